Background: an optimization exercise with open tools, aiming at a short achievable clock period and few clock cycles. Do not read the settings as production practice.
At most, simulation tests tie the RTL to the original design; equivalence was not proved.
Order is by start time. A run may have started before the one above it ended, and the first run may already hold edits.
Some runs may be left out. An edit can pass the tests and still lose a function that they never use.
No functional check of the RTL was part of run 6.
The clock cells of runs 4 to 13 come from the design's own scripts or RTL, not from TritonCTS.
The clock port is modelled as an ideal driver, which makes a skipped or thinned clock tree look cheaper than it is; a real chip needs a root buffer or a tree.

## config.mk

```make
export PLATFORM = sky130hd
export DESIGN_NAME = reduction
export DESIGN_NICKNAME = reduction
export VERILOG_FILES = /design/flow/design.v
export SDC_FILE = /design/flow/constraint.sdc
export NUM_CORES = 4
export LEC_CHECK = 0
export ABC_CLOCK_PERIOD_IN_PS = 10000
export CAP_MARGIN = 20
export CORE_MARGIN = 2
export CORE_UTILIZATION = 40
export PLACE_DENSITY = 0.6
export SLEW_MARGIN = 20
```

## constraint.sdc

```tcl
create_clock -name core_clock -period 13.0 [get_ports {clk}]
set_input_delay 2.6000 -clock core_clock [delete_from_list [all_inputs] [get_ports {clk}]]
set_output_delay 2.6000 -clock core_clock [all_outputs]
set_load 0.01 [all_outputs]
```

## design.v

```verilog
`timescale 1ns/1ns
module reduction
#( 
    parameter SOURCE_WIDTH = 640,
    parameter SOURCE_HEIGHT = 480,
    parameter SOURCE_DATA_WIDTH = 1,
    parameter SOURCE_ADDR_WIDTH = 19,
    parameter DEST_ADDR_WIDTH = 17,
    parameter DEST_DATA_WIDTH = 1
)
(
    input clk,
    input resetn,
    input go,
    input [SOURCE_DATA_WIDTH-1:0] source_data,
    output reg [SOURCE_ADDR_WIDTH-1:0] source_addr,
    output reg [DEST_ADDR_WIDTH-1:0] dest_addr,
    output reg [DEST_DATA_WIDTH-1:0] dest_data,
    output reg dest_write_enable,
    output reg done
);
    localparam RESET = 0,
               ISSUE_READ_TL = 1,
               ISSUE_READ_TR = 2,
               ISSUE_READ_BL_AND_TL_READY = 3,
               ISSUE_READ_BR_AND_TR_READY = 4,
               BL_READY = 5,
               BR_READY = 6,
               WRITE_RESULT = 7,
               DONE = 8;
     reg [4:0] curState, nextState;
     always@(posedge clk) begin
         if(resetn == 1'b0)
             curState <= RESET;
         else
             curState <= nextState;
     end
     always@(*) begin
         case (curState)
             RESET: begin
                if(go)
                    nextState <= ISSUE_READ_TL;
                else
                    nextState <= RESET;
             end
             ISSUE_READ_TL: begin
                 nextState <= ISSUE_READ_TR;
             end
             ISSUE_READ_TR: begin
                 nextState <= ISSUE_READ_BL_AND_TL_READY;
             end
             ISSUE_READ_BL_AND_TL_READY: begin
                 nextState <= ISSUE_READ_BR_AND_TR_READY;
             end
             ISSUE_READ_BR_AND_TR_READY: begin
                 nextState <= BL_READY;
             end
             BL_READY: begin
                 nextState <= BR_READY;
             end
             BR_READY: begin
                 nextState <= WRITE_RESULT;
             end
             WRITE_RESULT: begin
                 if(dest_addr == (SOURCE_WIDTH * SOURCE_HEIGHT)/4 - 1)
                     nextState <= DONE;
                 else
                     nextState <= ISSUE_READ_TL;
             end
             DONE: begin
                 nextState <= DONE;
             end
             default: begin
                 nextState <= RESET;
             end
         endcase
     end
     reg [SOURCE_ADDR_WIDTH-1:0] source_index;
     reg last;
     always@(posedge clk) begin
        case (curState)
            RESET: begin
                source_index <= 0;
                source_addr <= 0;
                dest_addr <= 0;
                dest_data <= 0;
                dest_write_enable <= 0;
                done <= 0;
                last <= 0;
            end
            ISSUE_READ_TL: begin
                source_addr <= source_index;
                dest_write_enable <= 0;
            end
            ISSUE_READ_TR: begin
                source_addr <= source_index + 1;
            end
            ISSUE_READ_BL_AND_TL_READY: begin
                source_addr <= (source_index + SOURCE_WIDTH);
                dest_data <= source_data[0];
            end
            ISSUE_READ_BR_AND_TR_READY: begin
                source_addr <= (source_index + SOURCE_WIDTH + 1);
                dest_data <= (dest_data & source_data[0]);
            end
            BL_READY: begin
                source_addr <= 0;
                dest_data <=  (dest_data & source_data[0]);
            end
            BR_READY: begin
                source_addr <= 0;
                dest_data <= (dest_data & source_data[0]);
                dest_write_enable <= 1;
            end
            WRITE_RESULT: begin
                if( (source_index + 2) % SOURCE_WIDTH == 0) begin
                    source_index <= source_index + 2 + SOURCE_WIDTH;
                    last <= 1;
                end
                else begin
                    source_index <= source_index + 2;
                    last <= 0;
                end
                dest_addr <= dest_addr + 1;
                dest_write_enable <= 0;
            end
            DONE: begin
                done <= 1'b1;
                dest_write_enable <= 0;
            end
            default: begin
                done <= 1'b0;
                dest_data <= 1'b0;
            end
        endcase
    end
endmodule
```

## run.sh

```bash
#!/bin/bash
# synth_recipe.tcl (not shown) runs the flow's synth.tcl, then flattens the netlist and writes it again
# the make line also repeats each setting of config.mk as NAME=value (left out here)
make -C /OpenROAD-flow-scripts/flow DESIGN_CONFIG=/design/flow/config.mk WORK_HOME=/design/flow/orfs CLKGATE_MAP_FILE= SYNTH_SCRIPT=/design/flow/synth_recipe.tcl finish
```

==> results of run 1 <==
==> logic make-up (layout without fill, tap and decap cells) <==
group | Yosys count | after routing
AO/OA/AOI/OAI | 293 | 293
buffers and inverters | 67 | 110
XOR/XNOR | 91 | 91
flip-flops | 61 | 61
adder cells (fa/ha/maj) | 7 | 7
AND/OR/NAND/NOR | 515 | 515
multiplexers | 20 | 20
==> worst min path at each step <==
stage,from,to,slack [ps],depth (start not counted)
2_1_floorplan,curState[1],curState[2],530,2
5_1_grt,curState[2],curState[2],660,2
6_report,curState[2],curState[2],620,2
4_1_cts,curState[2],curState[2],620,2
3_3_place_gp,curState[2],curState[2],600,2
3_5_place_dp,curState[2],curState[2],610,2
==> Yosys cell counts, drive strengths merged, types with 11 or more instances <==
cell    number  area share, %
and2        20            1.5
clkbuf      13           0.59
or3         16            1.4
o22ai       12           0.89
nor4        22            2.6
o21ai       47            2.8
nand4       26            2.3
edfxtp      57             20
a211oi      20            2.0
nor3        48            3.5
a21o        17            1.5
xnor2       64            6.8
buf         40            3.6
nand2       98            4.5
inv         14           0.62
nor2       143            6.4
xor2        27            2.9
o21a        11            1.1
and3        22            1.7
nand3       58            3.7
a21oi       56            3.5
mux2i       13            1.5
a31oi       23            2.3
==> layout make-up <==
class	instances	area [µm²]	area share [%]
multi-input combinational	926	6280	66.2
sequential	61	1790	18.9
inverter	14	52.6	0.554
tap	275	344	3.63
clock buffer	10	229	2.41
timing repair buffer	81	713	7.52
clock inverter	5	76.3	0.804
==> worst min-delay path, stage by stage (launching register included) <==
cell and delay, ps:
sky130_fd_sc_hd__dfxtp_1 410, sky130_fd_sc_hd__nand2_1 100, sky130_fd_sc_hd__a21oi_1 60
==> stage by stage <==
step                      util (%)  setup slack, ps  instances  cell area [µm²]  hold slack (ps)
after floorplan                  -             2090       1054             8440              529
after global placement        43.6              684       1351             9110              598
after detailed placement      43.6              604       1351             9110              610
after CTS                     45.1              573       1366             9420              622
after global routing          45.4             56.0       1372             9490              659
final                         45.4              764       1372             9490              616
==> what timing repair did <==
item                                    4_1_cts  5_1_grt
endpoints found under the hold margin         0        0
resized for setup                             0        6
setup buffers                                 0        6
endpoints found under the setup margin        0       12
==> layer usage <==
layer	global-route usage, %	vias up	share of wire (%)
met5	0	-	0
met4	4.57	0	1.4
met3	2.17	36	5.2
met2	36.0	304	46
met1	32.7	4075	48
li1	-	4126	-
==> sequential cells by signal (all words and copies together) (netlist names) <==
signal / count
source_addr: 19
source_index: 18
dest_addr: 17
curState: 4
dest_data: 1
dest_write_enable: 1
done: 1
==> qor.log, run 1 <==
[cells_and_area] Fillers 2112
[die] Core Box Area 20900 µm²
[timing] maximum clock skew at final layout 10.9 ps
[cells_and_area] nets 1104
[outcome] outcome complete, no violations
[yosys] post-synthesis share of cell area spent on full adders, half adders and majority gates 1.04%
[yosys] main combinational cell family by area after synthesis simple AND/OR/NAND/NOR gates
[place] I/O Buffers 42
[critical_path] arrival time at the worst endpoint 12300 ps
[timing] normalized max-slew margin 33.3%
[critical_path] worst flop-to-flop path startpoint source_index[1]
[yosys] flip-flop cell with the highest count after synthesis sky130_fd_sc_hd__edfxtp_1
[critical_path] nature of the critical path endpoint flop
[cells_and_area] P&R area growth vs syn 12.5%
[timing] highest clock frequency the design can meet 81.7 MHz
[clocking] Clock Latency Late Sink 320 ps
[yosys] share of the yosys chip area belonging to registers 21.2%
[timing] Tcrit/Tclk final 94.1%
[critical_path] path type of the worst setup path flop to flop
[die] height of the die 149 µm
[critical_path] Slowest cell on crit path sky130_fd_sc_hd__a2111oi_4
[die] die width 149 µm
[cells_and_area] diode count 0
[place] weighted congestion at the end of routability-driven global placement 0.962
[critical_path] source of the critical timing path source_index[1]
[yosys] number of distinct standard cells referenced by the synthesized netlist 117
[critical_path] top cell family by delay on the critical path compound AO/OA/AOI/OAI gates
[drt] average detailed-routed wire length per instance 18.7 µm
[timing] setup TNS 0 ps
[die] Initial Util 40.4%
[cells_and_area] most common cell after layout, fill and taps aside sky130_fd_sc_hd__nor2_1
[yosys] number of synthesized flops with an enable pin 57
[yosys] fraction of synthesized cell area in xor and xnor cells 9.72%
[yosys] post-synthesis instance area 8440 µm²
[drt] number of DRC violations after detailed routing 0
[yosys] synthesized-area fraction occupied by ao, oa, aoi and oai cells 27.3%
[critical_path] cell count of the worst reg-to-reg path 37
[die] Die Footprint 22300 µm²
[clocking] clock tree from TritonCTS yes
[grt] vias in the first global route 7742
[critical_path] critical path fanouts, max 16
[timing] Least-Margin Pin Slew 998 ps
[clocking] CTS H-tree depth 3
[clocking] maximum clock insertion buffer count 2
[drt] DRC violation total after the first TritonRoute iteration 884
[place] half-perimeter wire length after placement 19900 µm
[drt] post-DR vias/cell 6.23
[grt] GR Util All Layers 22.4%
[critical_path] maximum single-stage delay on the critical path 590 ps
[clocking] Hold Buf Count CTS 0
[grt] leftover overflow at the end of global routing 0
[clocking] number of buffers inserted during clock tree synthesis 9
[worst_hold_path] worst hold path class flop to flop
[grt] initial antenna violation count 0
[cells_and_area] fraction of layout cells with a size suffix above 1 13.4%
[drt] Routed WL 25700 µm
[yosys] mean area per synthesized cell 8.00 µm²
[yosys] fraction of synthesis flops using an asynchronous set or reset pin 0%
[timing] count of final setup violators 0
[drt] Detail Route Antenna Nets 0
[die] I/O pin cnt 43
[critical_path] worst reg2reg path endpoint source_index[15]
[yosys] count of warnings emitted by yosys 1
[grt] first-pass GRT wire length 40600 µm
[yosys] synthesized netlist cell count 1054
[yosys] syn_nets 1065
[drt] drt first pass iters 6
[critical_path] Stages on worst setup path 37
[die] count of standard-cell rows 53
[critical_path] capture point of the worst path source_index[15]
[critical_path] crit path buf inv count 1
[timing] RSZ-0062 raised after global routing false
[critical_path] type of origin of the critical path flop
[critical_path] data required time at the worst endpoint 13060 ps
[yosys] share of synthesized area spent on multiplexers 2.57%
[timing] total count of max-transition violations in the final report 0
[clocking] Sink Count 61
[critical_path] worst-case register-to-register setup slack 760 ps
[timing] number of failing hold endpoints at the final stage 0
[grt] maximum number of pins on one net before global-route repair 36
[clocking] Worst-path clk slew 50 ps
[yosys] Seq cells post-synth 61
[timing] post-layout minimum cycle time 12240 ps
[clocking] CTS Root Buffer Type sky130_fd_sc_hd__clkbuf_16
[yosys] simple-gate portion of the synthesized area 33.3%
[cells_and_area] most frequent cells in the layout sky130_fd_sc_hd__nor2_1 (141), sky130_fd_sc_hd__nand2_1 (95), sky130_fd_sc_hd__xnor2_1 (60)
[flow_run] Max Cap Violations 0
[drt] total number of vias 8541
Testbench counts, summed over its fixed seeds: cycles 3,225,612.
Power of run 1 is not shown: the default activity estimate is doubtful for this run.
==> inputs of run 2 (changes only) <==
==> design.v (replaced) <==
`timescale 1ns/1ns
module reduction
#(
    parameter SOURCE_WIDTH = 640,
    parameter SOURCE_HEIGHT = 480,
    parameter SOURCE_DATA_WIDTH = 1,
    parameter SOURCE_ADDR_WIDTH = 19,
    parameter DEST_ADDR_WIDTH = 17,
    parameter DEST_DATA_WIDTH = 1
)
(
    input clk,
    input resetn,
    input go,
    input [SOURCE_DATA_WIDTH-1:0] source_data,
    output reg [SOURCE_ADDR_WIDTH-1:0] source_addr,
    output reg [DEST_ADDR_WIDTH-1:0] dest_addr,
    output reg [DEST_DATA_WIDTH-1:0] dest_data,
    output reg dest_write_enable,
    output reg done
);
    localparam AW = SOURCE_ADDR_WIDTH;
    localparam DW = DEST_ADDR_WIDTH;
    localparam BOXES_PER_ROW = SOURCE_WIDTH / 2;
    localparam NBOX = (SOURCE_WIDTH * SOURCE_HEIGHT) / 4;
    reg started;
    reg          v0, v1, v2;
    reg [1:0]    k0, k1, k2;
    reg [AW-1:0] s0, s1, s2;
    reg [AW-1:0] t0, t1, t2;
    reg [DW-1:0] d0, d1, d2;
    reg [AW-1:0] ca2;        
    reg          dq;         
    reg [AW-1:0] ns, nt;     
    reg [AW-1:0] rs, rt;     
    reg [DW-1:0] nd;
    reg [8:0]    col;
    reg          lastcol, lastbox, exhausted;
    wire fin   = ~v2 | ~dq | (k2 == 2'd3);
    wire alloc = fin & started & ~exhausted;
    always @(posedge clk) begin
        if (!resetn)
            started <= 1'b0;
        else if (go)
            started <= 1'b1;
    end
    always @(posedge clk) begin
        v1 <= v0; k1 <= k0; s1 <= s0; t1 <= t0; d1 <= d0;
        v2 <= v1; k2 <= k1; s2 <= s1; t2 <= t1; d2 <= d1;
        ca2 <= ((k1 == 2'd0) ? s1 : t1) | {{(AW-1){1'b0}}, ~k1[0]};
        dq <= source_data[0];
        if (fin) begin
            v0 <= alloc;
            k0 <= 2'd0;
            s0 <= ns;
            t0 <= nt;
            d0 <= nd;
            source_addr <= ns;
        end else begin
            v0 <= 1'b1;
            k0 <= k2 + 2'd1;
            s0 <= s2;
            t0 <= t2;
            d0 <= d2;
            source_addr <= ca2;
        end
        dest_addr <= d2;
        dest_data <= dq;
        dest_write_enable <= v2 & (~dq | (k2 == 2'd3));
        if (!resetn) begin
            v0 <= 1'b0;
            v1 <= 1'b0;
            v2 <= 1'b0;
            dest_write_enable <= 1'b0;
        end
    end
    always @(posedge clk) begin
        if (!started) begin
            ns <= 0;
            nt <= SOURCE_WIDTH;
            rs <= 2 * SOURCE_WIDTH;
            rt <= 3 * SOURCE_WIDTH;
            nd <= 0;
            col <= 0;
            lastcol <= 1'b0;
            lastbox <= 1'b0;
            exhausted <= 1'b0;
        end else if (alloc) begin
            nd <= nd + 1'b1;
            if (lastcol) begin
                ns <= rs;
                nt <= rt;
                rs <= rs + 2 * SOURCE_WIDTH;
                rt <= rt + 2 * SOURCE_WIDTH;
                col <= 0;
                lastcol <= 1'b0;
            end else begin
                ns <= ns + 2'd2;
                nt <= nt + 2'd2;
                col <= col + 1'b1;
                lastcol <= (col == BOXES_PER_ROW - 2);
            end
            lastbox <= (nd == NBOX - 2);
            exhausted <= lastbox;
        end
    end
    always @(posedge clk) begin
        if (!resetn)
            done <= 1'b0;
        else if (started & exhausted & ~v0 & ~v1 & ~v2)
            done <= 1'b1;
    end
endmodule
==> qor.log, run 2 <==
[outcome] outcome complete, no violations
[die] Initial Util 40.5%
[grt] met2 Usage GRT 24.4%
[yosys] fraction of synthesis flops using an asynchronous set or reset pin 0%
[clocking] Clock Latency Late Sink 500 ps
[yosys] Seq cells post-synth 318
[critical_path] crit path buf inv count 1
[yosys] number of distinct standard cells referenced by the synthesized netlist 54
[cells_and_area] multi-input combinational cell area 3510 µm²
[grt] met3 GRT Util 2.72%
[yosys] mean area per synthesized cell 10.1 µm²
[critical_path] series of cell instances along the critical path clkdlybuf4s50_1
[clocking] # Post-CTS Setup Buffers 0
[drt] post-DR vias/cell 5.07
[drt] DRC violation total after the first TritonRoute iteration 570
[grt] GRT met1 Usage 21.3%
[grt] maximum number of pins on one net before global-route repair 69
[cells_and_area] Fillers 2271
[drt] drt first pass iters 5
[timing] Tcrit/Tclk final 30.4%
[yosys] ranking of synthesized cells by area sky130_fd_sc_hd__dfxtp_1 (63%), sky130_fd_sc_hd__nand2_1 (8.2%), sky130_fd_sc_hd__mux2_2 (2.0%)
[yosys] flip-flop cell with the highest count after synthesis sky130_fd_sc_hd__dfxtp_1
[clocking] CTS Root Buffer Type sky130_fd_sc_hd__clkbuf_16
[timing] number of failing hold endpoints at the final stage 0
[timing] setup TNS 0 ps
[timing] Least-Margin Pin Slew 843 ps
[cells_and_area] diode count 0
[yosys] leading cell type by number of instances after synthesis sky130_fd_sc_hd__dfxtp_1
[die] die width 163 µm
[clocking] maximum clock insertion buffer count 3
[clocking] clock tree from TritonCTS yes
[yosys] cell type with the highest aggregate area in the netlist sky130_fd_sc_hd__dfxtp_1
[yosys] area share of the leading cell type in the synthesized netlist 62.8%
[clocking] CTS H-tree depth 2
[place] half-perimeter wire length after placement 12400 µm
[critical_path] data required time at the worst endpoint 10400 ps
[drt] average detailed-routed wire length per instance 14.6 µm
[yosys] post-synthesis instance area 10100 µm²
[timing] highest clock frequency the design can meet 253 MHz
[clocking] Worst-path clk slew 60 ps
[timing] total count of max-transition violations in the final report 0
[die] Die Footprint 26600 µm²
[timing] post-layout minimum cycle time 3950 ps
[timing] maximum clock skew at final layout 22.5 ps
[grt] first-pass GRT wire length 33700 µm
[cells_and_area] most frequent cells in the layout sky130_fd_sc_hd__dfxtp_1 (318), sky130_fd_sc_hd__nand2_1 (220), sky130_fd_sc_hd__clkdlybuf4s50_1 (42)
[cells_and_area] area taken by flip-flops and latches 6370 µm²
[timing] RSZ-0062 raised after global routing false
[worst_hold_path] worst hold path class flop to flop
[cells_and_area] P&R area growth vs syn 19.0%
[drt] number of DRC violations after detailed routing 0
[grt] global route hottest layer met2
[yosys] share of the yosys chip area belonging to registers 62.8%
[cells_and_area] nets 1048
[die] I/O pin cnt 43
[place] I/O Buffers 42
[clocking] Sink Count 318
[die] count of standard-cell rows 58
[critical_path] top cell family by delay on the critical path buffers and inverters
[drt] total number of vias 7028
[place] weighted congestion at the end of routability-driven global placement 0.782
[yosys] Commonest cells post-synth sky130_fd_sc_hd__dfxtp_1 (318), sky130_fd_sc_hd__nand2_1 (220), sky130_fd_sc_hd__clkbuf_1 (46), sky130_fd_sc_hd__nor2_1 (40)
[yosys] synthesized netlist cell count 999
[critical_path] worst-case register-to-register setup slack 10040 ps
[grt] vias in the first global route 6569
[grt] GR Util All Layers 15.5%
[die] height of the die 163 µm
[clocking] number of buffers inserted during clock tree synthesis 34
[grt] leftover overflow at the end of global routing 0
[critical_path] type of origin of the critical path flop
[critical_path] nature of the critical path endpoint output port
[flow_run] Max Cap Violations 0
[drt] Routed WL 20200 µm
[yosys] number of synthesized flops with an enable pin 0
[yosys] syn_nets 1012
[critical_path] path type of the worst setup path flop to output port
[timing] normalized max-slew margin 43.3%
[cells_and_area] fraction of layout cells with a size suffix above 1 8.33%
[timing] count of final setup violators 0
[die] Core Box Area 25000 µm²
[drt] Detail Route Antenna Nets 0
[critical_path] Slowest cell on crit path sky130_fd_sc_hd__clkdlybuf4s50_1
[grt] initial antenna violation count 0
[critical_path] critical path fanouts, max 2
[critical_path] maximum single-stage delay on the critical path 530 ps
[cells_and_area] most common cell after layout, fill and taps aside sky130_fd_sc_hd__dfxtp_1
[clocking] cts repair resizes 0
[critical_path] arrival time at the worst endpoint 1350 ps
[yosys] count of warnings emitted by yosys 1
[clocking] Hold Buf Count CTS 0
==> run 2: changes by cell type in the layout (fill, tap and decap cells not counted), moves of 31 or more <==
cell and delta:
sky130_fd_sc_hd__buf_4 -31, sky130_fd_sc_hd__dfxtp_1 +314, sky130_fd_sc_hd__edfxtp_1 -57, sky130_fd_sc_hd__nand2_1 +125, sky130_fd_sc_hd__nor2_1 -101, sky130_fd_sc_hd__xnor2_1 -37
==> run 2: metal layers <==
| metal | wire length (µm) | up-vias | share of wire [%] |
|---|---|---|---|
| met4 | 478 | 0 | 2.4 |
| li1 | - | 3536 | - |
| met2 | 9190 | 134 | 45 |
| met3 | 808 | 44 | 4.0 |
| met1 | 9770 | 3314 | 48 |
| met5 | 0 | - | 0 |
==> run 2: through the flow <==
stage | worst slack, ps | hold slack [ps] | util [%] | instance area (µm²) | cells
after floorplan | 10050 | 310 | - | 10100 | 999
after global placement | 9510 | 310 | 43.2 | 10800 | 1329
after detailed placement | 9500 | 312 | 43.2 | 10800 | 1329
after CTS | 9030 | 312 | 48.2 | 12100 | 1386
after global routing | 9010 | 315 | 48.2 | 12100 | 1386
final | 9050 | 310 | 48.2 | 12100 | 1386
==> run 2: area by class of cell <==
cell class | instances | area share (%)
Clock inverter | 14 | 2.16
Sequential cell | 318 | 52.8
Timing Repair Buffer | 50 | 3.98
Inverter | 14 | 0.436
Clock buffer | 43 | 8.09
Tap cell | 330 | 3.42
Multi-Input combinational cell | 617 | 29.1
==> run 2: worst paths after layout <==
| check | startpoint | end | cells past startpoint |
|---|---|---|---|
| setup / recovery | done | done | 1 |
| hold / removal | d1[2] | d2[2] | 0 |
| setup reg to reg | started | lastbox | 5 |
| hold reg to reg | d1[2] | d2[2] | 0 |
==> run 2: cell families (layout without fill, tap and decap cells) <==
group	after synthesis	in the layout	share of synthesized area (%)
flip-flops	318	318	62.8
buffers and inverters	64	121	2.53
AO/OA/AOI/OAI	118	118	7.60
AND/OR/NAND/NOR	429	429	20.1
XOR/XNOR	32	32	2.77
adder cells (fa/ha/maj)	9	9	1.11
multiplexers	29	29	3.09
Testbench counts for the RTL of run 2, summed over its fixed seeds: cycles 562,212.
Power of run 2 is not shown: the default activity estimate is doubtful for this run.
==> inputs of run 3 (changes only) <==
--- a/design.v
+++ b/design.v
@@ -47,7 +47,7 @@
     always @(posedge clk) begin
         v1 <= v0; k1 <= k0; s1 <= s0; t1 <= t0; d1 <= d0;
         v2 <= v1; k2 <= k1; s2 <= s1; t2 <= t1; d2 <= d1;
-        ca2 <= ((k1 == 2'd0) ? s1 : t1) | {{(AW-1){1'b0}}, ~k1[0]};
+        ca2 <= (k1[0] ? s1 : t1) | {{(AW-1){1'b0}}, ~k1[1]};
         dq <= source_data[0];
         if (fin) begin
             v0 <= alloc;
==> flow/run.sh (new file) <==
#!/bin/bash
# Standard synthesis and layout; the layout's timing repair aims for a wide
# setup margin so that cells on the I/O and register paths get sized up
# (the design's clock and constraints are unchanged).
set -euo pipefail
bash standard.sh synth > synth.log 2>&1
bash standard.sh SETUP_SLACK_MARGIN=9.8 finish > layout.log 2>&1
==> standard.sh (new file) <==
#!/bin/bash
# synth_recipe.tcl (not shown) runs the flow's synth.tcl, then flattens the netlist and writes it again
# the make line also repeats each setting of config.mk as NAME=value (left out here)
make -C /OpenROAD-flow-scripts/flow DESIGN_CONFIG=/design/flow/config.mk WORK_HOME=/design/flow/orfs CLKGATE_MAP_FILE= SYNTH_SCRIPT=/design/flow/synth_recipe.tcl "${@:-finish}"
removed: run.sh
==> qor.log, run 3 <==
[cells_and_area] multi-input combinational cell area 3530 µm²
[drt] Routed WL 20600 µm
[die] Core Box Area 25100 µm²
[yosys] post-synthesis share of cell area spent on full adders, half adders and majority gates 1.10%
[drt] drt first pass iters 5
[critical_path] critical path fanouts, max 2
[timing] RSZ-0062 raised after global routing true
[drt] total number of vias 7072
[yosys] share of the yosys chip area belonging to registers 63.0%
[critical_path] arrival time at the worst endpoint 930 ps
[yosys] Seq cells post-synth 321
[worst_hold_path] worst hold path class flop to flop
[clocking] maximum clock insertion buffer count 3
[clocking] Clock Latency Late Sink 500 ps
[timing] final worst setup slack 9470 ps
[die] die width 164 µm
[critical_path] Slowest cell on crit path sky130_fd_sc_hd__dfxtp_2
[yosys] number of synthesized flops with an enable pin 0
[yosys] number of distinct standard cells referenced by the synthesized netlist 54
[critical_path] Stages on worst setup path 1
[timing] normalized max-slew margin 33.7%
[cells_and_area] area taken by flip-flops and latches 6430 µm²
[yosys] syn_nets 1017
[yosys] cell type with the highest aggregate area in the netlist sky130_fd_sc_hd__dfxtp_1
[critical_path] worst flop-to-flop path startpoint k2[0]
[timing] count of final setup violators 0
[yosys] fraction of synthesis flops using an asynchronous set or reset pin 0%
[critical_path] path type of the worst setup path flop to output port
[clocking] CTS H-tree depth 2
[yosys] ranking of synthesized cells by area sky130_fd_sc_hd__dfxtp_1 (63%), sky130_fd_sc_hd__nand2_1 (8.1%), sky130_fd_sc_hd__mux2_2 (2.0%)
[timing] setup TNS 0 ps
[place] Post-Place Worst Slack 9510 ps
[place] weighted congestion at the end of routability-driven global placement 0.798
[yosys] simple-gate portion of the synthesized area 19.9%
[yosys] share of synthesized area spent on multiplexers 3.16%
[critical_path] cell count of the worst reg-to-reg path 6
[drt] post-DR vias/cell 5.07
[clocking] Worst-path clk slew 60 ps
[die] height of the die 164 µm
[cells_and_area] diode count 0
[place] half-perimeter wire length after placement 12400 µm
[drt] average detailed-routed wire length per instance 14.8 µm
[cells_and_area] nets 1053
[clocking] Sink Count 321
[critical_path] worst reg2reg path endpoint lastbox
[timing] post-layout minimum cycle time 3530 ps
[cells_and_area] most common cell after layout, fill and taps aside sky130_fd_sc_hd__dfxtp_1
[grt] leftover overflow at the end of global routing 0
[critical_path] type of origin of the critical path flop
[critical_path] data required time at the worst endpoint 10400 ps
[timing] number of failing hold endpoints at the final stage 0
[die] I/O pin cnt 43
[drt] DRC violation total after the first TritonRoute iteration 525
[cells_and_area] Fillers 2372
[critical_path] maximum single-stage delay on the critical path 320 ps
[clocking] clock tree from TritonCTS yes
[clocking] CTS Root Buffer Type sky130_fd_sc_hd__clkbuf_16
[cells_and_area] most frequent cells in the layout sky130_fd_sc_hd__dfxtp_1 (315), sky130_fd_sc_hd__nand2_1 (220), sky130_fd_sc_hd__nor2_1 (39)
[cells_and_area] P&R area growth vs syn 16.7%
[yosys] fraction of synthesized cell area in xor and xnor cells 2.75%
[die] Die Footprint 26800 µm²
[yosys] main combinational cell family by area after synthesis simple AND/OR/NAND/NOR gates
[timing] highest clock frequency the design can meet 284 MHz
[grt] GR Util All Layers 15.4%
[yosys] leading cell type by number of instances after synthesis sky130_fd_sc_hd__dfxtp_1
[critical_path] nature of the critical path endpoint output port
[yosys] flip-flop cell with the highest count after synthesis sky130_fd_sc_hd__dfxtp_1
[grt] maximum number of pins on one net before global-route repair 80
[critical_path] worst-case register-to-register setup slack 10100 ps
[yosys] mean area per synthesized cell 10.2 µm²
[cells_and_area] fraction of layout cells with a size suffix above 1 12.3%
[yosys] count of warnings emitted by yosys 1
[drt] number of DRC violations after detailed routing 0
[clocking] number of buffers inserted during clock tree synthesis 34
[timing] maximum clock skew at final layout 15.4 ps
[yosys] Commonest cells post-synth sky130_fd_sc_hd__dfxtp_1 (321), sky130_fd_sc_hd__nand2_1 (221), sky130_fd_sc_hd__clkbuf_1 (45), sky130_fd_sc_hd__nor2_1 (39)
[die] Initial Util 40.6%
[place] I/O Buffers 42
[flow_run] Max Cap Violations 0
[timing] total count of max-transition violations in the final report 0
[grt] initial antenna violation count 0
[critical_path] top cell family by delay on the critical path flip-flops
[die] count of standard-cell rows 58
[outcome] outcome complete, no violations
[critical_path] series of cell instances along the critical path buf_6
[yosys] post-synthesis instance area 10200 µm²
[yosys] area share of the leading cell type in the synthesized netlist 63.0%
[critical_path] capture point of the worst path done
[critical_path] crit path buf inv count 1
[grt] vias in the first global route 6495
[timing] Tcrit/Tclk final 27.1%
[grt] first-pass GRT wire length 33400 µm
[critical_path] source of the critical timing path done
[yosys] synthesized netlist cell count 1004
[timing] Least-Margin Pin Slew 992 ps
[yosys] synthesized-area fraction occupied by ao, oa, aoi and oai cells 7.54%
[drt] Detail Route Antenna Nets 0
-- run 3: cell type report --
type	count	share of cell area, %
Sequential cell	321	54.0
Multi-Input combinational cell	619	29.7
Clock buffer	52	8.92
Tap cell	330	3.47
Timing Repair Buffer	50	2.66
Clock inverter	8	0.840
Inverter	14	0.441
-- run 3: how the worst min path moves through the flow --
stage	start	to	slack [ps]	depth (start not counted)
floorplan	d0[0]	d1[0]	310	0
CTS	d1[8]	d2[8]	310	0
global route	d1[8]	d2[8]	330	0
detailed placement	s0[18]	s1[18]	310	0
finish	d1[8]	d2[8]	310	0
global placement	k0[0]	k1[0]	310	0
-- run 3: kinds of logic (layout without fill, tap and decap cells) --
| kind of cell | after synthesis | in the layout |
|---|---|---|
| and+or+nand+nor | 429 | 430 |
| AOI/OAI and AO/OA | 118 | 118 |
| xor gates and xnor gates | 32 | 32 |
| DFF | 321 | 321 |
| muxes | 30 | 30 |
| adders and majority gates | 9 | 9 |
| buffers and inverters | 65 | 124 |
-- run 3: metrics by stage --
step	cell area, µm²	utilization [%]	hold slack (ps)	std cells
floorplan	10200	-	310	1004
global placement	10900	43.4	310	1333
detailed placement	10900	43.4	312	1333
CTS	11900	47.3	313	1393
global route	11900	47.4	327	1394
finish	11900	47.4	314	1394
-- run 3: routing by layer --
| metal | routed length (µm) | GRT usage (%) | up-vias |
|---|---|---|---|
| li1 | - | - | 3554 |
| met1 | 10100 | 22.0 | 3334 |
| met2 | 8910 | 23.5 | 148 |
| met3 | 1030 | 2.95 | 36 |
| met4 | 488 | 5.30 | 0 |
| met5 | 0 | 0 | - |
-- run 3: repair_timing --
action,4_1_cts,5_1_grt
endpoints found under the setup margin,44,56
gates cloned,0,1
endpoints found under the hold margin,0,0
gates resized for setup,158,9
hold buffers,0,0
buffers inserted,0,0
Testbench counts for the RTL of run 3, summed over its fixed seeds: cycles 561,903.
Power of run 3 is not shown: the default activity estimate is doubtful for this run.
==> inputs of run 4 (changes only) <==
==> flow/run.sh (replaced) <==
#!/bin/bash
# Standard synthesis and placement; a hand-built two-level clock tree with
# timing repair aiming for a wide setup margin (flow/cts.tcl) in place of
# ORFS's CTS step; then ORFS's routing and finishing with the same margin.
# The design's clock and constraints are unchanged.
set -euo pipefail
MARGIN=9.8
bash standard.sh synth > synth.log 2>&1
bash standard.sh place > place.log 2>&1
export RESULTS=$PWD/orfs/results/sky130hd/reduction/base
export FLOWDIR=$PWD/flow
export MARGIN CTS_NTOP=4 CTS_NLEAF=16 CTS_LEAF_BUF=sky130_fd_sc_hd__clkbuf_16
export DONT_USE="sky130_fd_sc_hd__probe_p_8 sky130_fd_sc_hd__probec_p_8 sky130_fd_sc_hd__lpflow_*"
openroad -no_init -exit flow/cts.tcl > cts.log 2>&1
bash standard.sh SETUP_SLACK_MARGIN=$MARGIN finish > finish.log 2>&1
==> flow/cts.tcl (new file) <==
# Clock tree and timing repair in place of ORFS's CTS step: reads the placed
# design, builds a two-level clock tree by hand (mcts.tcl), repairs setup
# with a wide margin and then hold, and writes ORFS's 4_1_cts.odb and 4_cts.sdc.
set P $::env(FLOW_HOME)/platforms/sky130hd
set R $::env(RESULTS)
read_lef $P/lef/sky130_fd_sc_hd.tlef
read_lef $P/lef/sky130_fd_sc_hd_merged.lef
read_liberty $P/lib/sky130_fd_sc_hd__tt_025C_1v80.lib
read_db $R/3_place.odb
read_sdc $R/3_place.sdc
source $P/setRC.tcl
set_dont_use $::env(DONT_USE)

source $::env(FLOWDIR)/mcts.tcl
manual_cts $::env(CTS_NTOP) $::env(CTS_NLEAF) sky130_fd_sc_hd__clkbuf_16 $::env(CTS_LEAF_BUF)
detailed_placement
set_propagated_clock [all_clocks]
estimate_parasitics -placement
report_clock_latency
report_checks -path_delay max -format full_clock_expanded

repair_timing -setup -setup_margin $::env(MARGIN) -repair_tns 100 -verbose
detailed_placement
estimate_parasitics -placement
repair_timing -hold -hold_margin 0.05 -verbose
detailed_placement
check_placement -verbose
estimate_parasitics -placement
report_clock_latency
report_checks -path_delay max -format full_clock_expanded
report_checks -path_delay max -group_path_count 5
report_checks -path_delay min

write_db $R/4_1_cts.odb
write_sdc $R/4_cts.sdc
==> flow/mcts.tcl (new file) <==
# Manual two-level clock tree: the clock port drives NTOP clock buffers,
# each drives some of NLEAF leaf clock buffers, and each leaf buffer feeds
# one cluster of registers (balanced k-means on positions). Every register
# sees the same two buffer stages.
proc mcts_cluster {pts nk} {
  # pts: list of {x y}; returns {assignment centres}
  set n [llength $pts]
  set cap [expr {int(ceil(double($n)/$nk))}]
  set sorted [lsort -real -index 0 $pts]
  set cx {}; set cy {}
  for {set k 0} {$k < $nk} {incr k} {
    set s [lindex $sorted [expr {int(($k+0.5)*$n/$nk)}]]
    lappend cx [lindex $s 0]; lappend cy [lindex $s 1]
  }
  for {set iter 0} {$iter < 40} {incr iter} {
    set pairs {}
    set i 0
    foreach s $pts {
      for {set k 0} {$k < $nk} {incr k} {
        set dx [expr {[lindex $s 0]-[lindex $cx $k]}]
        set dy [expr {[lindex $s 1]-[lindex $cy $k]}]
        lappend pairs [list $i $k [expr {$dx*$dx+$dy*$dy}]]
      }
      incr i
    }
    set pairs [lsort -real -index 2 $pairs]
    array unset asg; array unset cnt
    for {set k 0} {$k < $nk} {incr k} {set cnt($k) 0; set sx($k) 0.0; set sy($k) 0.0}
    foreach p $pairs {
      lassign $p i k d
      if {[info exists asg($i)]} continue
      if {$cnt($k) >= $cap} continue
      set asg($i) $k; incr cnt($k)
    }
    for {set i 0} {$i < $n} {incr i} {
      set k $asg($i)
      set sx($k) [expr {$sx($k)+[lindex $pts $i 0]}]
      set sy($k) [expr {$sy($k)+[lindex $pts $i 1]}]
    }
    set cx {}; set cy {}
    for {set k 0} {$k < $nk} {incr k} {
      lappend cx [expr {$sx($k)/max(1,$cnt($k))}]
      lappend cy [expr {$sy($k)/max(1,$cnt($k))}]
    }
  }
  set a {}
  for {set i 0} {$i < $n} {incr i} {lappend a $asg($i)}
  return [list $a $cx $cy]
}

proc mcts_buffer {block master name innet x y} {
  set inst [odb::dbInst_create $block $master $name]
  set net [odb::dbNet_create $block "${name}_net"]
  $net setSigType CLOCK
  [$inst findITerm A] connect $innet
  [$inst findITerm X] connect $net
  set w [[$inst getMaster] getWidth]
  set h [[$inst getMaster] getHeight]
  $inst setLocation [expr {int($x - $w/2)}] [expr {int($y - $h/2)}]
  $inst setPlacementStatus PLACED
  return $net
}

proc manual_cts {ntop nleaf top_master_name leaf_master_name} {
  set block [ord::get_db_block]
  set db [ord::get_db]
  set tmaster [$db findMaster $top_master_name]
  set lmaster [$db findMaster $leaf_master_name]
  set clknet [$block findNet clk]
  set sinks {}
  set pts {}
  foreach it [$clknet getITerms] {
    set bb [[$it getInst] getBBox]
    lappend sinks $it
    lappend pts [list [expr {([$bb xMin]+[$bb xMax])/2.0}] [expr {([$bb yMin]+[$bb yMax])/2.0}]]
  }
  lassign [mcts_cluster $pts $nleaf] lasg lcx lcy
  set lpts {}
  for {set k 0} {$k < $nleaf} {incr k} {lappend lpts [list [lindex $lcx $k] [lindex $lcy $k]]}
  lassign [mcts_cluster $lpts $ntop] tasg tcx tcy
  for {set t 0} {$t < $ntop} {incr t} {
    set tnet($t) [mcts_buffer $block $tmaster "clkbuf_top_$t" $clknet [lindex $tcx $t] [lindex $tcy $t]]
  }
  for {set k 0} {$k < $nleaf} {incr k} {
    set lnet($k) [mcts_buffer $block $lmaster "clkbuf_leaf_$k" $tnet([lindex $tasg $k]) [lindex $lcx $k] [lindex $lcy $k]]
  }
  set i 0
  foreach it $sinks {
    $it disconnect
    $it connect $lnet([lindex $lasg $i])
    incr i
  }
  puts "manual_cts: [llength $sinks] sinks, $nleaf leaf and $ntop top buffers"
}
==> qor.log, run 4 <==
[drt] total number of vias 6924
[die] die width 164 µm
[timing] total count of max-transition violations in the final report 0
[timing] normalized max-slew margin 32.0%
[critical_path] source of the critical timing path dest_data
[grt] maximum number of pins on one net before global-route repair 80
[die] height of the die 164 µm
[critical_path] critical path fanouts, max 1
[cells_and_area] most frequent cells in the layout sky130_fd_sc_hd__dfxtp_1 (315), sky130_fd_sc_hd__nand2_1 (220), sky130_fd_sc_hd__nor2_1 (39)
[critical_path] worst reg2reg path endpoint lastbox
[worst_hold_path] hold path endpoint d2[13]
[drt] Detail Route Antenna Nets 0
[timing] count of final setup violators 0
[critical_path] path type of the worst setup path flop to output port
[worst_hold_path] number of cells on the worst hold path 0
[timing] Tcrit/Tclk final 25.8%
[timing] final worst setup slack 9650 ps
[yosys] count of warnings emitted by yosys 1
[critical_path] top cell family by delay on the critical path flip-flops
[yosys] cell type with the highest aggregate area in the netlist sky130_fd_sc_hd__dfxtp_1
[timing] highest clock frequency the design can meet 299 MHz
[drt] DRC violation total after the first TritonRoute iteration 513
[critical_path] data required time at the worst endpoint 10400 ps
[critical_path] worst-case register-to-register setup slack 10050 ps
[yosys] number of distinct standard cells referenced by the synthesized netlist 54
[die] I/O pin cnt 43
[critical_path] crit path buf inv count 1
[drt] Routed WL 20200 µm
[yosys] Commonest cells post-synth sky130_fd_sc_hd__dfxtp_1 (321), sky130_fd_sc_hd__nand2_1 (221), sky130_fd_sc_hd__clkbuf_1 (45), sky130_fd_sc_hd__nor2_1 (39)
[timing] maximum clock skew at final layout 20.3 ps
[critical_path] worst flop-to-flop path startpoint k2[0]
[clocking] Worst-path clk slew 80 ps
[critical_path] cell count of the worst reg-to-reg path 6
[critical_path] arrival time at the worst endpoint 750 ps
[critical_path] series of cell instances along the critical path buf_2
[place] weighted congestion at the end of routability-driven global placement 0.798
[drt] number of DRC violations after detailed routing 0
[yosys] synthesized netlist cell count 1004
[place] half-perimeter wire length after placement 12400 µm
[drt] drt first pass iters 7
[cells_and_area] most common cell after layout, fill and taps aside sky130_fd_sc_hd__dfxtp_1
[critical_path] nature of the critical path endpoint output port
[critical_path] type of origin of the critical path flop
[yosys] Seq cells post-synth 321
[grt] vias in the first global route 6289
[die] Die Footprint 26800 µm²
[yosys] post-synthesis instance area 10200 µm²
[place] I/O Buffers 42
[place] Post-Place Worst Slack 9510 ps
[timing] post-layout minimum cycle time 3350 ps
[yosys] share of the yosys chip area belonging to registers 63.0%
[cells_and_area] P&R area growth vs syn 10.2%
[yosys] area share of the leading cell type in the synthesized netlist 63.0%
[yosys] syn_nets 1017
[yosys] mean area per synthesized cell 10.2 µm²
[cells_and_area] diode count 0
[critical_path] maximum single-stage delay on the critical path 310 ps
[grt] initial antenna violation count 0
[flow_run] Max Cap Violations 0
[yosys] flip-flop cell with the highest count after synthesis sky130_fd_sc_hd__dfxtp_1
[cells_and_area] fraction of layout cells with a size suffix above 1 9.57%
[yosys] leading cell type by number of instances after synthesis sky130_fd_sc_hd__dfxtp_1
[yosys] ranking of synthesized cells by area sky130_fd_sc_hd__dfxtp_1 (63%), sky130_fd_sc_hd__nand2_1 (8.1%), sky130_fd_sc_hd__mux2_2 (2.0%)
[worst_hold_path] worst hold path class flop to flop
[grt] first-pass GRT wire length 32700 µm
[die] Initial Util 40.6%
[drt] post-DR vias/cell 5.11
[die] Core Box Area 25100 µm²
[outcome] outcome complete, no violations
[timing] Least-Margin Pin Slew 1010 ps
[clocking] Clock Latency Late Sink 310 ps
[critical_path] Slowest cell on crit path sky130_fd_sc_hd__dfxtp_2
[cells_and_area] end-of-flow core utilization 44.8%
[cells_and_area] nets 1039
[die] count of standard-cell rows 58
[worst_hold_path] startpoint of the most critical hold path d1[13]
[grt] GR Util All Layers 14.7%
[yosys] number of synthesized flops with an enable pin 0
[drt] average detailed-routed wire length per instance 14.9 µm
[timing] number of failing hold endpoints at the final stage 0
[timing] setup TNS 0 ps
[timing] RSZ-0062 raised after global routing true
[yosys] fraction of synthesis flops using an asynchronous set or reset pin 0%
[grt] leftover overflow at the end of global routing 0
==> run 4: cell counts after synthesis <==
Identical to the previous run, type by type.
==> run 4: stage by stage <==
stage               hold WS [ps]  std cells  instance area (µm²)
floorplan                    310       1004                10200
global route                 328       1354                11200
detailed placement           312       1333                10900
global placement             310       1333                10900
finish                       316       1354                11200
==> run 4: worst max-delay path by stage <==
stage / to / cells after the start
after floorplan: done / 0
after global placement: dest_write_enable / 3
after detailed placement: dest_write_enable / 3
after global routing: done / 1
final: dest_data[0] / 1
==> run 4: per-layer routing <==
layer / GRT usage (%) / vias to the layer above / share of wire (%) / routed length (µm)
li1: - / 3500 / - / -
met1: 22.0 / 3259 / 50 / 10100
met2: 23.0 / 132 / 43 / 8740
met3: 1.62 / 33 / 4.5 / 915
met4: 2.59 / 0 / 1.9 / 386
met5: 0 / - / 0 / 0
==> run 4: kinds of logic (layout without fill, tap and decap cells) <==
logic type                 after synthesis  in the layout  synth area share, %
and+or+nand+nor                        429            430                 19.9
DFF                                    321            321                 63.0
AOI/OAI and AO/OA                      118            118                 7.54
buffers and inverters                   65             84                 2.55
xor gates and xnor gates                32             32                 2.75
muxes                                   30             30                 3.16
adders and majority gates                9              9                 1.10
==> run 4: final cells by class <==
type                    count  area (µm²)
fillers                  2447       13900
flip-flops and latches    321        6430
multi-input cells         619        3530
plain buffers              20         500
well taps                 330         413
repair buffers             50         313
inverters                  14        52.6
Power of run 4 is not shown: the default activity estimate is doubtful for this run.
==> inputs of run 5 (changes only) <==
--- a/flow/run.sh
+++ b/flow/run.sh
@@ -4,12 +4,12 @@
 # ORFS's CTS step; then ORFS's routing and finishing with the same margin.
 # The design's clock and constraints are unchanged.
 set -euo pipefail
-MARGIN=9.8
+MARGIN=9.9
 bash standard.sh synth > synth.log 2>&1
 bash standard.sh place > place.log 2>&1
 export RESULTS=$PWD/orfs/results/sky130hd/reduction/base
 export FLOWDIR=$PWD/flow
-export MARGIN CTS_NTOP=4 CTS_NLEAF=16 CTS_LEAF_BUF=sky130_fd_sc_hd__clkbuf_16
+export MARGIN CTS_NTOP=4 CTS_NLEAF=24 CTS_TOP_BUF=sky130_fd_sc_hd__clkinv_16 CTS_LEAF_BUF=sky130_fd_sc_hd__clkinv_8
 export DONT_USE="sky130_fd_sc_hd__probe_p_8 sky130_fd_sc_hd__probec_p_8 sky130_fd_sc_hd__lpflow_*"
 openroad -no_init -exit flow/cts.tcl > cts.log 2>&1
 bash standard.sh SETUP_SLACK_MARGIN=$MARGIN finish > finish.log 2>&1
--- a/flow/cts.tcl
+++ b/flow/cts.tcl
@@ -12,7 +12,7 @@
 set_dont_use $::env(DONT_USE)
 
 source $::env(FLOWDIR)/mcts.tcl
-manual_cts $::env(CTS_NTOP) $::env(CTS_NLEAF) sky130_fd_sc_hd__clkbuf_16 $::env(CTS_LEAF_BUF)
+manual_cts $::env(CTS_NTOP) $::env(CTS_NLEAF) $::env(CTS_TOP_BUF) $::env(CTS_LEAF_BUF)
 detailed_placement
 set_propagated_clock [all_clocks]
 estimate_parasitics -placement
--- a/flow/mcts.tcl
+++ b/flow/mcts.tcl
@@ -1,4 +1,4 @@
-# Manual two-level clock tree: the clock port drives NTOP clock buffers,
+# Manual two-level clock tree: the clock port drives NTOP clock buffers (or inverters),
 # each drives some of NLEAF leaf clock buffers, and each leaf buffer feeds
 # one cluster of registers (balanced k-means on positions). Every register
 # sees the same two buffer stages.
@@ -53,7 +53,9 @@
   set net [odb::dbNet_create $block "${name}_net"]
   $net setSigType CLOCK
   [$inst findITerm A] connect $innet
-  [$inst findITerm X] connect $net
+  foreach it [$inst getITerms] {
+    if {[$it isOutputSignal]} { $it connect $net }
+  }
   set w [[$inst getMaster] getWidth]
   set h [[$inst getMaster] getHeight]
   $inst setLocation [expr {int($x - $w/2)}] [expr {int($y - $h/2)}]
==> qor.log, run 5 <==
[outcome] outcome complete, no violations
[critical_path] maximum single-stage delay on the critical path 300 ps
[yosys] share of the yosys chip area belonging to registers 63.0%
[critical_path] path type of the worst setup path flop to output port
[worst_hold_path] number of cells on the worst hold path 0
[cells_and_area] fraction of layout cells with a size suffix above 1 10.3%
[clocking] Worst-path clk slew 60 ps
[yosys] post-synthesis instance area 10200 µm²
[critical_path] top cell family by delay on the critical path flip-flops
[timing] count of final setup violators 0
[cells_and_area] most common cell after layout, fill and taps aside sky130_fd_sc_hd__dfxtp_1
[timing] Least-Margin Pin Slew 1010 ps
[grt] vias in the first global route 6388
[die] I/O pin cnt 43
[yosys] ranking of synthesized cells by area sky130_fd_sc_hd__dfxtp_1 (63%), sky130_fd_sc_hd__nand2_1 (8.1%), sky130_fd_sc_hd__mux2_2 (2.0%)
[drt] DRC violation total after the first TritonRoute iteration 547
[cells_and_area] P&R area growth vs syn 10.4%
[yosys] Seq cells post-synth 321
[critical_path] Stages on worst setup path 1
[die] Initial Util 40.6%
[yosys] cell type with the highest aggregate area in the netlist sky130_fd_sc_hd__dfxtp_1
[yosys] fraction of synthesis flops using an asynchronous set or reset pin 0%
[yosys] count of warnings emitted by yosys 1
[drt] number of DRC violations after detailed routing 0
[timing] setup TNS 0 ps
[critical_path] worst flop-to-flop path startpoint started
[drt] drt first pass iters 7
[place] I/O Buffers 42
[timing] Tcrit/Tclk final 24.7%
[timing] total count of max-transition violations in the final report 0
[critical_path] worst reg2reg path endpoint lastbox
[yosys] area share of the leading cell type in the synthesized netlist 63.0%
[critical_path] crit path buf inv count 1
[cells_and_area] nets 1047
[grt] first-pass GRT wire length 33200 µm
[yosys] mean area per synthesized cell 10.2 µm²
[place] weighted congestion at the end of routability-driven global placement 0.798
[worst_hold_path] startpoint of the most critical hold path s0[1]
[critical_path] nature of the critical path endpoint output port
[critical_path] type of origin of the critical path flop
[die] count of standard-cell rows 58
[critical_path] Slowest cell on crit path sky130_fd_sc_hd__dfxtp_1
[die] Die Footprint 26800 µm²
[critical_path] critical path fanouts, max 1
[timing] post-layout minimum cycle time 3210 ps
[grt] leftover overflow at the end of global routing 0
[cells_and_area] most frequent cells in the layout sky130_fd_sc_hd__dfxtp_1 (315), sky130_fd_sc_hd__nand2_1 (220), sky130_fd_sc_hd__nor2_1 (39)
[die] height of the die 164 µm
[clocking] Clock Latency Late Sink 190 ps
[cells_and_area] diode count 0
[drt] Detail Route Antenna Nets 0
[die] die width 164 µm
[grt] GR Util All Layers 14.9%
[grt] maximum number of pins on one net before global-route repair 80
[drt] post-DR vias/cell 5.12
[yosys] number of distinct standard cells referenced by the synthesized netlist 54
[critical_path] cell count of the worst reg-to-reg path 5
[timing] number of failing hold endpoints at the final stage 0
[timing] RSZ-0062 raised after global routing true
[critical_path] arrival time at the worst endpoint 610 ps
[critical_path] source of the critical timing path dest_write_enable
[flow_run] Max Cap Violations 0
[drt] Routed WL 20300 µm
[place] half-perimeter wire length after placement 12400 µm
[yosys] synthesized netlist cell count 1004
[timing] normalized max-slew margin 32.8%
[timing] highest clock frequency the design can meet 312 MHz
[critical_path] data required time at the worst endpoint 10400 ps
[drt] total number of vias 6969
[yosys] number of synthesized flops with an enable pin 0
[timing] maximum clock skew at final layout 20.8 ps
[critical_path] worst-case register-to-register setup slack 10160 ps
[yosys] Commonest cells post-synth sky130_fd_sc_hd__dfxtp_1 (321), sky130_fd_sc_hd__nand2_1 (221), sky130_fd_sc_hd__clkbuf_1 (45), sky130_fd_sc_hd__nor2_1 (39)
[grt] initial antenna violation count 0
[worst_hold_path] hold path endpoint s1[1]
[yosys] leading cell type by number of instances after synthesis sky130_fd_sc_hd__dfxtp_1
[die] Core Box Area 25100 µm²
[yosys] flip-flop cell with the highest count after synthesis sky130_fd_sc_hd__dfxtp_1
[critical_path] series of cell instances along the critical path buf_2
[drt] average detailed-routed wire length per instance 14.9 µm
[worst_hold_path] worst hold path class flop to flop
[yosys] syn_nets 1017
## run 5: kinds of logic (layout without fill, tap and decap cells)
family	after synthesis	count (layout)	share of synthesized area, %
AOI/OAI and AO/OA	118	118	7.54
xor gates and xnor gates	32	32	2.75
adders and majority gates	9	9	1.10
buffers and inverters	65	92	2.55
DFF	321	321	63.0
muxes	30	30	3.16
and+or+nand+nor	429	430	19.9
## run 5: how the worst max path moves through the flow
stage	endpoint	slack, ps
after floorplan	done	10050
after global placement	dest_write_enable	9490
after detailed placement	dest_write_enable	9510
after global routing	dest_write_enable	9760
final	dest_write_enable	9790
## run 5: final cells by class
class,count,area [µm²]
multi-input combinational,619,3530
fill,2449,13800
inverter,42,563
tap,330,413
sequential,321,6430
timing repair buffer,50,327
## run 5: routing by layer
| metal | vias up | wire (µm) | part of all wire, % | track usage (%) |
|---|---|---|---|---|
| met1 | 3277 | 9970 | 49 | 22.0 |
| li1 | 3515 | - | - | - |
| met2 | 146 | 8920 | 44 | 23.7 |
| met4 | 0 | 473 | 2.3 | 3.27 |
| met5 | - | 0 | 0 | 0 |
| met3 | 31 | 982 | 4.8 | 1.64 |
## run 5: metrics by stage
| stage | setup slack, ps | util [%] | area, µm² | instances | hold WS, ps |
|---|---|---|---|---|---|
| after floorplan | 10050 | - | 10200 | 1004 | 310 |
| after detailed placement | 9510 | 43.4 | 10900 | 1333 | 312 |
| after global placement | 9490 | 43.4 | 10900 | 1333 | 310 |
| final | 9790 | 44.9 | 11300 | 1362 | 317 |
| after global routing | 9760 | 44.9 | 11300 | 1362 | 329 |
Power of run 5 is not shown: the default activity estimate is doubtful for this run.
==> inputs of run 6 (changes only) <==
--- a/design.v
+++ b/design.v
@@ -26,18 +26,19 @@
     reg started;
     reg          v0, v1, v2;
     reg [1:0]    k0, k1, k2;
-    reg [AW-1:0] s0, s1, s2;
-    reg [AW-1:0] t0, t1, t2;
+    reg [AW-2:0] s0, s1, s2;
     reg [DW-1:0] d0, d1, d2;
     reg [AW-1:0] ca2;        
     reg          dq;         
-    reg [AW-1:0] ns, nt;     
-    reg [AW-1:0] rs, rt;     
+    reg [AW-2:0] ns;         
+    reg [AW-2:0] rs;         
     reg [DW-1:0] nd;
     reg [8:0]    col;
     reg          lastcol, lastbox, exhausted;
     wire fin   = ~v2 | ~dq | (k2 == 2'd3);
     wire alloc = fin & started & ~exhausted;
+    wire [AW-1:0] tl1 = {s1, 1'b0};
+    wire [AW-1:0] bl1 = tl1 + SOURCE_WIDTH;
     always @(posedge clk) begin
         if (!resetn)
             started <= 1'b0;
@@ -45,22 +46,24 @@
             started <= 1'b1;
     end
     always @(posedge clk) begin
-        v1 <= v0; k1 <= k0; s1 <= s0; t1 <= t0; d1 <= d0;
-        v2 <= v1; k2 <= k1; s2 <= s1; t2 <= t1; d2 <= d1;
-        ca2 <= (k1[0] ? s1 : t1) | {{(AW-1){1'b0}}, ~k1[1]};
+        v1 <= v0; k1 <= k0; s1 <= s0; d1 <= d0;
+        v2 <= v1; k2 <= k1; s2 <= s1; d2 <= d1;
+        case (k1)
+            2'd0:    ca2 <= bl1 | 1'b1;      
+            2'd1:    ca2 <= tl1 | 1'b1;      
+            default: ca2 <= bl1;             
+        endcase
         dq <= source_data[0];
         if (fin) begin
             v0 <= alloc;
             k0 <= 2'd0;
             s0 <= ns;
-            t0 <= nt;
             d0 <= nd;
-            source_addr <= ns;
+            source_addr <= {ns, 1'b0};
         end else begin
             v0 <= 1'b1;
             k0 <= k2 + 2'd1;
             s0 <= s2;
-            t0 <= t2;
             d0 <= d2;
             source_addr <= ca2;
         end
@@ -77,9 +80,7 @@
     always @(posedge clk) begin
         if (!started) begin
             ns <= 0;
-            nt <= SOURCE_WIDTH;
-            rs <= 2 * SOURCE_WIDTH;
-            rt <= 3 * SOURCE_WIDTH;
+            rs <= SOURCE_WIDTH;
             nd <= 0;
             col <= 0;
             lastcol <= 1'b0;
@@ -89,14 +90,11 @@
             nd <= nd + 1'b1;
             if (lastcol) begin
                 ns <= rs;
-                nt <= rt;
-                rs <= rs + 2 * SOURCE_WIDTH;
-                rt <= rt + 2 * SOURCE_WIDTH;
+                rs <= rs + SOURCE_WIDTH;
                 col <= 0;
                 lastcol <= 1'b0;
             end else begin
-                ns <= ns + 2'd2;
-                nt <= nt + 2'd2;
+                ns <= ns + 1'b1;
                 col <= col + 1'b1;
                 lastcol <= (col == BOXES_PER_ROW - 2);
             end
==> qor.log, run 6 <==
[yosys] Seq cells post-synth 220
[critical_path] path type of the worst setup path flop to output port
[grt] leftover overflow at the end of global routing 0
[critical_path] type of origin of the critical path flop
[place] weighted congestion at the end of routability-driven global placement 0.788
[drt] total number of vias 4872
[critical_path] nature of the critical path endpoint output port
[timing] maximum clock skew at final layout 15.5 ps
[critical_path] crit path buf inv count 1
[timing] setup TNS 0 ps
[timing] Least-Margin Pin Slew 896 ps
[yosys] area share of the leading cell type in the synthesized netlist 62.3%
[timing] highest clock frequency the design can meet 313 MHz
[cells_and_area] diode count 0
[drt] average detailed-routed wire length per instance 14.0 µm
[clocking] Clock Latency Late Sink 170 ps
[yosys] share of the yosys chip area belonging to registers 62.3%
[yosys] syn_nets 724
[yosys] cell type with the highest aggregate area in the netlist sky130_fd_sc_hd__dfxtp_1
[critical_path] series of cell instances along the critical path buf_6
[die] Die Footprint 18800 µm²
[place] dpl cells 949
[yosys] count of warnings emitted by yosys 1
[grt] maximum number of pins on one net before global-route repair 77
[clocking] Worst-path clk slew 50 ps
[timing] Tcrit/Tclk final 24.6%
[cells_and_area] area taken by flip-flops and latches 4430 µm²
[yosys] ranking of synthesized cells by area sky130_fd_sc_hd__dfxtp_1 (62%), sky130_fd_sc_hd__nand2_1 (8.5%), sky130_fd_sc_hd__xnor2_1 (2.7%)
[critical_path] data required time at the worst endpoint 10400 ps
[die] height of the die 137 µm
[grt] vias in the first global route 4650
[flow_run] Max Cap Violations 0
[grt] initial antenna violation count 0
[place] half-perimeter wire length after placement 8930 µm
[yosys] number of distinct standard cells referenced by the synthesized netlist 54
[die] I/O pin cnt 43
[cells_and_area] nets 766
[timing] Final Hold Slack 313 ps
[cells_and_area] most common cell after layout, fill and taps aside sky130_fd_sc_hd__dfxtp_1
[die] Initial Util 40.9%
[critical_path] Slowest cell on crit path sky130_fd_sc_hd__dfxtp_2
[die] Core Box Area 17300 µm²
[worst_hold_path] worst hold path class flop to flop
[cells_and_area] fraction of layout cells with a size suffix above 1 12.9%
[yosys] flip-flop cell with the highest count after synthesis sky130_fd_sc_hd__dfxtp_1
[drt] DRC violation total after the first TritonRoute iteration 316
[critical_path] critical path fanouts, max 2
[cells_and_area] most flop-heavy register ca2
[timing] RSZ-0062 raised after global routing true
[yosys] number of synthesized flops with an enable pin 0
[yosys] fraction of synthesis flops using an asynchronous set or reset pin 0%
[drt] Detail Route Antenna Nets 0
[cells_and_area] Fillers 1640
[cells_and_area] number of standard cells in the final layout excluding fillers 977
[critical_path] maximum single-stage delay on the critical path 320 ps
[cells_and_area] multi-input combinational cell area 2450 µm²
[drt] Routed WL 13700 µm
[yosys] synthesized netlist cell count 712
[drt] number of DRC violations after detailed routing 0
[cells_and_area] Largest register FFs 19
[timing] normalized max-slew margin 40.0%
[drt] drt first pass iters 5
[yosys] mean area per synthesized cell 9.93 µm²
[yosys] post-synthesis instance area 7070 µm²
[drt] post-DR vias/cell 4.99
[place] I/O Buffers 42
[critical_path] arrival time at the worst endpoint 600 ps
[cells_and_area] most frequent cells in the layout sky130_fd_sc_hd__dfxtp_1 (203), sky130_fd_sc_hd__nand2_1 (161), sky130_fd_sc_hd__nor2_1 (35)
[die] die width 137 µm
[timing] post-layout minimum cycle time 3200 ps
[timing] total count of max-transition violations in the final report 0
[cells_and_area] P&R area growth vs syn 14.4%
[timing] number of failing hold endpoints at the final stage 0
[yosys] Commonest cells post-synth sky130_fd_sc_hd__dfxtp_1 (220), sky130_fd_sc_hd__nand2_1 (161), sky130_fd_sc_hd__nor2_1 (35), sky130_fd_sc_hd__a21oi_1 (29)
[critical_path] top cell family by delay on the critical path flip-flops
[timing] count of final setup violators 0
[die] count of standard-cell rows 48
[grt] first-pass GRT wire length 22900 µm
[grt] GR Util All Layers 14.8%
[yosys] leading cell type by number of instances after synthesis sky130_fd_sc_hd__dfxtp_1
[outcome] outcome complete, no violations
-- run 6: cell count changes after synthesis, moves of 13 or more --
cell / previous run / this run
sky130_fd_sc_hd__nand4_1: 29 / 14
sky130_fd_sc_hd__or4_1: 26 / 8
sky130_fd_sc_hd__clkbuf_1: 45 / 22
sky130_fd_sc_hd__nor3_1: 28 / 12
sky130_fd_sc_hd__a22oi_1: 14 / 1
sky130_fd_sc_hd__dfxtp_1: 321 / 220
sky130_fd_sc_hd__nand2_1: 221 / 161
sky130_fd_sc_hd__mux2_2: 18 / 1
-- run 6: cell families (layout without fill, tap and decap cells) --
| family | after synthesis | in the layout | synth area share, % |
|---|---|---|---|
| flops | 220 | 220 | 62.3 |
| mux | 3 | 3 | 0.442 |
| xor+xnor | 35 | 35 | 4.34 |
| buf+inv | 49 | 89 | 3.27 |
| compound gates | 82 | 82 | 6.99 |
| fa+ha+maj | 8 | 8 | 1.42 |
| simple gates | 315 | 315 | 21.3 |
-- run 6: through the flow --
stage                     area (µm²)  util (%)  worst slack (ps)
after floorplan                 7070         -              9990
after global placement          7630      44.1              9550
after detailed placement        7630      44.1              9530
after global routing            8090      46.8              9770
final                           8090      46.8              9800
-- run 6: path summary, 6_finish.rpt --
check	startpoint	end	slack, ps	cells past startpoint
worst max-delay path	done	done	9800	1
worst min-delay path	s0[17]	s1[17]	310	0
worst max register to register	k2[0]	nd[15]	10410	6
worst min register to register	s0[17]	s1[17]	310	0
-- run 6: layout make-up --
class	instances	share of cell area, %
multi-input combinational	443	30.3
tap	225	3.48
inverter	43	7.01
sequential	220	54.7
timing repair buffer	46	4.53
-- run 6: routing by layer --
layer	part of all wire [%]	global-route usage (%)	wire, µm
met1	44	19.8	6090
met2	47	24.7	6470
met3	5.0	2.26	687
met4	3.2	4.41	435
met5	0	0	0
Power of run 6 is not shown: the default activity estimate is doubtful for this run.
==> inputs of run 7 (changes only) <==
--- a/design.v
+++ b/design.v
@@ -105,7 +105,7 @@
     always @(posedge clk) begin
         if (!resetn)
             done <= 1'b0;
-        else if (started & exhausted & ~v0 & ~v1 & ~v2)
-            done <= 1'b1;
+        else
+            done <= started & exhausted & ~v0 & ~v1 & ~v2;
     end
 endmodule
--- a/flow/run.sh
+++ b/flow/run.sh
@@ -9,7 +9,7 @@
 bash standard.sh place > place.log 2>&1
 export RESULTS=$PWD/orfs/results/sky130hd/reduction/base
 export FLOWDIR=$PWD/flow
-export MARGIN CTS_NTOP=4 CTS_NLEAF=24 CTS_TOP_BUF=sky130_fd_sc_hd__clkinv_16 CTS_LEAF_BUF=sky130_fd_sc_hd__clkinv_8
+export MARGIN CTS_NTOP=4 CTS_NLEAF=12 CTS_TOP_BUF=sky130_fd_sc_hd__clkinv_16 CTS_LEAF_BUF=sky130_fd_sc_hd__clkinv_8
 export DONT_USE="sky130_fd_sc_hd__probe_p_8 sky130_fd_sc_hd__probec_p_8 sky130_fd_sc_hd__lpflow_*"
 openroad -no_init -exit flow/cts.tcl > cts.log 2>&1
 bash standard.sh SETUP_SLACK_MARGIN=$MARGIN finish > finish.log 2>&1
==> qor.log, run 7 <==
[outcome] outcome complete, no violations
[yosys] area share of the leading cell type in the synthesized netlist 62.2%
[timing] maximum clock skew at final layout 15.0 ps
[cells_and_area] diode count 0
[cells_and_area] most flop-heavy register ca2
[place] half-perimeter wire length after placement 8450 µm
[critical_path] path type of the worst setup path flop to output port
[critical_path] critical path fanouts, max 1
[place] I/O Buffers 42
[critical_path] series of cell instances along the critical path buf_2
[yosys] share of the yosys chip area belonging to registers 62.2%
[cells_and_area] most frequent cells in the layout sky130_fd_sc_hd__dfxtp_1 (201), sky130_fd_sc_hd__nand2_1 (161), sky130_fd_sc_hd__nor2_1 (35)
[critical_path] top cell family by delay on the critical path flip-flops
[grt] leftover overflow at the end of global routing 0
[timing] normalized max-slew margin 38.0%
[critical_path] maximum single-stage delay on the critical path 320 ps
[yosys] ranking of synthesized cells by area sky130_fd_sc_hd__dfxtp_1 (62%), sky130_fd_sc_hd__nand2_1 (8.5%), sky130_fd_sc_hd__xnor2_1 (2.8%)
[timing] Tcrit/Tclk final 24.5%
[cells_and_area] multi-input combinational cell area 2480 µm²
[timing] total count of max-transition violations in the final report 0
[die] count of standard-cell rows 48
[die] Initial Util 41.0%
[drt] Routed WL 13200 µm
[flow_run] Max Cap Violations 0
[cells_and_area] nets 751
[timing] RSZ-0062 raised after global routing true
[yosys] number of distinct standard cells referenced by the synthesized netlist 54
[drt] total number of vias 4850
[critical_path] crit path buf inv count 1
[cells_and_area] Fillers 1648
[critical_path] source of the critical timing path source_addr[0]
[die] die width 137 µm
[clocking] Clock Latency Late Sink 150 ps
[die] Die Footprint 18800 µm²
[die] height of the die 137 µm
[yosys] Seq cells post-synth 220
[yosys] synthesized netlist cell count 712
[timing] Least-Margin Pin Slew 921 ps
[drt] Detail Route Antenna Nets 0
[drt] post-DR vias/cell 5.04
[yosys] post-synthesis instance area 7080 µm²
[grt] maximum number of pins on one net before global-route repair 86
[clocking] Worst-path clk slew 80 ps
[timing] number of failing hold endpoints at the final stage 0
[grt] first-pass GRT wire length 22700 µm
[worst_hold_path] worst hold path class flop to flop
[grt] initial antenna violation count 0
[grt] vias in the first global route 4813
[timing] count of final setup violators 0
[grt] GR Util All Layers 14.3%
[critical_path] worst-case register-to-register setup slack 10340 ps
[timing] post-layout minimum cycle time 3190 ps
[critical_path] data required time at the worst endpoint 10400 ps
[place] weighted congestion at the end of routability-driven global placement 0.783
[critical_path] Slowest cell on crit path sky130_fd_sc_hd__dfxtp_1
[yosys] number of synthesized flops with an enable pin 0
[drt] number of DRC violations after detailed routing 0
[drt] DRC violation total after the first TritonRoute iteration 296
[timing] highest clock frequency the design can meet 313 MHz
[critical_path] worst flop-to-flop path startpoint k2[0]
[critical_path] arrival time at the worst endpoint 590 ps
[cells_and_area] Largest register FFs 19
[cells_and_area] P&R area growth vs syn 11.9%
[critical_path] nature of the critical path endpoint output port
[drt] drt first pass iters 4
[yosys] cell type with the highest aggregate area in the netlist sky130_fd_sc_hd__dfxtp_1
[yosys] leading cell type by number of instances after synthesis sky130_fd_sc_hd__dfxtp_1
[yosys] Commonest cells post-synth sky130_fd_sc_hd__dfxtp_1 (220), sky130_fd_sc_hd__nand2_1 (161), sky130_fd_sc_hd__nor2_1 (35), sky130_fd_sc_hd__a21oi_1 (29), sky130_fd_sc_hd__clkbuf_1 (26)
[yosys] mean area per synthesized cell 9.95 µm²
[yosys] flip-flop cell with the highest count after synthesis sky130_fd_sc_hd__dfxtp_1
[yosys] fraction of synthesis flops using an asynchronous set or reset pin 0%
[cells_and_area] fraction of layout cells with a size suffix above 1 12.3%
[yosys] count of warnings emitted by yosys 1
[drt] average detailed-routed wire length per instance 13.7 µm
[die] Core Box Area 17300 µm²
[worst_hold_path] startpoint of the most critical hold path d1[13]
[cells_and_area] most common cell after layout, fill and taps aside sky130_fd_sc_hd__dfxtp_1
[die] I/O pin cnt 43
[yosys] syn_nets 724
[critical_path] type of origin of the critical path flop
[timing] setup TNS 0 ps
[cells_and_area] area taken by flip-flops and latches 4430 µm²
run 7: per-layer routing:
| metal | vias up | routed length [µm] | track usage (%) |
|---|---|---|---|
| met4 | 0 | 270 | 3.21 |
| met5 | - | 0 | 0 |
| met1 | 2278 | 6180 | 19.4 |
| met3 | 24 | 613 | 1.67 |
| li1 | 2449 | - | - |
| met2 | 99 | 6160 | 24.4 |
run 7: path summary, 6_finish.rpt:
path	to	cells after the start
setup / recovery	source_addr[0]	1
hold / removal	d2[13]	0
setup reg to reg	nd[13]	6
hold reg to reg	d2[13]	0
run 7: cell type report:
cell class	count	share of cell area [%]
Timing Repair Buffer	47	4.78
Sequential cell	220	55.8
Inverter	27	4.50
Tap cell	225	3.55
Multi-Input combinational cell	443	31.3
run 7: kinds of logic after synthesis:
kind of cell	after synthesis	share of synthesized area (%)
XOR/XNOR	36	4.45
buffers and inverters	49	3.04
multiplexers	4	0.583
AO/OA/AOI/OAI	84	7.12
AND/OR/NAND/NOR	311	21.2
flip-flops	220	62.2
adder cells (fa/ha/maj)	8	1.41
run 7: per-stage QoR:
stage,utilization [%],worst slack (ps),cells,hold WS (ps),area (µm²)
after floorplan,-,9990,712,310,7080
after global placement,44.2,9390,946,310,7650
after detailed placement,44.2,9370,946,312,7650
after global routing,45.8,9790,962,330,7930
final,45.8,9810,962,326,7930
Testbench counts for the RTL of run 7, summed over its fixed seeds: cycles 561,903.
Power of run 7 is not shown: the default activity estimate is doubtful for this run.
==> inputs of run 8 (changes only) <==
--- a/flow/run.sh
+++ b/flow/run.sh
@@ -9,7 +9,7 @@
 bash standard.sh place > place.log 2>&1
 export RESULTS=$PWD/orfs/results/sky130hd/reduction/base
 export FLOWDIR=$PWD/flow
-export MARGIN CTS_NTOP=4 CTS_NLEAF=12 CTS_TOP_BUF=sky130_fd_sc_hd__clkinv_16 CTS_LEAF_BUF=sky130_fd_sc_hd__clkinv_8
+export MARGIN CTS_NTOP=4 CTS_NLEAF=16 CTS_TOP_BUF=sky130_fd_sc_hd__clkinv_16 CTS_LEAF_BUF=sky130_fd_sc_hd__clkinv_8
 export DONT_USE="sky130_fd_sc_hd__probe_p_8 sky130_fd_sc_hd__probec_p_8 sky130_fd_sc_hd__lpflow_*"
 openroad -no_init -exit flow/cts.tcl > cts.log 2>&1
 bash standard.sh SETUP_SLACK_MARGIN=$MARGIN finish > finish.log 2>&1
==> qor.log, run 8 <==
[outcome] outcome complete, no violations
[yosys] main combinational cell family by area after synthesis simple AND/OR/NAND/NOR gates
[yosys] share of the yosys chip area belonging to registers 62.2%
[timing] RSZ-0062 raised after global routing true
[critical_path] crit path buf inv count 1
[place] weighted congestion at the end of routability-driven global placement 0.783
[critical_path] type of origin of the critical path flop
[yosys] mean area per synthesized cell 9.95 µm²
[critical_path] worst-case register-to-register setup slack 10300 ps
[critical_path] series of cell instances along the critical path buf_6
[timing] post-layout minimum cycle time 3180 ps
[flow_run] Max Cap Violations 0
[clocking] Clock Latency Late Sink 150 ps
[critical_path] nature of the critical path endpoint output port
[yosys] share of synthesized area spent on multiplexers 0.583%
[cells_and_area] Fillers 1634
[die] height of the die 137 µm
[yosys] simple-gate portion of the synthesized area 21.2%
[cells_and_area] fraction of layout cells with a size suffix above 1 12.7%
[timing] Tcrit/Tclk final 24.4%
[cells_and_area] most common cell after layout, fill and taps aside sky130_fd_sc_hd__dfxtp_1
[timing] number of failing hold endpoints at the final stage 0
[grt] maximum number of pins on one net before global-route repair 86
[die] I/O pin cnt 43
[yosys] post-synthesis share of cell area spent on full adders, half adders and majority gates 1.41%
[yosys] syn_nets 724
[critical_path] worst flop-to-flop path startpoint k2[0]
[critical_path] maximum single-stage delay on the critical path 320 ps
[critical_path] critical path fanouts, max 2
[worst_hold_path] worst hold path class flop to flop
[yosys] synthesized-area fraction occupied by ao, oa, aoi and oai cells 7.12%
[yosys] fraction of synthesis flops using an asynchronous set or reset pin 0%
[yosys] count of warnings emitted by yosys 1
[grt] initial antenna violation count 0
[grt] vias in the first global route 4844
[worst_hold_path] startpoint of the most critical hold path d1[16]
[die] Die Footprint 18800 µm²
[drt] DRC violation total after the first TritonRoute iteration 291
[place] I/O Buffers 42
[cells_and_area] most frequent cells in the layout sky130_fd_sc_hd__dfxtp_1 (202), sky130_fd_sc_hd__nand2_1 (161), sky130_fd_sc_hd__nor2_1 (35)
[critical_path] path type of the worst setup path flop to output port
[worst_hold_path] hold path endpoint d2[16]
[yosys] leading cell type by number of instances after synthesis sky130_fd_sc_hd__dfxtp_1
[die] Initial Util 41.0%
[die] Core Box Area 17300 µm²
[cells_and_area] most flop-heavy register ca2
[place] Post-Place Worst Slack 9370 ps
[timing] total count of max-transition violations in the final report 0
[yosys] area share of the leading cell type in the synthesized netlist 62.2%
[worst_hold_path] number of cells on the worst hold path 0
[timing] setup TNS 0 ps
[drt] post-DR vias/cell 5.00
[yosys] Seq cells post-synth 220
[drt] Routed WL 13400 µm
[place] half-perimeter wire length after placement 8450 µm
[yosys] number of synthesized flops with an enable pin 0
[die] count of standard-cell rows 48
[timing] count of final setup violators 0
[timing] Least-Margin Pin Slew 931 ps
[drt] number of DRC violations after detailed routing 0
[cells_and_area] nets 755
[yosys] Commonest cells post-synth sky130_fd_sc_hd__dfxtp_1 (220), sky130_fd_sc_hd__nand2_1 (161), sky130_fd_sc_hd__nor2_1 (35), sky130_fd_sc_hd__a21oi_1 (29), sky130_fd_sc_hd__clkbuf_1 (26)
[critical_path] cell count of the worst reg-to-reg path 6
[critical_path] data required time at the worst endpoint 10400 ps
[yosys] flip-flop cell with the highest count after synthesis sky130_fd_sc_hd__dfxtp_1
[timing] maximum clock skew at final layout 15.7 ps
[die] die width 137 µm
[critical_path] arrival time at the worst endpoint 580 ps
[yosys] cell type with the highest aggregate area in the netlist sky130_fd_sc_hd__dfxtp_1
[timing] final worst setup slack 9820 ps
[critical_path] worst reg2reg path endpoint nd[13]
[yosys] post-synthesis instance area 7080 µm²
[drt] average detailed-routed wire length per instance 13.9 µm
[cells_and_area] diode count 0
[cells_and_area] end-of-flow core utilization 46.2%
[drt] Detail Route Antenna Nets 0
[drt] total number of vias 4834
[yosys] fraction of synthesized cell area in xor and xnor cells 4.45%
[cells_and_area] Largest register FFs 19
[yosys] number of distinct standard cells referenced by the synthesized netlist 54
[timing] normalized max-slew margin 37.3%
[clocking] Worst-path clk slew 60 ps
[critical_path] top cell family by delay on the critical path flip-flops
[grt] GR Util All Layers 14.5%
[timing] highest clock frequency the design can meet 315 MHz
[yosys] ranking of synthesized cells by area sky130_fd_sc_hd__dfxtp_1 (62%), sky130_fd_sc_hd__nand2_1 (8.5%), sky130_fd_sc_hd__xnor2_1 (2.8%)
[cells_and_area] P&R area growth vs syn 12.7%
[critical_path] Slowest cell on crit path sky130_fd_sc_hd__dfxtp_2
[grt] first-pass GRT wire length 22900 µm
[drt] drt first pass iters 4
[grt] leftover overflow at the end of global routing 0
[yosys] synthesized netlist cell count 712
## run 8: changes by cell type in the layout (fill, tap and decap cells not counted), sizes merged
cell	delta
clkinv	+4
## run 8: final cells by class
type	count	area, µm²	share of cell area (%)
inverter	31	422	5.28
timing repair buffer	47	373	4.67
tap	225	282	3.52
sequential	220	4430	55.4
multi-input combinational	443	2480	31.1
## run 8: how the worst max path moves through the flow
stage	startpoint	end	depth (start not counted)
after floorplan	s0[0]	source_addr[1]	1
after global placement	resetn	done	3
after detailed placement	resetn	done	3
after global routing	dest_addr[4]	dest_addr[4]	1
final	s0[2]	source_addr[3]	1
## run 8: kinds of logic (layout without fill, tap and decap cells)
logic type / after synthesis / in the layout
adders and majority gates: 8 / 8
buffers and inverters: 49 / 78
and+or+nand+nor: 311 / 311
DFF: 220 / 220
xor gates and xnor gates: 36 / 36
muxes: 4 / 4
AOI/OAI and AO/OA: 84 / 84
## run 8: per-layer routing
layer | track usage, % | wire length (µm) | vias to the layer above
met3 | 1.78 | 626 | 32
li1 | - | - | 2447
met4 | 3.67 | 350 | 0
met1 | 19.4 | 6220 | 2258
met2 | 24.7 | 6250 | 97
met5 | 0 | 0 | -
## run 8: worst reg2reg max path, stage by stage, from the launching register on
cell and delay (ps):
sky130_fd_sc_hd__dfxtp_1 330, sky130_fd_sc_hd__ha_1 180, sky130_fd_sc_hd__and3b_2 200, sky130_fd_sc_hd__buf_4 370, sky130_fd_sc_hd__or4_1 870, sky130_fd_sc_hd__or4_1 530, sky130_fd_sc_hd__a21oi_1 150
## run 8: through the flow
step	cell area, µm²	hold WS [ps]	std cells
6_report	7990	308	966
5_1_grt	7990	324	966
3_5_place_dp	7650	312	946
3_3_place_gp	7650	310	946
2_1_floorplan	7080	310	712
Power of run 8 is not shown: the default activity estimate is doubtful for this run.
==> inputs of run 9 (changes only) <==
--- a/flow/run.sh
+++ b/flow/run.sh
@@ -9,7 +9,7 @@
 bash standard.sh place > place.log 2>&1
 export RESULTS=$PWD/orfs/results/sky130hd/reduction/base
 export FLOWDIR=$PWD/flow
-export MARGIN CTS_NTOP=4 CTS_NLEAF=16 CTS_TOP_BUF=sky130_fd_sc_hd__clkinv_16 CTS_LEAF_BUF=sky130_fd_sc_hd__clkinv_8
+export MARGIN CTS_NTOP=4 CTS_NLEAF=32 CTS_TOP_BUF=sky130_fd_sc_hd__clkinv_16 CTS_LEAF_BUF=sky130_fd_sc_hd__clkinv_4
 export DONT_USE="sky130_fd_sc_hd__probe_p_8 sky130_fd_sc_hd__probec_p_8 sky130_fd_sc_hd__lpflow_*"
 openroad -no_init -exit flow/cts.tcl > cts.log 2>&1
 bash standard.sh SETUP_SLACK_MARGIN=$MARGIN finish > finish.log 2>&1
==> qor.log, run 9 <==
[die] Initial Util 41.0%
[grt] GR Util All Layers 14.6%
[cells_and_area] nets 771
[clocking] Worst-path clk slew 50 ps
[place] cell area after placement 7650 µm²
[timing] RSZ-0062 raised after global routing true
[timing] total count of max-transition violations in the final report 0
[critical_path] Slowest cell on crit path sky130_fd_sc_hd__dfxtp_2
[yosys] count of warnings emitted by yosys 1
[grt] leftover overflow at the end of global routing 0
[cells_and_area] P&R area growth vs syn 13.1%
[yosys] share of synthesized area spent on multiplexers 0.583%
[worst_hold_path] hold path endpoint k1[0]
[yosys] post-synthesis instance area 7080 µm²
[cells_and_area] Largest register FFs 19
[yosys] cell type with the highest aggregate area in the netlist sky130_fd_sc_hd__dfxtp_1
[yosys] simple-gate portion of the synthesized area 21.2%
[yosys] Seq cells post-synth 220
[timing] count of final setup violators 0
[drt] Routed WL 13400 µm
[drt] average detailed-routed wire length per instance 13.6 µm
[yosys] synthesized-area fraction occupied by ao, oa, aoi and oai cells 7.12%
[drt] post-DR vias/cell 5.04
[yosys] leading cell type by number of instances after synthesis sky130_fd_sc_hd__dfxtp_1
[critical_path] critical path fanouts, max 2
[timing] setup TNS 0 ps
[critical_path] maximum single-stage delay on the critical path 320 ps
[clocking] Clock Latency Late Sink 160 ps
[die] Die Footprint 18800 µm²
[drt] Detail Route Antenna Nets 0
[critical_path] data required time at the worst endpoint 10400 ps
[die] height of the die 137 µm
[yosys] area share of the leading cell type in the synthesized netlist 62.2%
[die] I/O pin cnt 43
[die] die width 137 µm
[critical_path] top cell family by delay on the critical path flip-flops
[worst_hold_path] worst hold path class flop to flop
[yosys] synthesized netlist cell count 712
[critical_path] worst-case register-to-register setup slack 10350 ps
[grt] vias in the first global route 5022
[drt] total number of vias 4947
[critical_path] path type of the worst setup path flop to output port
[timing] post-layout minimum cycle time 3200 ps
[drt] number of DRC violations after detailed routing 0
[yosys] number of synthesized flops with an enable pin 0
[worst_hold_path] number of cells on the worst hold path 0
[outcome] outcome complete, no violations
[cells_and_area] fraction of layout cells with a size suffix above 1 14.7%
[cells_and_area] diode count 0
[cells_and_area] most frequent cells in the layout sky130_fd_sc_hd__dfxtp_1 (201), sky130_fd_sc_hd__nand2_1 (161), sky130_fd_sc_hd__nor2_1 (35)
[yosys] main combinational cell family by area after synthesis simple AND/OR/NAND/NOR gates
[critical_path] worst reg2reg path endpoint nd[15]
[yosys] fraction of synthesis flops using an asynchronous set or reset pin 0%
[worst_hold_path] startpoint of the most critical hold path k0[0]
[yosys] mean area per synthesized cell 9.95 µm²
[yosys] post-synthesis share of cell area spent on full adders, half adders and majority gates 1.41%
[critical_path] crit path buf inv count 1
[cells_and_area] end-of-flow core utilization 46.3%
[place] half-perimeter wire length after placement 8450 µm
[timing] Least-Margin Pin Slew 939 ps
[timing] highest clock frequency the design can meet 312 MHz
[grt] initial antenna violation count 0
[yosys] ranking of synthesized cells by area sky130_fd_sc_hd__dfxtp_1 (62%), sky130_fd_sc_hd__nand2_1 (8.5%), sky130_fd_sc_hd__xnor2_1 (2.8%)
[cells_and_area] Fillers 1659
[grt] first-pass GRT wire length 23100 µm
[place] Post-Place Worst Slack 9370 ps
[critical_path] type of origin of the critical path flop
[flow_run] Max Cap Violations 0
[yosys] fraction of synthesized cell area in xor and xnor cells 4.45%
[yosys] share of the yosys chip area belonging to registers 62.2%
[grt] maximum number of pins on one net before global-route repair 86
[yosys] syn_nets 724
[critical_path] worst flop-to-flop path startpoint k2[0]
[yosys] flip-flop cell with the highest count after synthesis sky130_fd_sc_hd__dfxtp_1
[place] I/O Buffers 42
[critical_path] cell count of the worst reg-to-reg path 6
[cells_and_area] most flop-heavy register ca2
[timing] maximum clock skew at final layout 28.7 ps
[critical_path] series of cell instances along the critical path buf_6
[timing] Tcrit/Tclk final 24.6%
[timing] normalized max-slew margin 36.8%
[drt] DRC violation total after the first TritonRoute iteration 289
[yosys] number of distinct standard cells referenced by the synthesized netlist 54
[critical_path] arrival time at the worst endpoint 600 ps
[die] count of standard-cell rows 48
[critical_path] nature of the critical path endpoint output port
[cells_and_area] most common cell after layout, fill and taps aside sky130_fd_sc_hd__dfxtp_1
[yosys] Commonest cells post-synth sky130_fd_sc_hd__dfxtp_1 (220), sky130_fd_sc_hd__nand2_1 (161), sky130_fd_sc_hd__nor2_1 (35), sky130_fd_sc_hd__a21oi_1 (29), sky130_fd_sc_hd__clkbuf_1 (26)
[timing] final worst setup slack 9800 ps
[timing] number of failing hold endpoints at the final stage 0
[drt] drt first pass iters 4
[die] Core Box Area 17300 µm²
[cells_and_area] Non-Filler Cell Area, Final 8010 µm²
[place] weighted congestion at the end of routability-driven global placement 0.783
-- run 9: changes by cell type in the layout (fill, tap and decap cells not counted) --
cell and delta:
sky130_fd_sc_hd__buf_6 +1, sky130_fd_sc_hd__clkinv_4 +32, sky130_fd_sc_hd__dfxtp_1 -1, sky130_fd_sc_hd__buf_2 -1, sky130_fd_sc_hd__clkinv_8 -16, sky130_fd_sc_hd__dfxtp_2 +1
-- run 9: how the worst max path moves through the flow --
| stage | from | end | slack [ps] | cells after the start |
|---|---|---|---|---|
| 2_1_floorplan | s0[0] | source_addr[1] | 9990 | 1 |
| 3_5_place_dp | resetn | done | 9370 | 3 |
| 6_report | s0[2] | source_addr[3] | 9800 | 1 |
| 5_1_grt | s0[2] | source_addr[3] | 9780 | 1 |
| 3_3_place_gp | resetn | done | 9390 | 3 |
-- run 9: metal layers --
metal	track usage, %	vias to the layer above	wire length, µm
li1	-	2496	-
met1	18.8	2299	6090
met2	24.7	115	6170
met3	2.44	37	765
met4	4.98	0	363
met5	0	-	0
-- run 9: logic make-up (layout without fill, tap and decap cells) --
logic type      count (synthesis)  count (layout)
simple gates                  311             311
buf+inv                        49              94
compound gates                 84              84
fa+ha+maj                       8               8
mux                             4               4
xor+xnor                       36              36
flops                         220             220
-- run 9: area by class of cell --
cell class	count	area (µm²)	area share (%)
Sequential cell	220	4430	55.3
Multi-Input combinational cell	443	2480	31.0
Inverter	47	442	5.51
Timing Repair Buffer	47	379	4.73
Tap cell	225	282	3.51
-- run 9: stage by stage --
stage,hold slack [ps],cells
final,315,982
after floorplan,310,712
after global placement,310,946
after detailed placement,312,946
after global routing,323,982
Power of run 9 is not shown: the default activity estimate is doubtful for this run.
==> inputs of run 10 (changes only) <==
--- a/flow/run.sh
+++ b/flow/run.sh
@@ -9,7 +9,7 @@
 bash standard.sh place > place.log 2>&1
 export RESULTS=$PWD/orfs/results/sky130hd/reduction/base
 export FLOWDIR=$PWD/flow
-export MARGIN CTS_NTOP=4 CTS_NLEAF=32 CTS_TOP_BUF=sky130_fd_sc_hd__clkinv_16 CTS_LEAF_BUF=sky130_fd_sc_hd__clkinv_4
+export MARGIN CTS_NTOP=4 CTS_NLEAF=24 CTS_TOP_BUF=sky130_fd_sc_hd__clkinv_16 CTS_LEAF_BUF=sky130_fd_sc_hd__clkinv_2
 export DONT_USE="sky130_fd_sc_hd__probe_p_8 sky130_fd_sc_hd__probec_p_8 sky130_fd_sc_hd__lpflow_*"
 openroad -no_init -exit flow/cts.tcl > cts.log 2>&1
 bash standard.sh SETUP_SLACK_MARGIN=$MARGIN finish > finish.log 2>&1
==> qor.log, run 10 <==
[die] I/O pin cnt 43
[drt] DRC violation total after the first TritonRoute iteration 313
[critical_path] critical path fanouts, max 1
[drt] number of DRC violations after detailed routing 0
[yosys] area share of the leading cell type in the synthesized netlist 62.2%
[critical_path] type of origin of the critical path flop
[drt] drt first pass iters 4
[drt] post-DR vias/cell 5.01
[die] die width 137 µm
[timing] post-layout minimum cycle time 3200 ps
[yosys] share of the yosys chip area belonging to registers 62.2%
[critical_path] Slowest cell on crit path sky130_fd_sc_hd__dfxtp_1
[worst_hold_path] hold path endpoint s1[7]
[critical_path] worst flop-to-flop path startpoint k2[0]
[cells_and_area] Largest register FFs 19
[cells_and_area] P&R area growth vs syn 10.9%
[cells_and_area] most frequent cells in the layout sky130_fd_sc_hd__dfxtp_1 (201), sky130_fd_sc_hd__nand2_1 (160), sky130_fd_sc_hd__nor2_1 (35)
[die] count of standard-cell rows 48
[cells_and_area] diode count 0
[critical_path] worst-case register-to-register setup slack 10300 ps
[critical_path] maximum single-stage delay on the critical path 330 ps
[critical_path] arrival time at the worst endpoint 600 ps
[worst_hold_path] number of cells on the worst hold path 0
[yosys] cell type with the highest aggregate area in the netlist sky130_fd_sc_hd__dfxtp_1
[timing] total count of max-transition violations in the final report 0
[yosys] post-synthesis instance area 7080 µm²
[yosys] mean area per synthesized cell 9.95 µm²
[yosys] leading cell type by number of instances after synthesis sky130_fd_sc_hd__dfxtp_1
[grt] GR Util All Layers 14.4%
[timing] count of final setup violators 0
[timing] Final Hold Slack 329 ps
[yosys] count of warnings emitted by yosys 1
[grt] maximum number of pins on one net before global-route repair 86
[cells_and_area] fraction of layout cells with a size suffix above 1 13.8%
[timing] Least-Margin Pin Slew 934 ps
[grt] leftover overflow at the end of global routing 0
[yosys] synthesized netlist cell count 712
[timing] number of failing hold endpoints at the final stage 0
[critical_path] path type of the worst setup path flop to output port
[critical_path] data required time at the worst endpoint 10400 ps
[yosys] ranking of synthesized cells by area sky130_fd_sc_hd__dfxtp_1 (62%), sky130_fd_sc_hd__nand2_1 (8.5%), sky130_fd_sc_hd__xnor2_1 (2.8%)
[place] weighted congestion at the end of routability-driven global placement 0.783
[yosys] flip-flop cell with the highest count after synthesis sky130_fd_sc_hd__dfxtp_1
[die] Core Box Area 17300 µm²
[cells_and_area] most common cell after layout, fill and taps aside sky130_fd_sc_hd__dfxtp_1
[critical_path] worst reg2reg path endpoint nd[13]
[critical_path] cell count of the worst reg-to-reg path 6
[critical_path] top cell family by delay on the critical path flip-flops
[timing] normalized max-slew margin 37.2%
[timing] maximum clock skew at final layout 31.9 ps
[yosys] syn_nets 724
[worst_hold_path] startpoint of the most critical hold path s0[7]
[place] dpl cells 946
[place] I/O Buffers 42
[grt] first-pass GRT wire length 22900 µm
[timing] setup TNS 0 ps
[drt] Detail Route Antenna Nets 0
[critical_path] nature of the critical path endpoint output port
[grt] initial antenna violation count 0
[clocking] Worst-path clk slew 100 ps
[yosys] number of distinct standard cells referenced by the synthesized netlist 54
[grt] vias in the first global route 4916
[cells_and_area] Fillers 1655
[die] height of the die 137 µm
[die] Die Footprint 18800 µm²
[timing] Tcrit/Tclk final 24.6%
[yosys] Commonest cells post-synth sky130_fd_sc_hd__dfxtp_1 (220), sky130_fd_sc_hd__nand2_1 (161), sky130_fd_sc_hd__nor2_1 (35), sky130_fd_sc_hd__a21oi_1 (29), sky130_fd_sc_hd__clkbuf_1 (26)
[worst_hold_path] worst hold path class flop to flop
[critical_path] crit path buf inv count 1
[outcome] outcome complete, no violations
[drt] total number of vias 4881
[cells_and_area] most flop-heavy register ca2
[clocking] Clock Latency Late Sink 150 ps
[die] Initial Util 41.0%
[drt] average detailed-routed wire length per instance 13.7 µm
[yosys] Seq cells post-synth 220
[cells_and_area] nets 763
[timing] highest clock frequency the design can meet 313 MHz
[yosys] number of synthesized flops with an enable pin 0
[flow_run] Max Cap Violations 0
[place] half-perimeter wire length after placement 8450 µm
[critical_path] series of cell instances along the critical path buf_2
[drt] Routed WL 13300 µm
[yosys] fraction of synthesis flops using an asynchronous set or reset pin 0%
[cells_and_area] number of standard cells in the final layout excluding fillers 974
[timing] RSZ-0062 raised after global routing true
==> run 10: per-stage QoR <==
step	setup slack (ps)	util, %	instance area, µm²
2_1_floorplan	9990	-	7080
3_3_place_gp	9390	44.2	7650
3_5_place_dp	9370	44.2	7650
5_1_grt	9760	45.4	7850
6_report	9800	45.4	7850
==> run 10: how the worst max path moves through the flow <==
stage | depth (start not counted) | endpoint | start
floorplan | 1 | source_addr[1] | s0[0]
global placement | 3 | done | resetn
detailed placement | 3 | done | resetn
global route | 1 | dest_addr[4] | dest_addr[4]
finish | 1 | source_addr[0] | source_addr[0]
==> run 10: layout make-up <==
cell class	count	area [µm²]	share of cell area, %
sequential	220	4430	56.4
multi-input combinational	443	2480	31.6
timing repair buffer	47	379	4.83
inverter	39	282	3.58
tap	225	282	3.58
==> run 10: logic make-up (layout without fill, tap and decap cells) <==
kind of cell | after synthesis | after routing | share of synthesized area, %
XOR/XNOR | 36 | 36 | 4.45
AO/OA/AOI/OAI | 84 | 84 | 7.12
AND/OR/NAND/NOR | 311 | 311 | 21.2
multiplexers | 4 | 4 | 0.583
buffers and inverters | 49 | 86 | 3.04
adder cells (fa/ha/maj) | 8 | 8 | 1.41
flip-flops | 220 | 220 | 62.2
==> run 10: routing by layer <==
metal | wire length, µm | share of wire, % | global-route usage [%] | up-vias
met3 | 585 | 4.4 | 2.15 | 24
met5 | 0 | 0 | 0 | -
met4 | 306 | 2.3 | 4.07 | 0
met2 | 6190 | 46 | 24.6 | 96
met1 | 6260 | 47 | 19.0 | 2285
li1 | - | - | - | 2476
Power of run 10 is not shown: the default activity estimate is doubtful for this run.
==> inputs of run 11 (changes only) <==
--- a/flow/run.sh
+++ b/flow/run.sh
@@ -9,7 +9,7 @@
 bash standard.sh place > place.log 2>&1
 export RESULTS=$PWD/orfs/results/sky130hd/reduction/base
 export FLOWDIR=$PWD/flow
-export MARGIN CTS_NTOP=4 CTS_NLEAF=24 CTS_TOP_BUF=sky130_fd_sc_hd__clkinv_16 CTS_LEAF_BUF=sky130_fd_sc_hd__clkinv_2
+export MARGIN CTS_NTOP=4 CTS_NLEAF=24 CTS_TOP_BUF=sky130_fd_sc_hd__clkinv_16 CTS_LEAF_BUF=sky130_fd_sc_hd__clkinv_4
 export DONT_USE="sky130_fd_sc_hd__probe_p_8 sky130_fd_sc_hd__probec_p_8 sky130_fd_sc_hd__lpflow_*"
 openroad -no_init -exit flow/cts.tcl > cts.log 2>&1
 bash standard.sh SETUP_SLACK_MARGIN=$MARGIN finish > finish.log 2>&1
==> qor.log, run 11 <==
[grt] maximum number of pins on one net before global-route repair 86
[drt] post-DR vias/cell 4.97
[yosys] fraction of synthesis flops using an asynchronous set or reset pin 0%
[yosys] syn_nets 724
[critical_path] critical path fanouts, max 2
[clocking] Worst-path clk slew 60 ps
[timing] post-layout minimum cycle time 3170 ps
[grt] GR Util All Layers 14.4%
[critical_path] data required time at the worst endpoint 10400 ps
[yosys] number of synthesized flops with an enable pin 0
[yosys] count of warnings emitted by yosys 1
[timing] normalized max-slew margin 37.6%
[drt] drt first pass iters 4
[worst_hold_path] worst hold path class flop to flop
[critical_path] Slowest cell on crit path sky130_fd_sc_hd__dfxtp_2
[grt] initial antenna violation count 0
[yosys] post-synthesis instance area 7080 µm²
[cells_and_area] P&R area growth vs syn 12.1%
[timing] highest clock frequency the design can meet 315 MHz
[cells_and_area] nets 763
[outcome] outcome complete, no violations
[timing] RSZ-0062 raised after global routing true
[place] dpl cells 946
[cells_and_area] Non-Filler Cell Area, Final 7940 µm²
[die] Initial Util 41.0%
[yosys] flip-flop cell with the highest count after synthesis sky130_fd_sc_hd__dfxtp_1
[critical_path] top cell family by delay on the critical path flip-flops
[timing] Least-Margin Pin Slew 927 ps
[die] I/O pin cnt 43
[yosys] mean area per synthesized cell 9.95 µm²
[yosys] synthesized netlist cell count 712
[cells_and_area] number of standard cells in the final layout excluding fillers 974
[yosys] cell type with the highest aggregate area in the netlist sky130_fd_sc_hd__dfxtp_1
[timing] Tcrit/Tclk final 24.4%
[place] weighted congestion at the end of routability-driven global placement 0.783
[cells_and_area] most frequent cells in the layout sky130_fd_sc_hd__dfxtp_1 (201), sky130_fd_sc_hd__nand2_1 (161), sky130_fd_sc_hd__nor2_1 (35)
[yosys] Commonest cells post-synth sky130_fd_sc_hd__dfxtp_1 (220), sky130_fd_sc_hd__nand2_1 (161), sky130_fd_sc_hd__nor2_1 (35), sky130_fd_sc_hd__a21oi_1 (29), sky130_fd_sc_hd__clkbuf_1 (26)
[yosys] share of the yosys chip area belonging to registers 62.2%
[yosys] Seq cells post-synth 220
[drt] DRC violation total after the first TritonRoute iteration 256
[critical_path] nature of the critical path endpoint output port
[timing] maximum clock skew at final layout 17.5 ps
[yosys] leading cell type by number of instances after synthesis sky130_fd_sc_hd__dfxtp_1
[drt] number of DRC violations after detailed routing 0
[timing] Final Hold Slack 322 ps
[critical_path] path type of the worst setup path flop to output port
[timing] number of failing hold endpoints at the final stage 0
[cells_and_area] most flop-heavy register ca2
[cells_and_area] diode count 0
[grt] first-pass GRT wire length 22900 µm
[timing] setup TNS 0 ps
[critical_path] maximum single-stage delay on the critical path 330 ps
[critical_path] type of origin of the critical path flop
[drt] Detail Route Antenna Nets 0
[timing] total count of max-transition violations in the final report 0
[grt] vias in the first global route 4912
[clocking] Clock Latency Late Sink 140 ps
[drt] total number of vias 4841
[die] count of standard-cell rows 48
[grt] leftover overflow at the end of global routing 0
[yosys] ranking of synthesized cells by area sky130_fd_sc_hd__dfxtp_1 (62%), sky130_fd_sc_hd__nand2_1 (8.5%), sky130_fd_sc_hd__xnor2_1 (2.8%)
[die] Die Footprint 18800 µm²
[die] height of the die 137 µm
[flow_run] Max Cap Violations 0
[cells_and_area] most common cell after layout, fill and taps aside sky130_fd_sc_hd__dfxtp_1
[die] Core Box Area 17300 µm²
[place] half-perimeter wire length after placement 8450 µm
[cells_and_area] Largest register FFs 19
[drt] average detailed-routed wire length per instance 13.7 µm
[cells_and_area] Fillers 1649
[critical_path] series of cell instances along the critical path buf_6
[place] cell area after placement 7650 µm²
[critical_path] crit path buf inv count 1
[timing] count of final setup violators 0
[cells_and_area] fraction of layout cells with a size suffix above 1 13.6%
[yosys] number of distinct standard cells referenced by the synthesized netlist 54
[yosys] area share of the leading cell type in the synthesized netlist 62.2%
[place] I/O Buffers 42
[critical_path] cell count of the worst reg-to-reg path 5
[critical_path] Stages on worst setup path 1
[drt] Routed WL 13400 µm
[worst_hold_path] number of cells on the worst hold path 0
[die] die width 137 µm
[critical_path] arrival time at the worst endpoint 570 ps
[run 11: cell families after synthesis]
logic type      synth area share [%]
xor+xnor                        4.45
compound gates                  7.12
fa+ha+maj                       1.41
flops                           62.2
buf+inv                         3.04
mux                            0.583
simple gates                    21.2
[run 11: routing by layer]
metal,share of wire (%),vias up,track usage [%]
li1,-,2474,-
met1,45,2233,19.0
met2,46,109,24.7
met3,5.7,25,2.04
met4,2.5,0,3.95
met5,0,-,0
[run 11: final timing paths]
kind	from	endpoint	slack, ps
hold / removal	s0[7]	s1[7]	320
setup reg to reg	started	lastbox	10110
setup / recovery	s0[2]	source_addr[3]	9830
hold reg to reg	s0[7]	s1[7]	320
[run 11: layout make-up]
| class | instances | area [µm²] | area share (%) |
|---|---|---|---|
| Sequential cell | 220 | 4430 | 55.8 |
| Multi-Input combinational cell | 443 | 2480 | 31.2 |
| Timing Repair Buffer | 47 | 379 | 4.77 |
| Inverter | 39 | 372 | 4.68 |
| Tap cell | 225 | 282 | 3.54 |
[run 11: through the flow]
step,util [%],setup slack (ps)
6_report,45.9,9830
5_1_grt,45.9,9790
3_5_place_dp,44.2,9370
3_3_place_gp,44.2,9390
2_1_floorplan,-,9990
Power of run 11 is not shown: the default activity estimate is doubtful for this run.
==> inputs of run 12 (changes only) <==
--- a/config.mk
+++ b/config.mk
@@ -8,6 +8,6 @@
 export ABC_CLOCK_PERIOD_IN_PS = 10000
 export CAP_MARGIN = 20
 export CORE_MARGIN = 2
-export CORE_UTILIZATION = 40
-export PLACE_DENSITY = 0.6
+export CORE_UTILIZATION = 70
+export PLACE_DENSITY = 0.85
 export SLEW_MARGIN = 20
==> qor.log, run 12 <==
[outcome] outcome complete, no violations
[yosys] ranking of synthesized cells by area sky130_fd_sc_hd__dfxtp_1 (62%), sky130_fd_sc_hd__nand2_1 (8.5%), sky130_fd_sc_hd__xnor2_1 (2.8%)
[grt] GR Util All Layers 26.5%
[drt] DR top layer met4
[yosys] Seq cells post-synth 220
[yosys] syn_nets 724
[clocking] Clock Latency Late Sink 140 ps
[critical_path] data required time at the worst endpoint 10400 ps
[die] Initial Util 72.1%
[yosys] number of synthesized flops with an enable pin 0
[yosys] number of distinct standard cells referenced by the synthesized netlist 54
[yosys] area share of the leading cell type in the synthesized netlist 62.2%
[drt] post-DR vias/cell 5.79
[place] cell area after placement 7520 µm²
[yosys] flip-flop cell with the highest count after synthesis sky130_fd_sc_hd__dfxtp_1
[drt] number of DRC violations after detailed routing 0
[yosys] count of warnings emitted by yosys 1
[critical_path] nature of the critical path endpoint output port
[drt] average detailed-routed wire length per instance 16.4 µm
[cells_and_area] most common cell after layout, fill and taps aside sky130_fd_sc_hd__dfxtp_1
[cells_and_area] diode count 0
[critical_path] maximum single-stage delay on the critical path 330 ps
[cells_and_area] Non-Filler Cell Area, Final 7830 µm²
[die] I/O pin cnt 43
[drt] Post-Route M1 WL 5820 µm
[critical_path] type of origin of the critical path flop
[flow_run] Max Cap Violations 0
[die] Die Footprint 10900 µm²
[timing] total count of max-transition violations in the final report 0
[critical_path] arrival time at the worst endpoint 580 ps
[critical_path] crit path buf inv count 1
[yosys] mean area per synthesized cell 9.95 µm²
[yosys] fraction of synthesis flops using an asynchronous set or reset pin 0%
[cells_and_area] number of standard cells in the final layout excluding fillers 880
[cells_and_area] nets 761
[timing] Least-Margin Pin Slew 1100 ps
[timing] count of final setup violators 0
[grt] leftover overflow at the end of global routing 0
[drt] DRC violation total after the first TritonRoute iteration 277
[critical_path] Slowest cell on crit path sky130_fd_sc_hd__dfxtp_2
[drt] total met2 wirelength after detailed routing 7480 µm
[drt] Detail Route Antenna Nets 0
[timing] RSZ-0062 raised after global routing true
[cells_and_area] P&R area growth vs syn 10.5%
[yosys] cell type with the highest aggregate area in the netlist sky130_fd_sc_hd__dfxtp_1
[cells_and_area] Fillers 661
[critical_path] critical path fanouts, max 2
[yosys] Commonest cells post-synth sky130_fd_sc_hd__dfxtp_1 (220), sky130_fd_sc_hd__nand2_1 (161), sky130_fd_sc_hd__nor2_1 (35), sky130_fd_sc_hd__a21oi_1 (29), sky130_fd_sc_hd__clkbuf_1 (26)
[cells_and_area] Largest register FFs 19
[drt] wire length on met3 672 µm
[die] count of standard-cell rows 36
[timing] normalized max-slew margin 26.1%
[place] I/O Buffers 42
[timing] post-layout minimum cycle time 3180 ps
[timing] setup TNS 0 ps
[cells_and_area] most frequent cells in the layout sky130_fd_sc_hd__dfxtp_1 (198), sky130_fd_sc_hd__nand2_1 (161), sky130_fd_sc_hd__nor2_1 (35)
[grt] initial antenna violation count 0
[critical_path] series of cell instances along the critical path buf_6
[place] weighted congestion at the end of routability-driven global placement 0.854
[timing] highest clock frequency the design can meet 315 MHz
[grt] vias in the first global route 5171
[grt] maximum number of pins on one net before global-route repair 86
[worst_hold_path] worst hold path class flop to flop
[place] dpl cells 852
[timing] Tcrit/Tclk final 24.5%
[cells_and_area] end-of-flow core utilization 79.7%
[drt] drt first pass iters 5
[yosys] synthesized netlist cell count 712
[timing] number of failing hold endpoints at the final stage 0
[die] Core Box Area 9820 µm²
[critical_path] path type of the worst setup path flop to output port
[drt] total number of vias 5092
[yosys] post-synthesis instance area 7080 µm²
[timing] maximum clock skew at final layout 18.7 ps
[critical_path] top cell family by delay on the critical path flip-flops
[place] half-perimeter wire length after placement 9120 µm
[cells_and_area] most flop-heavy register ca2
[yosys] share of the yosys chip area belonging to registers 62.2%
[cells_and_area] fraction of layout cells with a size suffix above 1 13.9%
[grt] first-pass GRT wire length 24200 µm
[clocking] Worst-path clk slew 70 ps
[yosys] leading cell type by number of instances after synthesis sky130_fd_sc_hd__dfxtp_1
[drt] Routed WL 14400 µm
[die] height of the die 105 µm
[die] die width 105 µm
==> run 12: cell counts after synthesis <==
Identical to the previous run, type by type.
==> run 12: cell families after synthesis <==
logic type	synth area share (%)
AOI/OAI and AO/OA	7.12
xor gates and xnor gates	4.45
adders and majority gates	1.41
buffers and inverters	3.04
DFF	62.2
muxes	0.583
and+or+nand+nor	21.2
==> run 12: worst paths after layout <==
| path | from | end | slack, ps | depth (start not counted) |
|---|---|---|---|---|
| max | s0[2] | source_addr[3] | 9820 | 1 |
| min | d0[13] | d1[13] | 320 | 0 |
| max reg2reg | started | lastbox | 10260 | 4 |
| min reg2reg | d0[13] | d1[13] | 320 | 0 |
==> run 12: stage by stage <==
step,setup WS (ps),hold slack [ps]
6_report,9820,320
5_1_grt,9800,324
3_5_place_dp,9340,312
3_3_place_gp,9410,311
2_1_floorplan,9990,310
==> run 12: metal layers <==
layer  GRT usage, %  vias up
li1               -     2468
met1           31.0     2422
met2           49.9      162
met3           3.74       40
met4           8.10        0
met5              0        -
==> run 12: final cells by class <==
| type | instances | area (µm²) | area share (%) |
|---|---|---|---|
| Sequential cell | 220 | 4430 | 56.6 |
| Multi-Input combinational cell | 443 | 2470 | 31.6 |
| Timing Repair Buffer | 45 | 383 | 4.89 |
| Inverter | 39 | 372 | 4.75 |
| Tap cell | 133 | 166 | 2.13 |
Power of run 12 is not shown: the default activity estimate is doubtful for this run.
==> inputs of run 13 (changes only) <==
--- a/config.mk
+++ b/config.mk
@@ -8,6 +8,6 @@
 export ABC_CLOCK_PERIOD_IN_PS = 10000
 export CAP_MARGIN = 20
 export CORE_MARGIN = 2
-export CORE_UTILIZATION = 70
-export PLACE_DENSITY = 0.85
+export CORE_UTILIZATION = 60
+export PLACE_DENSITY = 0.75
 export SLEW_MARGIN = 20
==> qor.log, run 13 <==
[yosys] main combinational cell family by area after synthesis simple AND/OR/NAND/NOR gates
[grt] global route hottest layer met2
[grt] GRT met1 Usage 27.1%
[critical_path] worst-case register-to-register setup slack 10190 ps
[place] I/O Buffers 42
[timing] total count of max-transition violations in the final report 0
[cells_and_area] most frequent cells in the layout sky130_fd_sc_hd__dfxtp_1 (206), sky130_fd_sc_hd__nand2_1 (161), sky130_fd_sc_hd__nor2_1 (35)
[drt] DRC violation total after the first TritonRoute iteration 277
[cells_and_area] most common cell after layout, fill and taps aside sky130_fd_sc_hd__dfxtp_1
[grt] met2 Usage GRT 34.3%
[die] Initial Util 61.8%
[critical_path] data required time at the worst endpoint 10400 ps
[critical_path] worst reg2reg path endpoint nd[13]
[worst_hold_path] hold path endpoint d1[1]
[critical_path] series of cell instances along the critical path buf_6
[critical_path] type of origin of the critical path flop
[flow_run] Max Cap Violations 0
[critical_path] path type of the worst setup path flop to output port
[die] Core Box Area 11500 µm²
[grt] maximum number of pins on one net before global-route repair 86
[die] Die Footprint 12700 µm²
[grt] GR Util All Layers 20.3%
[yosys] leading cell type by number of instances after synthesis sky130_fd_sc_hd__dfxtp_1
[die] count of standard-cell rows 39
[timing] Tcrit/Tclk final 24.4%
[yosys] number of distinct standard cells referenced by the synthesized netlist 54
[worst_hold_path] startpoint of the most critical hold path d0[1]
[grt] met3 GRT Util 3.73%
[yosys] share of synthesized area spent on multiplexers 0.583%
[die] height of the die 113 µm
[critical_path] critical path fanouts, max 2
[worst_hold_path] number of cells on the worst hold path 0
[outcome] outcome complete, no violations
[yosys] mean area per synthesized cell 9.95 µm²
[grt] initial antenna violation count 0
[grt] first-pass GRT wire length 22000 µm
[drt] Detail Route Antenna Nets 0
[timing] count of final setup violators 0
[timing] RSZ-0062 raised after global routing true
[yosys] Seq cells post-synth 220
[critical_path] crit path buf inv count 1
[cells_and_area] fraction of layout cells with a size suffix above 1 13.0%
[critical_path] arrival time at the worst endpoint 570 ps
[critical_path] top cell family by delay on the critical path flip-flops
[cells_and_area] diode count 0
[critical_path] nature of the critical path endpoint output port
[place] half-perimeter wire length after placement 8370 µm
[drt] drt first pass iters 5
[yosys] syn_nets 724
[critical_path] maximum single-stage delay on the critical path 320 ps
[yosys] ranking of synthesized cells by area sky130_fd_sc_hd__dfxtp_1 (62%), sky130_fd_sc_hd__nand2_1 (8.5%), sky130_fd_sc_hd__xnor2_1 (2.8%)
[cells_and_area] P&R area growth vs syn 9.93%
[critical_path] cell count of the worst reg-to-reg path 6
[place] weighted congestion at the end of routability-driven global placement 0.876
[drt] Routed WL 12900 µm
[yosys] count of warnings emitted by yosys 1
[drt] average detailed-routed wire length per instance 14.5 µm
[worst_hold_path] worst hold path class flop to flop
[yosys] post-synthesis instance area 7080 µm²
[die] I/O pin cnt 43
[grt] vias in the first global route 4710
[yosys] flip-flop cell with the highest count after synthesis sky130_fd_sc_hd__dfxtp_1
[yosys] area share of the leading cell type in the synthesized netlist 62.2%
[cells_and_area] Largest register FFs 19
[yosys] synthesized-area fraction occupied by ao, oa, aoi and oai cells 7.12%
[drt] post-DR vias/cell 5.63
[cells_and_area] Fillers 909
[yosys] post-synthesis share of cell area spent on full adders, half adders and majority gates 1.41%
[yosys] fraction of synthesis flops using an asynchronous set or reset pin 0%
[yosys] cell type with the highest aggregate area in the netlist sky130_fd_sc_hd__dfxtp_1
[critical_path] worst flop-to-flop path startpoint k2[0]
[yosys] simple-gate portion of the synthesized area 21.2%
[yosys] synthesized netlist cell count 712
[cells_and_area] nets 762
[drt] total number of vias 5014
[timing] setup TNS 0 ps
[grt] leftover overflow at the end of global routing 0
[timing] highest clock frequency the design can meet 315 MHz
[timing] normalized max-slew margin 40.9%
[yosys] number of synthesized flops with an enable pin 0
[yosys] Commonest cells post-synth sky130_fd_sc_hd__dfxtp_1 (220), sky130_fd_sc_hd__nand2_1 (161), sky130_fd_sc_hd__nor2_1 (35), sky130_fd_sc_hd__a21oi_1 (29), sky130_fd_sc_hd__clkbuf_1 (26)
[timing] post-layout minimum cycle time 3170 ps
[drt] number of DRC violations after detailed routing 0
[timing] maximum clock skew at final layout 17.6 ps
[cells_and_area] most flop-heavy register ca2
[cells_and_area] multi-input combinational cell area 2470 µm²
[yosys] fraction of synthesized cell area in xor and xnor cells 4.45%
[clocking] Clock Latency Late Sink 140 ps
[clocking] Worst-path clk slew 60 ps
[die] die width 113 µm
[critical_path] Slowest cell on crit path sky130_fd_sc_hd__dfxtp_2
[yosys] share of the yosys chip area belonging to registers 62.2%
[cells_and_area] area taken by flip-flops and latches 4420 µm²
[timing] number of failing hold endpoints at the final stage 0
[timing] Least-Margin Pin Slew 886 ps
-- run 13: cell counts after synthesis --
Identical to the previous run, type by type.
-- run 13: logic make-up after synthesis --
kind of cell | after synthesis
muxes | 4
adders and majority gates | 8
and+or+nand+nor | 311
AOI/OAI and AO/OA | 84
xor gates and xnor gates | 36
buffers and inverters | 49
DFF | 220
-- run 13: metrics by stage --
stage	hold WS (ps)	std cells	utilization, %	instance area, µm²	setup WS [ps]
floorplan	310	712	-	7080	9990
global placement	310	863	65.8	7540	9380
detailed placement	313	863	65.8	7540	9390
global route	322	891	67.9	7790	9800
finish	320	891	67.9	7790	9830
-- run 13: metal layers --
metal	up-vias	share of wire, %
li1	2472	-
met4	0	2.2
met2	144	48
met1	2366	44
met3	32	6.0
met5	-	0
-- run 13: worst max path at each step --
| stage | endpoint | cells past startpoint | startpoint |
|---|---|---|---|
| floorplan | source_addr[1] | 1 | s0[0] |
| finish | source_addr[1] | 1 | s0[0] |
| detailed placement | done | 3 | resetn |
| global placement | done | 3 | resetn |
| global route | source_addr[8] | 1 | source_addr[8] |
-- run 13: layout make-up --
type / count / share of cell area [%]
flip-flops and latches: 220 / 56.8
multi-input cells: 443 / 31.8
inverters: 39 / 4.77
repair buffers: 46 / 4.37
well taps: 143 / 2.30
Power of run 13 is not shown: the default activity estimate is doubtful for this run.

[what the ideal ports hide]
No port has a modelled driver above. Below, the same layouts with a new extraction and two added sets of constraints.
Step 1, drivers: a clkbuf_16 drives clk and a buf_2 each remaining input, both assumed.
Step 2 adds t to the input delays and takes it off the output delays; t is the mean of the earliest and latest rising clock arrival at the registers after step 1. Input paths then give back, and output paths get back, about the clock's delay inside the block.
Three values: ideal, step 1, step 2; two values: the first two.
run	t, ns	setup WS [ns]	clock arrival spread, ns
run 1	0.354	0.764 / 0.764 / 0.764	0.011 / 0.012
run 2	0.536	9.054 / 9.007 / 9.517	0.023 / 0.023
run 3	0.544	9.473 / 9.425 / 9.507	0.016 / 0.016
run 4	0.398	9.652 / 9.554 / 9.730	0.020 / 0.021
run 5	0.419	9.794 / 9.555 / 9.713	0.022 / 0.024
run 6	0.382	9.801 / 9.577 / 9.889	0.016 / 0.020
run 7	0.352	9.810 / 9.599 / 9.824	0.016 / 0.015
run 8	0.364	9.823 / 9.604 / 9.793	0.017 / 0.018
run 9	0.360	9.798 / 9.583 / 9.827	0.029 / 0.033
run 10	0.348	9.803 / 9.590 / 9.831	0.032 / 0.034
run 11	0.347	9.828 / 9.610 / 9.791	0.017 / 0.019
run 12	0.341	9.820 / 9.613 / 9.800	0.023 / 0.024
run 13	0.342	9.829 / 9.622 / 9.818	0.018 / 0.020
After both steps every run listed still meets setup and hold. The setup slack of run 5, which loses most, moves by -0.239 ns with the drivers and by -0.081 ns with both steps.
